This is an optimization exercise on Yosys and OpenROAD, whose aim is small area, not a production implementation.
In this exercise RTL edits were held to simulation tests only and were not proved equivalent to the original.
Order is by start time. A run may have started before the one above it ended, and the first run may already hold edits.
The series may have gaps, and a smaller design here may also do less where the tests do not look.
Power figures rest on the tool's default switching activity, not on a simulated workload.

==> flow/design.v <==
module tick_clock(CLOCK_50,rst,move_en);
input wire CLOCK_50;
input wire rst;
output wire move_en;
reg move_clock;
reg [11:0]count;
assign move_en = (count == 2499) && ~move_clock;
always @( posedge CLOCK_50 )
	begin
		if (rst)
		begin
			count <= 0;
			move_clock <= 1'b0;
		end
		else
		begin
		count <= count + 1;
		if(count == 2499)
		begin
			move_clock <= ~move_clock;
			count <= 0;
		end
		end
	end
	endmodule
module vga_time_generator(
input       clk,
input       rst,
input       pix_en,
input [11:0]h_disp,
input [11:0]h_fporch,
input [11:0]h_sync,
input [11:0]h_bporch,
input [11:0]v_disp,
input [11:0]v_fporch,
input [11:0]v_sync,
input [11:0]v_bporch,
output     vga_hs,
output     vga_vs,
output     vga_blank,
output  reg[11:0]CounterY,
output  reg[11:0]CounterX
);
wire [11:0]h_total;
assign h_total = h_disp+h_fporch+h_sync+h_bporch;
reg [11:0]h_counter;
reg VGA_HS_o;
reg VGA_BLANK_HS_o;
always @(posedge clk)begin
if (rst) h_counter <= 0;
else if (pix_en) begin
if (h_counter  < (h_total-1) ) h_counter <= h_counter+1;
else h_counter <= 0;
end
end
reg [1:0] h_next;
always @(*)begin
h_next = {VGA_BLANK_HS_o,VGA_HS_o};
case(h_counter)
                        0:h_next=2'b01;
                 h_fporch:h_next=2'b00;
          h_fporch+h_sync:h_next=2'b01;
 h_fporch+h_sync+h_bporch:h_next=2'b11;
endcase
end
always @(posedge clk)begin
if (rst) {VGA_BLANK_HS_o,VGA_HS_o} <= 2'b00;
else if (pix_en) {VGA_BLANK_HS_o,VGA_HS_o} <= h_next;
end
wire hs_en;
assign hs_en = pix_en & ~VGA_HS_o & h_next[0];
wire [11:0]v_total;
assign v_total = v_disp+v_fporch+v_sync+v_bporch;
reg [11:0]v_counter;
reg VGA_VS_o;
reg VGA_BLANK_VS_o;
always @(posedge clk)begin
if (rst) v_counter <= 0;
else if (hs_en) begin
if (v_counter < (v_total-1)) v_counter <= v_counter+1; 
else v_counter <= 0;
end
end
always @(posedge clk)begin
if (rst) {VGA_BLANK_VS_o,VGA_VS_o} <= 2'b00;
else if (hs_en)
case(v_counter)
                        0:{VGA_BLANK_VS_o,VGA_VS_o}<=2'b01;
                 v_fporch:{VGA_BLANK_VS_o,VGA_VS_o}<=2'b00;
          v_fporch+v_sync:{VGA_BLANK_VS_o,VGA_VS_o}<=2'b01;
 v_fporch+v_sync+v_bporch:{VGA_BLANK_VS_o,VGA_VS_o}<=2'b11;
endcase
end
assign vga_hs=VGA_HS_o;
assign vga_vs=VGA_VS_o;
assign vga_blank=VGA_BLANK_VS_o & VGA_BLANK_HS_o;
always @(posedge clk)begin
if (rst) CounterX <= 0;
else if (pix_en) begin
if(!VGA_BLANK_HS_o)CounterX <= 0;
else CounterX <= CounterX+1;
end
end
always @(posedge clk)begin
if (rst) CounterY <= 0;
else if (hs_en) begin
if(!VGA_BLANK_VS_o)CounterY <= 0;
else CounterY <= CounterY+1;
end
end
endmodule
module direction(CLOCK_50,rst,sw0, sw1, sw2, sw3,direction,reset);
input wire sw0,sw1,sw2,sw3;
input wire reset;
input CLOCK_50;
input rst;
output reg [2:0] direction;
always@(posedge CLOCK_50)
begin
if (rst)
		direction<=3'd0;
else if (~reset)
	begin
		if (~sw0)
		direction<=3'd1;
		else if (~sw1)
		direction<=3'd2;
		else if (~sw2)
		direction<=(3'd3);
		else if (~sw3)
		direction<=3'd4;
		else direction<=direction;
	end
else
		direction<=3'd0;
end
endmodule
module snakebody(CLOCK_50,rst,move_en,CounterX,CounterY,start,reset,head,sw0, sw1, sw2, sw3);
input wire start,reset;
wire [2:0] direction;
input CLOCK_50,rst,move_en;
input wire [11:0]CounterX;
input wire [11:0]CounterY;
output reg head;
reg [11:0]headX; 
reg [11:0]headY; 
input wire sw0, sw1, sw2, sw3;
direction dir(.CLOCK_50(CLOCK_50),.rst(rst),.sw0(sw0), .sw1(sw1), .sw2(sw2), .sw3(sw3),
			 .direction(direction),.reset(reset));
always @(posedge CLOCK_50)
begin
	if (rst)
		begin
			headX<=320;
			headY<=240;
		end
	else if (move_en)
	begin
	if(start && (~reset))
		begin
	case(direction) 
		3'd1:headX<=headX+5; 
		3'd2:headX<=headX-5; 
		3'd3:headY<=headY+5; 
		3'd4:headY<=headY-5; 
		default:
		begin
		headX<=headX;
		headY<=headY;
		end
	endcase
	end
	else if(~start || reset)
		begin
			headX<=320;
			headY<=240;
		end
	end
end
always @(posedge CLOCK_50)
begin
	if (rst)
		head<=1'b0;
	else
		head<=(CounterX>headX && CounterX<(headX+5)) && (CounterY>headY && CounterY<headY+5);
end
endmodule
module ESLab_VGA(CLOCK_50,RESET,VGA_R,VGA_G,VGA_B,VGA_BLANK_N,VGA_CLK,VGA_HS,VGA_SYNC_N,VGA_VS,
					  KEY,
					  SW,LEDR,LEDG
					  );
wire start,reset;
input 						CLOCK_50;
input 						RESET;
output		  [7:0]		VGA_B;
output		        		VGA_BLANK_N;
output 	reg	        	VGA_CLK;
output		  [7:0]		VGA_G;
output	         		VGA_HS;
output  	  [7:0]		VGA_R;
output	         		VGA_SYNC_N;
output		        		VGA_VS;
input [3:0]KEY;
input [1:0] SW;
output [1:0] LEDR;
output [3:0] LEDG;
wire move_en;
wire pix_en;
always @( posedge CLOCK_50 )
	if (RESET)
		VGA_CLK <= 1'b0;
	else
		VGA_CLK <= VGA_CLK + 1'b1;
assign pix_en = ~VGA_CLK;
wire [11:0] CounterX;
wire [11:0] CounterY;
reg border;
wire head,body;
wire sw0, sw1, sw2, sw3;
assign reset=SW[0];
assign start=SW[1];
assign LEDR=SW;
assign LEDG=KEY;
tick_clock tick(.CLOCK_50(CLOCK_50),.rst(RESET),.move_en(move_en));
vga_time_generator vga0(
	.clk      (CLOCK_50),
	.rst      (RESET),
	.pix_en   (pix_en),
	.h_disp   (12'd640),
	.h_fporch (12'd16),
	.h_sync   (12'd96),
	.h_bporch (12'd48),
	.v_disp   (12'd480),
	.v_fporch (12'd10),
	.v_sync   (12'd2),
	.v_bporch (12'd33),
	.vga_hs   (VGA_HS),
	.vga_vs   (VGA_VS),
	.vga_blank(VGA_BLANK_N),
	.CounterY(CounterY),
	.CounterX(CounterX)
);
snakebody snake(.CLOCK_50(CLOCK_50),.rst(RESET),.move_en(move_en),.CounterX(CounterX),.CounterY(CounterY),
					 .start(start),.reset(reset),.head(head),.sw0(KEY[0]), .sw1(KEY[1]), .sw2(KEY[2]), .sw3(KEY[3])
					 );
assign VGA_SYNC_N = 1;
assign VGA_B = 8'h00;
always@(posedge CLOCK_50)
begin
	if (RESET)
		border <= 1'b0;
	else
		border<= (CounterX>=0) && (CounterX<=20)||(CounterX>=620) && (CounterX<=640) ||(CounterY>=0) && (CounterY<=20) ||(CounterY>=460) && (CounterY<=480);
end
assign VGA_R = VGA_BLANK_N && border? 10'h0FF : 10'h010;
assign VGA_G = VGA_BLANK_N && head? 10'h0FF : 10'h010;
endmodule
==> flow/run.sh <==
#!/bin/bash
# synth_recipe.tcl (not shown) runs the flow's synth.tcl, then flattens the netlist and writes it again
# the make line also repeats each setting of config.mk as NAME=value (left out here)
make -C /OpenROAD-flow-scripts/flow DESIGN_CONFIG=/design/flow/config.mk WORK_HOME=/design/flow/orfs CLKGATE_MAP_FILE= SYNTH_SCRIPT=/design/flow/synth_recipe.tcl finish
==> flow/config.mk <==
export PLATFORM = sky130hd
export DESIGN_NAME = ESLab_VGA
export DESIGN_NICKNAME = ESLab_VGA
export VERILOG_FILES = /design/flow/design.v
export SDC_FILE = /design/flow/constraint.sdc
export NUM_CORES = 4
export LEC_CHECK = 0
export CAP_MARGIN = 20
export CORE_MARGIN = 2
export CORE_UTILIZATION = 40
export SLEW_MARGIN = 20
==> flow/constraint.sdc <==
create_clock -name core_clock -period 20.0 [get_ports {CLOCK_50}]
set_input_delay 4.0000 -clock core_clock [delete_from_list [all_inputs] [get_ports {CLOCK_50}]]
set_output_delay 4.0000 -clock core_clock [all_outputs]
set_load 0.01 [all_outputs]
==> results of run 1 <==
[synthesized netlist by cell type (11+ instances only)]
library cell  count
nor3_1           18
dfxtp_1          95
a21oi_1          41
xor2_1           39
nor2b_1          11
nand2_1          49
nor2_1          107
nor4_1           15
buf_4            30
and3_1           18
ha_1             63
clkbuf_1         25
xnor2_1          35
inv_1            42
o21ai_0          32
nand4_1          24
nand3_1          29
[per-layer routing]
metal,GRT usage,up-vias
met1,0.2333,2527
li1,-,2850
met2,0.2561,116
met4,0.08303,0
met3,0.01961,21
met5,0,-
[kinds of logic (layout without fill, tap and decap cells)]
logic type / Yosys count / after routing
flops: 95 / 95
compound gates: 151 / 151
simple gates: 324 / 324
other cells: 2 / 11
mux: 8 / 8
xor+xnor: 74 / 74
fa+ha+maj: 63 / 63
buf+inv: 106 / 93
[state kept, by name, summed over array words and instances, names as in the netlist, 3 cells and up]
signal               cells
vga0.CounterY           12
vga0.v_counter          12
tick.count              12
vga0.h_counter          12
snake.headY             12
vga0.CounterX           12
snake.headX             12
snake.dir.direction      3
[per-stage QoR]
stage | utilization | hold WS (ns) | cell area (um^2) | instances
after floorplan | - | 0.4258 | 6615 | 832
after global placement | 0.4303 | 0.4405 | 6885 | 1020
after detailed placement | 0.4303 | 0.4460 | 6885 | 1020
after CTS | 0.4496 | 0.4615 | 7194 | 1035
after global routing | 0.4496 | 0.5167 | 7194 | 1035
final | 0.4496 | 0.4582 | 7194 | 1035
[layout by cell type, fill, tap and decap left out, types with 6 or more instances in the layout]
cell and count:
nor3_1 18, ha_1 63, a21oi_1 41, conb_1 11, nor2_1 107, or3_1 7
clkbuf_16 9, nand2b_1 8, mux2i_1 8, and2_1 7, xnor2_1 35, xor2_1 39
inv_1 42, nand2_1 49, o31ai_1 6, nand4_1 24, a21o_1 10, dfxtp_1 95
clkdlybuf4s50_1 31, and3_1 18, a211oi_1 8, nor2b_1 11, nand3_1 29, nor4_1 15
a31oi_1 10, o21ai_0 32
[path summary, 6_finish.rpt]
check / start / end / slack, ns / cells after the start
min: tick.count[0] / tick.count[0] / 0.46 / 1
max: SW[0] / LEDR[0] / 10.92 / 2
min reg2reg: tick.count[0] / tick.count[0] / 0.46 / 1
max reg2reg: snake.headY[0] / snake.head / 16.43 / 11
[layout make-up]
type,count,area share
clock buffer,13,0.03757
inverter,42,0.02191
tap,216,0.03757
sequential,95,0.2643
timing repair buffer,36,0.04835
clock inverter,2,0.005391
multi-input combinational,631,0.5849
[power by group through the flow]
stage | clock network (mW) | logic (mW) | registers (mW)
after floorplan | 0 | 0.0286 | 0.200
after global placement | 0 | 0.0369 | 0.202
after detailed placement | 0 | 0.0371 | 0.202
after CTS | 0.185 | 0.0373 | 0.197
after global routing | 0.192 | 0.0415 | 0.198
final | 0.179 | 0.0369 | 0.197
==> flow_summary.toml, run 1 <==
[cells_and_area]
drive_above_1_share = 0.03541
syn_to_final_growth_pct = 9.316
layout.nets = 886
register_area_um2 = 1902
n_fill_cell = 1642
multi_input_area_um2 = 4208
diodes = 0

[detailed_routing]
finalWirelength_um = 14530
routed.top_layer = "met4"
vias_per_cell = 5.328
drt_iter0_drc = 278
met3_length_um = 520
drcViolationCount = 0
dr.pass1.iters = 5
routedWlPerCell_um = 14.04
wl_met1_um = 7467
antenna_left = 0
vias = 5514
met2WireLength_um = 6142

[critical_path]
critical_path.cell_chain = "clkdlybuf4s50_1 -> clkdlybuf4s50_1"
critPathLaunchType = "primary input"
critPathSlowestCell = "clkdlybuf4s50_1"
cp_max_fo = 4
end_kind = "output port"
critical_path_buf_inv_count = 2
cp.required_ns = 16.00
worstPathArrival_ns = 5.08
max_stage_delay_ns = 0.56
crit_type = "in2out"
cp_common_cell = "clkdlybuf4s50_1"
path_delay_family = "buffers and inverters"

[status]
status = "timing/DRC/antenna clean"

[pwr]
p_leak_nw = 2.817
p_total_uw = 413.6
p_seq_frac = 0.477
pwr-share-clk = 0.434
power.density_nw_per_um2 = 57.49
p_int_uw = 314.7
netSwitchingFraction = 0.2391
switching_power_uw = 98.89
vdd_drop_max_uv = 32.18
pwr-share-comb = 0.089

[sta]
finalWorstSetupSlack_ns = 10.92
rsz0062_at_grt = "no"
setup_violations = 0
min_period_ns = 9.081
tns_ns = 0
worst_slew_pin_slew_ns = 0.9972
clock.fmax_ghz = 0.1101
clock_skew_ns = 0.008031
relSlewSlack = 0.3323
fin_crit_sh = 0.4541
hold_viol_final = 0
maxSlewViolCount = 0

[floorplan]
die_area_um2 = 17500
coreArea_um2 = 16000
rows = 46
die_y_um = 132.3
pin_count = 43
die_w_um = 132.3
start_util = 0.4113

[logic_synthesis]
synthTopCellsByArea = "dfxtp_1 29%, ha_1 12%, nor2_1 6.1%, xor2_1 5.2%, xnor2_1 4.7%"
ys_seq_area_frac = 0.2890
muxShareOfSynthArea = 0.01217
synth_top_area_share = 0.2890
synth_top_family_by_area = "simple AND/OR/NAND/NOR gates"
synthAdderAreaFrac = 0.1198
synthCells = 823
avgSynthCellArea_um2 = 7.997
synthFlopType = "dfxtp_1"
netlist-cell-type-count = 64
synthSimpleGateAreaFrac = 0.2519
synth-async-reset-ratio = 0
netlist_area_um2 = 6581
yosys_warnings = 5
synth_compound_area_frac = 0.1487
yosys_register_bits = 95
synth_edf_count = 0
synth_top_cell_by_area = "dfxtp_1"
synth_xor_area_frac = 0.09848

[cts]
path_clk_slew_ns = 0.06
ctsHoldBuffers = 0
worstSkewPairLatency_ns = 0.35
post-cts-setup-buffers = 0
clk_path_buf_depth = 2
cts.htree.levels = 3
numCtsBuffers = 9
cts_tree = "done"
cts_num_sinks = 95
clockRootBuffer = "clkbuf_16"
cts-resized-gates = 0

[grt]
grt-ovfl-total = 0
grt_use_total = 0.1674
grt_max_degree = 45
grt_pass1_wl_um = 24340
antenna_found_initial = 0
grt_pass1_vias = 4974

[hold_path]
hold_class = "reg2reg"

[job]
maxCapViolations = 0

[placed_design]
post-dp-hpwl_um = 10670
gp_congestion = 0.8445
preCtsSetupSlack_ns = 10.90
io_buffers = 31
==> run 2: changes to the inputs <==
==> flow/design.v (replaced) <==
module tick_clock(
  input  [10:0] p,
  input  [4:0]  r,
  output        move_en
);
wire [7:0] q = p[10:3];
assign move_en = (p[2:0] == 3'd2) & (
  (q == 8'd22  & r == 5'd1)  | (q == 8'd47  & r == 5'd4)  |
  (q == 8'd72  & r == 5'd7)  | (q == 8'd97  & r == 5'd10) |
  (q == 8'd122 & r == 5'd13) | (q == 8'd147 & r == 5'd16) |
  (q == 8'd172 & r == 5'd19) | (q == 8'd197 & r == 5'd23));
endmodule
module vga_time_generator(
  input             clk,
  input             rst,
  output reg [10:0] p,
  output reg [9:0]  y,
  output reg [4:0]  r,
  output            vga_clk,
  output            vga_hs,
  output            vga_vs,
  output            vga_blank,
  output            border
);
function ge11(input [10:0] v, input [10:0] c);
  integer i; reg t;
  begin t = 1'b1; for (i = 0; i < 11; i = i + 1) t = c[i] ? (v[i] & t) : (v[i] | t); ge11 = t; end
endfunction
function ge10(input [9:0] v, input [9:0] c);
  integer i; reg t;
  begin t = 1'b1; for (i = 0; i < 10; i = i + 1) t = c[i] ? (v[i] & t) : (v[i] | t); ge10 = t; end
endfunction
reg fresh;    
wire p_wrap = p[10] & p[9] & (&p[5:0]);           
wire line   = (p == 11'd1503);                     
wire y_wrap = y[9] & y[3] & y[2];                  
wire r_wrap = r[4] & r[3];                         
reg [10:0] p_inc; reg [9:0] y_inc; reg [4:0] r_inc;
integer i; reg c;
always @(*) begin
  c = 1'b1;
  for (i = 0; i < 11; i = i + 1) begin p_inc[i] = p[i] ^ c; c = c & p[i]; end
  c = 1'b1;
  for (i = 0; i < 10; i = i + 1) begin y_inc[i] = y[i] ^ c; c = c & y[i]; end
  c = 1'b1;
  for (i = 0; i < 5; i = i + 1) begin r_inc[i] = r[i] ^ c; c = c & r[i]; end
end
always @(posedge clk) begin
  fresh <= rst;
  if (rst) p <= 11'd1279;
  else p <= p_wrap ? 11'd0 : p_inc;
  if (rst) y <= 10'd480;
  else if (line) y <= y_wrap ? 10'd0 : y_inc;
  if (rst) r <= 5'd5;
  else if (line) r <= r_wrap ? 5'd0 : r_inc;
end
assign vga_clk   = ~p[0];
assign vga_hs    = ~fresh & (~ge11(p, 11'd1312) | ge11(p, 11'd1504));
assign vga_vs    = ~fresh & ~(y[9:1] == 9'd245);
assign vga_blank = ~ge11(p, 11'd1280) & ~ge10(y, 10'd480);
assign border    = ~ge11(p, 11'd43) | ge11(p, 11'd1241) | ~ge10(y, 10'd21) | ge10(y, 10'd460);
endmodule
module direction(
  input      CLOCK_50,
  input      rst,
  input      reset,
  input [3:0] KEY,
  output reg mv,
  output reg ax,
  output reg sg
);
wire any = ~&KEY;
always @(posedge CLOCK_50) begin
  if (rst | reset) mv <= 1'b0;
  else if (any) mv <= 1'b1;
  if (any) begin
    ax <= KEY[0] & KEY[1];
    sg <= KEY[0] & (~KEY[1] | KEY[2]);
  end
end
endmodule
module snakebody(
  input        CLOCK_50,
  input        rst,
  input        move_en,
  input [10:0] p,
  input [9:0]  y,
  input        start,
  input        reset,
  input [3:0]  KEY,
  output reg   head
);
wire mv, ax, sg;
reg [11:0] headX, headY;
direction dir(.CLOCK_50(CLOCK_50), .rst(rst), .reset(reset), .KEY(KEY), .mv(mv), .ax(ax), .sg(sg));
function [11:0] step5(input [11:0] v, input en, input sg);
  integer i; reg c;
  begin
    step5[0] = v[0] ^ en;
    c = en & (v[0] ^ sg);
    step5[1] = v[1] ^ c;
    c = c & (v[1] ^ sg);
    step5[2] = v[2] ^ en ^ c;
    c = en & ((v[2] ^ sg) | c);
    for (i = 3; i < 12; i = i + 1) begin step5[i] = v[i] ^ c; c = c & (v[i] ^ sg); end
  end
endfunction
function win(input [9:0] v, input [11:0] h);
  integer i; reg ok; reg c2;
  begin
    c2 = (v[1] & ~h[1]) | ((v[1] | ~h[1]) & v[0] & ~h[0]);
    ok = ~h[11] & ~h[10] & (v[9] | ~h[9]) & (c2 == ~(v[2] ^ h[2]));
    for (i = 2; i < 9; i = i + 1) ok = ok & (~(v[i+1] ^ h[i+1]) == (v[i] | ~h[i]));
    win = ok;
  end
endfunction
wire ld = rst | (move_en & ~(start & ~reset));
wire go = move_en & mv;
always @(posedge CLOCK_50) begin
  headX <= ld ? 12'd320 : step5(headX, go & ~ax, sg);
  headY <= ld ? 12'd240 : step5(headY, go & ax, sg);
end
always @(posedge CLOCK_50)
  head <= ~(p[10] & p[9]) & win(p[10:1], headX) & win(y, headY);
endmodule
module ESLab_VGA(CLOCK_50,RESET,VGA_R,VGA_G,VGA_B,VGA_BLANK_N,VGA_CLK,VGA_HS,VGA_SYNC_N,VGA_VS,
                 KEY,SW,LEDR,LEDG);
input         CLOCK_50;
input         RESET;
output [7:0]  VGA_B;
output        VGA_BLANK_N;
output        VGA_CLK;
output [7:0]  VGA_G;
output        VGA_HS;
output [7:0]  VGA_R;
output        VGA_SYNC_N;
output        VGA_VS;
input  [3:0]  KEY;
input  [1:0]  SW;
output [1:0]  LEDR;
output [3:0]  LEDG;
wire [10:0] p;
wire [9:0]  y;
wire [4:0]  r;
wire        move_en, border, head;
assign LEDR = SW;
assign LEDG = KEY;
assign VGA_SYNC_N = 1'b1;
assign VGA_B = 8'h00;
vga_time_generator vga0(.clk(CLOCK_50), .rst(RESET), .p(p), .y(y), .r(r), .vga_clk(VGA_CLK),
                        .vga_hs(VGA_HS), .vga_vs(VGA_VS), .vga_blank(VGA_BLANK_N), .border(border));
tick_clock tick(.p(p), .r(r), .move_en(move_en));
snakebody snake(.CLOCK_50(CLOCK_50), .rst(RESET), .move_en(move_en), .p(p), .y(y),
                .start(SW[1]), .reset(SW[0]), .KEY(KEY), .head(head));
assign VGA_R = (VGA_BLANK_N & border) ? 8'hFF : 8'h10;
assign VGA_G = (VGA_BLANK_N & head)   ? 8'hFF : 8'h10;
endmodule
==> flow_summary.toml, run 2 <==
[pwr]
p_leak_nw = 1.767
p_int_uw = 172.0
netSwitchingFraction = 0.3456
pwr-share-comb = 0.254
pwr-share-clk = 0.245
p_seq_frac = 0.501
vdd_drop_max_uv = 48.29
power.density_nw_per_um2 = 60.26
switching_power_uw = 90.81

[cells_and_area]
final_cell_mix = "53 x dfxtp_1, 48 x nand2_1, 43 x ha_1, 31 x a21oi_1, 31 x clkdlybuf4s50_1"
register_area_um2 = 1121
mostFrequentLayoutCell = "dfxtp_1"
top_regs = "snake.headX (12), snake.headY (12), vga0.p (11)"
n_fill_cell = 1012
diodes = 0
design_area_um2 = 4360
syn_to_final_growth_pct = 7.595
multi_input_area_um2 = 2527
layout.nets = 551
drive_above_1_share = 0.04591

[detailed_routing]
antenna_left = 0
finalWirelength_um = 9444
drt_iter0_drc = 131
vias_per_cell = 5.642
vias = 3577
drcViolationCount = 0
routedWlPerCell_um = 14.90
dr.pass1.iters = 5

[logic_synthesis]
synthFlopType = "dfxtp_1"
netlist-cell-type-count = 67
yosys_register_bits = 55
synth_edf_count = 2
ys_seq_area_frac = 0.2766
synth_top_area_share = 0.2618
netlist_area_um2 = 4053
synth.most_common_cell = "dfxtp_1"
netlist_top_cells_count = "53 x dfxtp_1, 48 x nand2_1, 43 x ha_1"
synth_top_cell_by_area = "dfxtp_1"
synth-async-reset-ratio = 0
synthCells = 503
avgSynthCellArea_um2 = 8.057
synthTopCellsByArea = "dfxtp_1 26%, ha_1 13%, buf_4 5.4%, nand2_1 4.4%, a21oi_1 3.8%"
yosys_warnings = 3

[floorplan]
rows = 36
start_util = 0.4127
die_y_um = 104.7
die_w_um = 104.7
die_area_um2 = 10950
pin_count = 43
coreArea_um2 = 9819

[sta]
setup_violations = 0
fin_crit_sh = 0.4523
rsz0062_at_grt = "no"
clock_skew_ns = 0.01052
tns_ns = 0
min_period_ns = 9.046
relSlewSlack = 0.4664
clock.fmax_ghz = 0.1105
hold_viol_final = 0
maxSlewViolCount = 0
worst_slew_pin_slew_ns = 0.8003

[job]
maxCapViolations = 0

[critical_path]
critPathSlowestCell = "clkdlybuf4s50_1"
end_kind = "output port"
cp_common_cell = "clkdlybuf4s50_1"
worstPathArrival_ns = 5.05
crit_type = "in2out"
max_stage_delay_ns = 0.55
critical_path.cell_chain = "clkdlybuf4s50_1 -> clkdlybuf4s50_1"
cp_max_fo = 3
cp.required_ns = 16.00
critPathLaunchType = "primary input"
path_delay_family = "buffers and inverters"
critical_path_buf_inv_count = 2

[cts]
cts.htree.levels = 2
clockRootBuffer = "clkbuf_8"
path_clk_slew_ns = 0.10
cts_num_sinks = 55
numCtsBuffers = 5
cts_tree = "done"
worstSkewPairLatency_ns = 0.32
ctsHoldBuffers = 0
clk_path_buf_depth = 2
cts-resized-gates = 0
post-cts-setup-buffers = 0

[hold_path]
hold_class = "reg2reg"

[placed_design]
placed_area_um2 = 4272
io_buffers = 31
gp_congestion = 0.8281
post-dp-hpwl_um = 6679

[grt]
grtUsageMet3 = 0.02121
grt_use_met1 = 0.2388
top_usage_layer = "met2"
grt_max_degree = 43
grt-ovfl-total = 0
grt_use_total = 0.1758
antenna_found_initial = 0
grt_pass1_vias = 3399
grt_pass1_wl_um = 15990
grt_use_met2 = 0.2862

[status]
status = "timing/DRC/antenna clean"
run 2: cell count changes in the layout (fill, tap and decap cells not counted), moves of 9 or more:
cell,change
nor2_1,-79
dfxtp_1,-42
xor2_1,-28
xnor2_1,-23
ha_1,-20
o21ai_0,-19
inv_1,-13
a21oi_1,-10
and3_1,-10
clkbuf_16,-9
nor3_1,-9
run 2: path summary, 6_finish.rpt:
path                                start        endpoint  slack [ns]  cells after the start
worst max-delay path                SW[0]         LEDR[0]       10.95                      2
worst min-delay path            vga0.y[1]       vga0.y[1]        0.51                      2
worst max register to register  vga0.r[1]  snake.headY[1]       17.34                      8
worst min register to register  vga0.y[1]       vga0.y[1]        0.51                      2
run 2: kinds of logic (layout without fill, tap and decap cells):
logic type / after synthesis / after routing / synth area share
compound gates: 101 / 101 / 0.1630
mux: 3 / 3 / 0.008952
other cells: 2 / 11 / 0.001853
fa+ha+maj: 44 / 44 / 0.1352
xor+xnor: 23 / 23 / 0.04971
buf+inv: 85 / 74 / 0.1081
simple gates: 190 / 190 / 0.2566
flops: 55 / 55 / 0.2766
run 2: power groups by stage:
stage	Combinational [mW]	Clock, mW	Sequential, mW
floorplan	0.0563	0	0.127
global placement	0.0654	0	0.134
detailed placement	0.0669	0	0.134
CTS	0.0673	0.0674	0.131
global route	0.0779	0.0707	0.134
finish	0.0668	0.0644	0.132
run 2: worst reg2reg max path, delay by kind of cell, from the launching register on:
family | cells | cell delay, ns
flops | 1 | 0.40
simple gates | 2 | 0.38
compound gates | 4 | 1.52
buf+inv | 1 | 0.09
fa+ha+maj | 1 | 0.18
run 2: area by class of cell:
class | count | share of cell area
flip-flops and latches | 55 | 0.2571
inverters | 31 | 0.02669
well taps | 133 | 0.03816
clock buffers | 5 | 0.01578
repair buffers | 35 | 0.07805
multi-input cells | 372 | 0.5796
clock inverters | 3 | 0.004591
run 2: layer usage:
layer	share of wire	routed length [um]
met1	0.48	4519
met2	0.45	4216
met3	0.049	464
met4	0.026	243
met5	0	0
run 2: metrics by stage:
step	std cells	power [mW]	hold slack, ns	util	setup slack [ns]
after CTS	634	0.2660	0.5077	0.4441	10.95
final	634	0.2628	0.5070	0.4441	10.95
after detailed placement	626	0.2009	0.4923	0.4350	10.96
after global placement	626	0.1990	0.4806	0.4350	10.96
after global routing	634	0.2821	0.5280	0.4441	10.92
after floorplan	512	0.1836	0.4615	-	11.88
==> run 3: changes to the inputs <==
--- a/flow/config.mk
+++ b/flow/config.mk
@@ -7,2 +7,3 @@
 export LEC_CHECK = 0
+export ABC_AREA = 1
 export CAP_MARGIN = 20
==> flow_summary.toml, run 3 <==
[logic_synthesis]
synth_top_area_share = 0.2744
avgSynthCellArea_um2 = 7.186
synthFlopType = "dfxtp_1"
ys_seq_area_frac = 0.2900
synthTopCellsByArea = "dfxtp_1 27%, ha_1 14%, inv_1 7.4%, nand2_1 7.3%, nor2_1 6.2%"
yosys_register_bits = 55
yosys_warnings = 3
synth_edf_count = 2
synth-async-reset-ratio = 0
synthCells = 538
synth_top_cell_by_area = "dfxtp_1"
netlist_area_um2 = 3866
netlist_top_cells_count = "76 x inv_1, 75 x nand2_1, 64 x nor2_1"
netlist-cell-type-count = 40
synth.most_common_cell = "inv_1"

[detailed_routing]
routed.top_layer = "met4"
vias_per_cell = 4.938
dr.pass1.iters = 5
wl_met1_um = 4174
routedWlPerCell_um = 12.54
drt_iter0_drc = 148
antenna_left = 0
vias = 3363
met3_length_um = 307
finalWirelength_um = 8540
drcViolationCount = 0
met2WireLength_um = 3956

[sta]
clock_skew_ns = 0.009350
clock.fmax_ghz = 0.1105
relSlewSlack = 0.6122
finalWorstSetupSlack_ns = 10.95
fin_crit_sh = 0.4525
setup_violations = 0
maxSlewViolCount = 0
hold_viol_final = 0
rsz0062_at_grt = "no"
worst_slew_pin_slew_ns = 0.5799
tns_ns = 0
min_period_ns = 9.050

[critical_path]
critical_path.cell_chain = "clkdlybuf4s50_1 -> clkdlybuf4s50_1"
r2r_start = "snake.dir.sg"
crit_path_start = "SW[0]"
max_stage_delay_ns = 0.55
critical_path_buf_inv_count = 2
crit_type = "in2out"
worstPathArrival_ns = 5.05
cp_common_cell = "clkdlybuf4s50_1"
end_kind = "output port"
cp_max_fo = 3
critPathLaunchType = "primary input"
cp.required_ns = 16.00
path_delay_family = "buffers and inverters"
critPathSlowestCell = "clkdlybuf4s50_1"

[grt]
grt_pass1_wl_um = 14400
grt_use_total = 0.1733
antenna_found_initial = 0
grt_max_degree = 18
grt-ovfl-total = 0
grt_pass1_vias = 3128

[floorplan]
die_area_um2 = 10470
start_util = 0.4145
die_y_um = 102.3
pin_count = 43
die_w_um = 102.3
rows = 35
coreArea_um2 = 9328

[job]
maxCapViolations = 0

[cts]
path_clk_slew_ns = 0.10
worstSkewPairLatency_ns = 0.32
ctsHoldBuffers = 0
clk_path_buf_depth = 2
cts_num_sinks = 55
cts-resized-gates = 0
cts_tree = "done"
cts.htree.levels = 2
post-cts-setup-buffers = 0
numCtsBuffers = 5
clockRootBuffer = "clkbuf_8"

[cells_and_area]
final_cell_mix = "76 x inv_1, 75 x nand2_1, 64 x nor2_1, 53 x dfxtp_1"
layout.nets = 602
mostFrequentLayoutCell = "inv_1"
diodes = 0
design_area_um2 = 4264
syn_to_final_growth_pct = 10.29
drive_above_1_share = 0.05978
n_fill_cell = 933
top_regs = "snake.headX (12), snake.headY (12), vga0.p (11)"

[pwr]
netSwitchingFraction = 0.3273
switching_power_uw = 90.72
pwr-share-clk = 0.305
p_seq_frac = 0.452
power.density_nw_per_um2 = 65.01
p_leak_nw = 1.959
vdd_drop_max_uv = 35.70
p_total_uw = 277.2
pwr-share-comb = 0.243
p_int_uw = 186.5

[hold_path]
hold_class = "reg2reg"
hp-start = "vga0.r[4]"

[placed_design]
placed_area_um2 = 4133
io_buffers = 31
gp_congestion = 0.9154
post-dp-hpwl_um = 6710
preCtsSetupSlack_ns = 10.96

[status]
status = "timing/DRC/antenna clean"
==> run 3: worst paths after layout <==
| kind | endpoint | slack, ns | depth (start not counted) |
|---|---|---|---|
| setup / recovery | LEDR[0] | 10.95 | 2 |
| hold / removal | vga0.r[4] | 0.50 | 1 |
| setup reg to reg | snake.headX[10] | 17.47 | 8 |
| hold reg to reg | vga0.r[4] | 0.50 | 1 |
==> run 3: metal layers <==
layer / track usage / up-vias
met2: 0.2991 / 64
met5: 0 / -
li1: - / 1756
met4: 0.04923 / 0
met3: 0.02326 / 8
met1: 0.2266 / 1535
==> run 3: final cells by class <==
cell class / instances / area (um^2) / share of cell area
multi-input cells: 371 / 2205 / 0.5170
inverters: 85 / 320.3 / 0.07512
flip-flops and latches: 55 / 1121 / 0.2629
well taps: 129 / 161.4 / 0.03785
clock inverters: 2 / 37.54 / 0.008803
repair buffers: 33 / 325.3 / 0.07629
clock buffers: 6 / 93.84 / 0.02201
==> run 3: cell families after synthesis <==
group | after synthesis | synth area share
flops | 55 | 0.2900
other cells | 2 | 0.001942
simple gates | 200 | 0.2424
fa+ha+maj | 43 | 0.1392
xor+xnor | 12 | 0.02718
buf+inv | 121 | 0.1485
compound gates | 105 | 0.1508
==> run 3: power groups by stage <==
stage                     sequential, mW  clock (mW)  combinational, mW
after floorplan                    0.125           0             0.0515
final                              0.125      0.0845             0.0674
after global placement             0.127           0             0.0661
after global routing               0.126      0.0911             0.0778
after detailed placement           0.128           0             0.0667
after CTS                          0.125      0.0870             0.0673
==> run 3: metrics by stage <==
step           hold slack, ns  instances  utilization
3_5_place_dp           0.4872        673       0.4431
5_1_grt                0.5340        681       0.4571
4_1_cts                0.5106        681       0.4571
3_3_place_gp           0.4783        673       0.4431
2_1_floorplan          0.4523        547            -
6_report               0.5033        681       0.4571
==> run 3: worst register-to-register path, cell delays in order (launching register included) <==
cell	delay, ns
edfxtp_1	0.65
inv_1	0.39
or2_2	0.39
o21ai_0	0.43
nand4_4	0.21
nor2_4	0.17
nand3_1	0.09
nand2_1	0.06
nor2_1	0.04
==> run 4: changes to the inputs <==
==> flow/flow/run.sh (new file) <==
#!/bin/bash
# Standard synthesis, then the combinational logic re-mapped by ABC for area (registers,
# their cell types and names untouched), checked equivalent by Yosys, then the standard
# layout steps on that netlist.
set -uo pipefail
W=$(pwd)
F=$W/flow
R=$W/orfs/results/$FLOW_PLATFORM/ESLab_VGA/base
YOSYS=$FLOW_HOME/../tools/install/yosys/bin/yosys
export LIB=$FLOW_HOME/platforms/sky130hd/lib/sky130_fd_sc_hd__tt_025C_1v80.lib
export TOP=$FLOW_TOP

bash standard.sh synth > std_synth.log 2>&1 || exit 1
cp $R/1_2_yosys.v std_1_2_yosys.v

ok=0
if $YOSYS -q -p "read_liberty -ignore_miss_func $LIB; write_verilog -noattr models_raw.v" > models.log 2>&1 &&
   python3 $F/models.py models_raw.v models.v >> models.log 2>&1; then
  export MODELS=$W/models.v IN_V=$W/std_1_2_yosys.v OUT_V=$W/reopt.v ABC_SCRIPT=$F/abc.script
  export DU="$(grep -oE 'cell \("sky130_fd_sc_hd__(lpflow|probe)[a-z0-9_]*' $LIB | sed 's/cell ("/-dont_use /' | tr '\n' ' ')"
  if $YOSYS -c $F/reopt.tcl > reopt.log 2>&1 && $YOSYS -c $F/equiv.tcl > equiv.log 2>&1; then
    ok=1
  fi
fi
if [[ $ok == 1 ]]; then
  echo "using the re-mapped netlist" > netlist_choice.txt
  cp reopt.v $R/1_2_yosys.v
else
  echo "using the standard netlist" > netlist_choice.txt
fi
touch $R/1_2_yosys.v
bash standard.sh finish > std_finish.log 2>&1 || exit 1
test -f out/final.def
==> flow/flow/abc.script (new file) <==
strash
dc2
dch -f
amap
topo
==> flow/flow/equiv.tcl (new file) <==
yosys read_liberty -ignore_miss_func $::env(LIB)
yosys read_verilog $::env(IN_V)
yosys rename $::env(TOP) gold
yosys read_verilog $::env(OUT_V)
yosys rename $::env(TOP) gate
yosys hierarchy -check
yosys flatten gold gate
yosys delete t:\$scopeinfo
yosys opt_clean
yosys equiv_make gold gate equiv
yosys hierarchy -top equiv
yosys equiv_simple
yosys equiv_status -assert
==> flow/flow/models.py (new file) <==
# Keep only the combinational cell models of a Yosys dump of the liberty file.
import re, sys
s = open(sys.argv[1]).read()
keep = []
for body, name in re.findall(r'(module (\S+)\(.*?endmodule)', s, re.S):
    kind = name.split('__')[1]
    if re.match(r'(df|edf|sdf|sedf|dl|sdl|conb|lpflow|probe|fill|tap|decap|diode|ebuf|einv|macro)', kind):
        continue
    if 'always' in body or 'reg ' in body:
        continue
    keep.append(body)
open(sys.argv[2], 'w').write("\n".join(keep) + "\n")
==> flow/flow/reopt.tcl (new file) <==
# re-map the combinational logic of the standard netlist; flip-flops and their names stay
yosys read_liberty -lib $::env(LIB)
yosys read_verilog $::env(IN_V)
yosys hierarchy -top $::env(TOP)
yosys techmap -map $::env(MODELS)
yosys techmap
yosys rename -hide w:_*_.*
yosys opt -fast
yosys opt_clean
yosys abc -liberty $::env(LIB) {*}$::env(DU) -script $::env(ABC_SCRIPT)
yosys opt_clean
yosys hilomap -singleton -hicell sky130_fd_sc_hd__conb_1 HI -locell sky130_fd_sc_hd__conb_1 LO
yosys splitnets
yosys insbuf -buf sky130_fd_sc_hd__buf_4 A X
yosys opt_clean
yosys write_verilog -noattr -noexpr -nohex -nodec $::env(OUT_V)
yosys tee -o $::env(OUT_V).stat stat -liberty $::env(LIB)
==> flow/standard.sh (new file) <==
#!/bin/bash
# synth_recipe.tcl (not shown) runs the flow's synth.tcl, then flattens the netlist and writes it again
# the make line also repeats each setting of config.mk as NAME=value (left out here)
make -C /OpenROAD-flow-scripts/flow DESIGN_CONFIG=/design/flow/config.mk WORK_HOME=/design/flow/orfs CLKGATE_MAP_FILE= SYNTH_SCRIPT=/design/flow/synth_recipe.tcl "${@:-finish}"
removed: flow/run.sh
==> flow_summary.toml, run 4 <==
[sta]
hold_viol_final = 0
clock.fmax_ghz = 0.1103
clock_skew_ns = 0.009479
tns_ns = 0
setup_violations = 0
relSlewSlack = 0.5115
min_period_ns = 9.066
maxSlewViolCount = 0
rsz0062_at_grt = "no"
worst_slew_pin_slew_ns = 0.7310
fin_crit_sh = 0.4533

[hold_path]
worstHoldPathCells = 1
hold_class = "reg2reg"
hp-start = "vga0.p[0]"

[detailed_routing]
antenna_left = 0
finalWirelength_um = 7969
drcViolationCount = 0
routedWlPerCell_um = 13.67
vias = 3214
dr.pass1.iters = 5
vias_per_cell = 5.513
drt_iter0_drc = 152

[placed_design]
io_buffers = 31
post-dp-hpwl_um = 6277
gp_congestion = 0.9464

[floorplan]
die_y_um = 93.89
start_util = 0.4161
die_area_um2 = 8814
rows = 32
die_w_um = 93.89
coreArea_um2 = 7767
pin_count = 43

[pwr]
switching_power_uw = 61.23
vdd_drop_max_uv = 27.70
p_int_uw = 157.3
p_leak_nw = 1.195
pwr-share-clk = 0.307
p_seq_frac = 0.547
power.density_nw_per_um2 = 60.81
pwr-share-comb = 0.146
netSwitchingFraction = 0.2802
p_total_uw = 218.5

[cells_and_area]
diodes = 0
drive_above_1_share = 0.01663
layout.nets = 488
final_cell_mix = "76 x nor2_1, 67 x clkinv_1, 53 x dfxtp_1, 45 x o21ai_0, 44 x nand2_1"
multi_input_area_um2 = 1675
mostFrequentLayoutCell = "nor2_1"
register_area_um2 = 1121
top_regs = "snake.headX (12), snake.headY (12), vga0.p (11)"
n_fill_cell = 811
syn_to_final_growth_pct = 11.19

[grt]
grt_use_total = 0.1909
antenna_found_initial = 0
grt_pass1_vias = 2857
grt_pass1_wl_um = 13510
grt_max_degree = 20
grt-ovfl-total = 0

[cts]
numCtsBuffers = 5
post-cts-setup-buffers = 0
cts_num_sinks = 55
cts_tree = "done"
ctsHoldBuffers = 0
cts-resized-gates = 0
clk_path_buf_depth = 2
cts.htree.levels = 2
path_clk_slew_ns = 0.09
worstSkewPairLatency_ns = 0.31
clockRootBuffer = "clkbuf_8"

[logic_synthesis]
synthCells = 461
netlist_area_um2 = 3232
avgSynthCellArea_um2 = 7.011
yosys_warnings = 3

[critical_path]
path_delay_family = "buffers and inverters"
end_kind = "output port"
critPathSlowestCell = "clkdlybuf4s50_1"
r2r_end = "snake.headX[11]"
cp_max_fo = 3
max_stage_delay_ns = 0.55
r2r_start = "vga0.p[8]"
cp_common_cell = "clkdlybuf4s50_1"
cp.required_ns = 16.00
crit_type = "in2out"
critical_path.cell_chain = "clkdlybuf4s50_1 -> clkdlybuf4s50_1"
cp-endpoint = "LEDG[2]"
worstPathArrival_ns = 5.07
critical_path_buf_inv_count = 2
critPathLaunchType = "primary input"
worst-path-stages = 2
reg2reg_depth = 17
reg2reg_slack_ns = 16.20
crit_path_start = "KEY[2]"

[job]
maxCapViolations = 0

[status]
status = "timing/DRC/antenna clean"
-- run 4: per-layer routing --
metal / global-route usage / share of wire
met1: 0.2620 / 0.47
met2: 0.3149 / 0.47
met3: 0.02889 / 0.046
met4: 0.04589 / 0.011
met5: 0 / 0
-- run 4: through the flow --
| step | hold WS, ns | cell area (um^2) | util | std cells | setup WS [ns] |
|---|---|---|---|---|---|
| 2_1_floorplan | 0.3972 | 3266 | - | 470 | 11.88 |
| 6_report | 0.4346 | 3593 | 0.4626 | 583 | 10.93 |
| 5_1_grt | 0.4484 | 3593 | 0.4626 | 583 | 10.88 |
| 3_3_place_gp | 0.4142 | 3493 | 0.4497 | 575 | 10.96 |
| 4_1_cts | 0.4415 | 3593 | 0.4626 | 583 | 10.93 |
| 3_5_place_dp | 0.4165 | 3493 | 0.4497 | 575 | 10.93 |
-- run 4: worst min path at each step --
stage,endpoint
3_3_place_gp,vga0.p[0]
4_1_cts,vga0.p[0]
3_5_place_dp,vga0.p[0]
5_1_grt,vga0.p[0]
6_report,vga0.p[0]
2_1_floorplan,vga0.p[0]
-- run 4: power groups by stage --
stage / logic (mW) / clock network [mW] / registers [mW]
global placement: 0.0318 / 0 / 0.122
floorplan: 0.0239 / 0 / 0.120
global route: 0.0364 / 0.0736 / 0.120
finish: 0.0319 / 0.0671 / 0.119
CTS: 0.0320 / 0.0696 / 0.119
detailed placement: 0.0317 / 0 / 0.122
-- run 4: layout make-up --
class                   count  area share
clock buffers               8     0.02786
inverters                  67     0.06999
multi-input cells         319      0.4662
flip-flops and latches     55      0.3120
well taps                 102     0.03552
repair buffers             32     0.08844
==> run 5: changes to the inputs <==
--- a/flow/flow/run.sh
+++ b/flow/flow/run.sh
@@ -31,2 +31,3 @@
 touch $R/1_2_yosys.v
+export BUFFER_PORTS_ARGS="-buffer_cell sky130_fd_sc_hd__buf_1"
 bash standard.sh finish > std_finish.log 2>&1 || exit 1
==> flow_summary.toml, run 5 <==
[cells_and_area]
diodes = 0
drive_above_1_share = 0.01663
design_area_um2 = 3391
layout.nets = 488
n_fill_cell = 831
final_cell_mix = "76 x nor2_1, 67 x clkinv_1, 53 x dfxtp_1, 45 x o21ai_0, 44 x nand2_1"
syn_to_final_growth_pct = 4.917
mostFrequentLayoutCell = "nor2_1"
top_regs = "snake.headX (12), snake.headY (12), vga0.p (11)"

[pwr]
p_int_uw = 150.4
pwr-share-clk = 0.302
switching_power_uw = 61.10
p_leak_nw = 1.115
pwr-share-comb = 0.134
p_seq_frac = 0.564
power.density_nw_per_um2 = 62.37
vdd_drop_max_uv = 40.62
p_total_uw = 211.5
netSwitchingFraction = 0.2889

[critical_path]
path_delay_family = "buffers and inverters"
worstPathArrival_ns = 4.28
max_stage_delay_ns = 0.16
cp_max_fo = 3
cp_common_cell = "buf_1"
critPathLaunchType = "primary input"
critical_path.cell_chain = "buf_1 -> buf_1"
crit_type = "in2out"
critical_path_buf_inv_count = 2
critPathSlowestCell = "buf_1"
cp.required_ns = 16.00
end_kind = "output port"

[cts]
post-cts-setup-buffers = 0
clk_path_buf_depth = 2
clockRootBuffer = "clkbuf_8"
numCtsBuffers = 5
cts.htree.levels = 2
path_clk_slew_ns = 0.09
cts-resized-gates = 0
ctsHoldBuffers = 0
cts_num_sinks = 55
worstSkewPairLatency_ns = 0.31
cts_tree = "done"

[logic_synthesis]
synthCells = 461
avgSynthCellArea_um2 = 7.011
netlist_area_um2 = 3232
yosys_warnings = 3

[detailed_routing]
vias_per_cell = 5.504
antenna_left = 0
vias = 3209
drcViolationCount = 0
routedWlPerCell_um = 13.36
dr.pass1.iters = 6
finalWirelength_um = 7788
drt_iter0_drc = 193

[grt]
grt-ovfl-total = 0
grt_pass1_wl_um = 12920
grt_pass1_vias = 2848
antenna_found_initial = 0
grt_max_degree = 20
grt_use_total = 0.1822

[sta]
tns_ns = 0
worst_slew_pin_slew_ns = 0.6822
relSlewSlack = 0.5441
clock.fmax_ghz = 0.1208
fin_crit_sh = 0.4141
hold_viol_final = 0
clock_skew_ns = 0.007176
setup_violations = 0
maxSlewViolCount = 0
rsz0062_at_grt = "no"
min_period_ns = 8.281

[status]
status = "timing/DRC/antenna clean"

[placed_design]
placed_area_um2 = 3299
gp_congestion = 0.9630
post-dp-hpwl_um = 6047
io_buffers = 31

[floorplan]
die_area_um2 = 8814
start_util = 0.4161
pin_count = 43
rows = 32
die_w_um = 93.89
coreArea_um2 = 7767
die_y_um = 93.89

[hold_path]
hold_class = "reg2reg"

[job]
maxCapViolations = 0
[run 5: cell types whose count changed in the layout (fill, tap and decap cells not counted), sizes merged]
cell / before / now
buf: 1 / 32
clkinv: 67 / 68
clkdlybuf4s50: 31 / 0
clkbuf: 8 / 7
[run 5: worst paths after layout]
check	start	endpoint	slack [ns]	cells after the start
setup / recovery	KEY[2]	LEDG[2]	11.72	2
hold / removal	vga0.p[0]	vga0.p[0]	0.43	1
setup reg to reg	vga0.r[0]	snake.headX[11]	16.34	19
hold reg to reg	vga0.p[0]	vga0.p[0]	0.43	1
[run 5: layer usage]
metal	vias up	GRT usage	share of wire
li1	1664	-	-
met1	1429	0.2418	0.47
met2	106	0.3024	0.46
met3	10	0.02889	0.052
met4	0	0.05797	0.015
met5	-	0	0
[run 5: power by group through the flow]
stage / combinational (mW) / clock [mW] / sequential (mW)
after detailed placement: 0.0281 / 0 / 0.122
after floorplan: 0.0239 / 0 / 0.120
after global routing: 0.0325 / 0.0712 / 0.120
after CTS: 0.0283 / 0.0666 / 0.119
final: 0.0284 / 0.0639 / 0.119
after global placement: 0.0279 / 0 / 0.122
[run 5: stage by stage]
| stage | worst slack, ns | hold WS, ns | std cells | util |
|---|---|---|---|---|
| 6_report | 11.72 | 0.4317 | 583 | 0.4365 |
| 5_1_grt | 11.69 | 0.4674 | 583 | 0.4365 |
| 4_1_cts | 11.71 | 0.4380 | 583 | 0.4365 |
| 3_5_place_dp | 11.72 | 0.4146 | 575 | 0.4248 |
| 3_3_place_gp | 11.73 | 0.4120 | 575 | 0.4248 |
| 2_1_floorplan | 11.88 | 0.3972 | 470 | - |
[run 5: cell type report]
class	instances	area, um^2	area share
timing repair buffer	32	123.9	0.03653
tap	102	127.6	0.03764
clock buffer	7	86.33	0.02546
sequential	55	1121	0.3306
inverter	67	251.5	0.07417
clock inverter	1	5.005	0.001476
multi-input combinational	319	1675	0.4941
==> run 6: changes to the inputs <==
--- a/flow/design.v
+++ b/flow/design.v
@@ -1,3 +1,3 @@
 module tick_clock(
-  input  [10:0] p,
+  input  [10:0] q,
   input  [4:0]  r,
@@ -5,8 +5,7 @@
 );
-wire [7:0] q = p[10:3];
-assign move_en = (p[2:0] == 3'd2) & (
-  (q == 8'd22  & r == 5'd1)  | (q == 8'd47  & r == 5'd4)  |
-  (q == 8'd72  & r == 5'd7)  | (q == 8'd97  & r == 5'd10) |
-  (q == 8'd122 & r == 5'd13) | (q == 8'd147 & r == 5'd16) |
-  (q == 8'd172 & r == 5'd19) | (q == 8'd197 & r == 5'd23));
+assign move_en =
+  (q == 11'd178  & r == 5'd28) | (q == 11'd378  & r == 5'd31) |
+  (q == 11'd578  & r == 5'd9)  | (q == 11'd778  & r == 5'd12) |
+  (q == 11'd978  & r == 5'd15) | (q == 11'd1178 & r == 5'd18) |
+  (q == 11'd1826 & r == 5'd21) | (q == 11'd2026 & r == 5'd25);
 endmodule
@@ -15,3 +14,3 @@
   input             rst,
-  output reg [10:0] p,
+  output reg [10:0] q,
   output reg [9:0]  y,
@@ -33,7 +32,6 @@
 reg fresh;    
-wire p_wrap = p[10] & p[9] & (&p[5:0]);           
-wire line   = (p == 11'd1503);                     
-wire y_wrap = y[9] & y[3] & y[2];                  
-wire r_wrap = r[4] & r[3];                         
-reg [10:0] p_inc; reg [9:0] y_inc; reg [4:0] r_inc;
+wire q_jump = q[10] & ~q[9] & (&q[7:1]) & ~q[0];    
+wire line   = (q == 11'd1951);                        
+wire y_jump = ~y[9] & y[8] & y[7] & y[6] & (&y[4:0]);  
+reg [10:0] q_inc; reg [9:0] y_inc; reg [4:0] r_inc; reg r_cy;
 integer i; reg c;
@@ -41,7 +39,8 @@
   c = 1'b1;
-  for (i = 0; i < 11; i = i + 1) begin p_inc[i] = p[i] ^ c; c = c & p[i]; end
-  c = 1'b1;
+  for (i = 0; i < 11; i = i + 1) begin q_inc[i] = q[i] ^ c; c = c & q[i]; end
+  c = line;
   for (i = 0; i < 10; i = i + 1) begin y_inc[i] = y[i] ^ c; c = c & y[i]; end
-  c = 1'b1;
+  c = line;
   for (i = 0; i < 5; i = i + 1) begin r_inc[i] = r[i] ^ c; c = c & r[i]; end
+  r_cy = c;
 end
@@ -49,14 +48,11 @@
   fresh <= rst;
-  if (rst) p <= 11'd1279;
-  else p <= p_wrap ? 11'd0 : p_inc;
-  if (rst) y <= 10'd480;
-  else if (line) y <= y_wrap ? 10'd0 : y_inc;
-  if (rst) r <= 5'd5;
-  else if (line) r <= r_wrap ? 5'd0 : r_inc;
+  q <= (rst | q_jump) ? 11'd1727 : q_inc;
+  y <= (rst | (line & y_jump)) ? 10'd979 : y_inc;
+  r <= (rst | r_cy) ? 5'd7 : r_inc;
 end
-assign vga_clk   = ~p[0];
-assign vga_hs    = ~fresh & (~ge11(p, 11'd1312) | ge11(p, 11'd1504));
-assign vga_vs    = ~fresh & ~(y[9:1] == 9'd245);
-assign vga_blank = ~ge11(p, 11'd1280) & ~ge10(y, 10'd480);
-assign border    = ~ge11(p, 11'd43) | ge11(p, 11'd1241) | ~ge10(y, 10'd21) | ge10(y, 10'd460);
+assign vga_clk   = ~q[0];
+assign vga_hs    = ~fresh & (~ge11(q, 11'd1760) | ge11(q, 11'd1952));
+assign vga_vs    = ~fresh & ~(y == 10'd989 || y == 10'd990);
+assign vga_blank = ~(q[10] & q[9] & (q[8] | q[6])) & ~y[9];
+assign border    = ~ge11(q, 11'd43) | ge11(q, 11'd1241) | ~ge10(y, 10'd21) | ge10(y, 10'd460);
 endmodule
@@ -85,3 +81,3 @@
   input        move_en,
-  input [10:0] p,
+  input [10:0] q,
   input [9:0]  y,
@@ -96,11 +92,14 @@
 function [11:0] step5(input [11:0] v, input en, input sg);
-  integer i; reg c;
+  integer i; reg cu, cd;
   begin
     step5[0] = v[0] ^ en;
-    c = en & (v[0] ^ sg);
-    step5[1] = v[1] ^ c;
-    c = c & (v[1] ^ sg);
-    step5[2] = v[2] ^ en ^ c;
-    c = en & ((v[2] ^ sg) | c);
-    for (i = 3; i < 12; i = i + 1) begin step5[i] = v[i] ^ c; c = c & (v[i] ^ sg); end
+    cu = en & ~sg & v[0];  cd = en & sg & ~v[0];
+    step5[1] = v[1] ^ (cu | cd);
+    cu = cu & v[1];        cd = cd & ~v[1];
+    step5[2] = v[2] ^ en ^ (cu | cd);
+    cu = en & ~sg & (v[2] | cu); cd = en & sg & (~v[2] | cd);
+    for (i = 3; i < 12; i = i + 1) begin
+      step5[i] = v[i] ^ (cu | cd);
+      cu = cu & v[i]; cd = cd & ~v[i];
+    end
   end
@@ -123,3 +122,3 @@
 always @(posedge CLOCK_50)
-  head <= ~(p[10] & p[9]) & win(p[10:1], headX) & win(y, headY);
+  head <= ~(q[10] & q[9]) & win(q[10:1], headX) & win(y, headY);
 endmodule
@@ -141,3 +140,3 @@
 output [3:0]  LEDG;
-wire [10:0] p;
+wire [10:0] q;
 wire [9:0]  y;
@@ -149,6 +148,6 @@
 assign VGA_B = 8'h00;
-vga_time_generator vga0(.clk(CLOCK_50), .rst(RESET), .p(p), .y(y), .r(r), .vga_clk(VGA_CLK),
+vga_time_generator vga0(.clk(CLOCK_50), .rst(RESET), .q(q), .y(y), .r(r), .vga_clk(VGA_CLK),
                         .vga_hs(VGA_HS), .vga_vs(VGA_VS), .vga_blank(VGA_BLANK_N), .border(border));
-tick_clock tick(.p(p), .r(r), .move_en(move_en));
-snakebody snake(.CLOCK_50(CLOCK_50), .rst(RESET), .move_en(move_en), .p(p), .y(y),
+tick_clock tick(.q(q), .r(r), .move_en(move_en));
+snakebody snake(.CLOCK_50(CLOCK_50), .rst(RESET), .move_en(move_en), .q(q), .y(y),
                 .start(SW[1]), .reset(SW[0]), .KEY(KEY), .head(head));
==> flow/flow/run.sh (replaced) <==
#!/bin/bash
set -uo pipefail
W=$(pwd)
F=$W/flow
R=$W/orfs/results/$FLOW_PLATFORM/ESLab_VGA/base
YOSYS=$FLOW_HOME/../tools/install/yosys/bin/yosys
export LIB=$FLOW_HOME/platforms/sky130hd/lib/sky130_fd_sc_hd__tt_025C_1v80.lib
export TOP=$FLOW_TOP

bash standard.sh synth > std_synth.log 2>&1 || exit 1
cp $R/1_2_yosys.v std.v

export DU="$(grep -oE 'cell \("sky130_fd_sc_hd__(lpflow|probe)[a-z0-9_]*' $LIB | sed 's/cell ("/-dont_use /' | tr '\n' ' ')"
$YOSYS -q -p "read_liberty -ignore_miss_func $LIB; write_verilog -noattr models_raw.v" > models.log 2>&1
python3 $F/models.py models_raw.v models.v >> models.log 2>&1
export MODELS=$W/models.v

# candidate NAME: make cand_NAME.v, then check it
reopt() {  # name script
  MODELS=$W/models.v IN_V=$W/std.v OUT_V=$W/cand_$1.v ABC_SCRIPT=$F/$2 $YOSYS -c $F/reopt.tcl > cand_$1.log 2>&1
}
own() {    # name script
  DESIGN_V=$W/design.v OUT_V=$W/own_$1.v ABC_SCRIPT=$F/$2 $YOSYS -c $F/own.tcl > cand_$1.log 2>&1 &&
  python3 $F/rename.py std.v own_$1.v cand_$1.v >> cand_$1.log 2>&1
}
reopt A abc.script &
own B abc.script &
reopt C abc_deep.script &
own D abc_deep.script &
wait

best=std; best_area=1e12
for c in A B C D; do
  [[ -f cand_$c.v ]] || continue
  if IN_V=$W/std.v OUT_V=$W/cand_$c.v $YOSYS -c $F/equiv.tcl > equiv_$c.log 2>&1; then
    a=$($YOSYS -q -p "read_liberty -lib $LIB; read_verilog cand_$c.v; hierarchy -top $TOP; tee -o /dev/stdout stat -liberty $LIB" 2>/dev/null | grep "Chip area" | awk '{print $NF}')
    echo "candidate $c: proven equivalent, area $a" >> choice.txt
    if [[ -n "$a" ]] && python3 -c "import sys; sys.exit(0 if float('$a') < float('$best_area') else 1)"; then
      best=$c; best_area=$a
    fi
  else
    echo "candidate $c: not proven equivalent" >> choice.txt
  fi
done
echo "chosen: $best" >> choice.txt
if [[ $best != std ]]; then cp cand_$best.v $R/1_2_yosys.v; fi
touch $R/1_2_yosys.v

export BUFFER_PORTS_ARGS="-buffer_cell sky130_fd_sc_hd__buf_1"
bash standard.sh finish > std_finish.log 2>&1 || exit 1
test -f out/final.def
==> flow/flow/abc_deep.script (new file) <==
strash
&get -n
&deepsyn -T 120
&put
dch -f
amap
topo
--- a/flow/flow/equiv.tcl
+++ b/flow/flow/equiv.tcl
@@ -1 +1,2 @@
+# combinational equivalence of two netlists whose flip-flops have the same instance names
 yosys read_liberty -ignore_miss_func $::env(LIB)
@@ -6,2 +7,3 @@
 yosys hierarchy -check
+yosys rename -hide gold/w:_* gold/c:_* gate/w:_* gate/c:_*
 yosys flatten gold gate
==> flow/flow/own.tcl (new file) <==
# own synthesis of the design from RTL (no fsm/share passes, flattened), mapped for area
yosys read_verilog -sv $::env(DESIGN_V)
yosys hierarchy -check -top $::env(TOP)
yosys synth -nofsm -noshare -flatten -top $::env(TOP)
yosys opt -purge
yosys dfflibmap -liberty $::env(LIB) {*}$::env(DU)
yosys opt_clean
yosys abc -liberty $::env(LIB) {*}$::env(DU) -script $::env(ABC_SCRIPT)
yosys opt_clean
yosys hilomap -singleton -hicell sky130_fd_sc_hd__conb_1 HI -locell sky130_fd_sc_hd__conb_1 LO
yosys splitnets
yosys insbuf -buf sky130_fd_sc_hd__buf_4 A X
yosys opt_clean
yosys write_verilog -noattr -noexpr -nohex -nodec $::env(OUT_V)
yosys tee -o $::env(OUT_V).stat stat -liberty $::env(LIB)
==> flow/flow/rename.py (new file) <==
# Give the own netlist's flip-flops the standard netlist's instance names, pairing them by the
# net on Q; fail unless every flip-flop pairs, one to one, with the same cell type.
import re, sys
FF = r'sky130_fd_sc_hd__(?:dfxtp|edfxtp|dfxbp|edfxbp|sdfxtp|dfrtp|dfstp|dfbbp|dfrbp|dfsbp|sdfrtp|sedfxtp|dlxtp)_\d+'
def ffs(text):
    out = {}
    for m in re.finditer(r'^\s*(' + FF + r')\s+(\S+)\s*\((.*?)\);', text, re.S | re.M):
        typ, name, body = m.group(1), m.group(2), m.group(3)
        q = re.search(r'\.Q\(\s*(.*?)\s*\)\s*(,|$)', body, re.S)
        if not q: sys.exit("no Q on " + name)
        out[q.group(1).strip()] = (typ, name, m.start(2), m.end(2))
    return out
std = ffs(open(sys.argv[1]).read())
own_text = open(sys.argv[2]).read()
own = ffs(own_text)
if set(std) != set(own) or len(std) != len(own):
    sys.exit("flip-flop Q nets differ: %s" % sorted(set(std) ^ set(own))[:10])
edits = []
for qn, (typ, name, s, e) in own.items():
    styp, sname = std[qn][0], std[qn][1]
    if re.sub(r'_\d+$', '', typ) != re.sub(r'_\d+$', '', styp):
        sys.exit("cell type differs for %s: %s vs %s" % (qn, typ, styp))
    edits.append((s, e, sname, styp, typ))
for s, e, sname, styp, typ in sorted(edits, reverse=True):
    own_text = own_text[:s] + sname + own_text[e:]
open(sys.argv[3], 'w').write(own_text)
print("renamed %d flip-flops" % len(edits))
==> flow_summary.toml, run 6 <==
[critical_path]
max_stage_delay_ns = 0.17
path_delay_family = "buffers and inverters"
cp_common_cell = "buf_1"
worst-path-stages = 2
cp-endpoint = "LEDG[0]"
critical_path.cell_chain = "buf_1 -> buf_1"
worstPathArrival_ns = 4.28
critPathLaunchType = "primary input"
reg2reg_depth = 18
critical_path_buf_inv_count = 2
r2r_start = "vga0.q[7]"
reg2reg_slack_ns = 15.74
end_kind = "output port"
critPathSlowestCell = "buf_1"
crit_type = "in2out"
cp_max_fo = 3
r2r_end = "snake.headX[11]"
crit_path_start = "KEY[0]"
cp.required_ns = 16.00

[sta]
rsz0062_at_grt = "no"
min_period_ns = 8.278
relSlewSlack = 0.6221
worst_slew_pin_slew_ns = 0.5609
tns_ns = 0
clock.fmax_ghz = 0.1208
maxSlewViolCount = 0
clock_skew_ns = 0.01034
fin_crit_sh = 0.4139
hold_viol_final = 0
setup_violations = 0

[floorplan]
coreArea_um2 = 7727
die_w_um = 93.31
pin_count = 43
start_util = 0.4129
die_y_um = 93.31
die_area_um2 = 8707
rows = 32

[cts]
ctsHoldBuffers = 0
numCtsBuffers = 5
clockRootBuffer = "clkbuf_8"
path_clk_slew_ns = 0.10
cts.htree.levels = 2
cts_num_sinks = 55
worstSkewPairLatency_ns = 0.31
clk_path_buf_depth = 2
post-cts-setup-buffers = 0
cts_tree = "done"
cts-resized-gates = 0

[detailed_routing]
vias_per_cell = 5.478
finalWirelength_um = 7727
vias = 3150
dr.pass1.iters = 5
drcViolationCount = 0
drt_iter0_drc = 148
antenna_left = 0
routedWlPerCell_um = 13.44

[logic_synthesis]
yosys_warnings = 3
avgSynthCellArea_um2 = 7.028
netlist_area_um2 = 3191
synthCells = 454

[cells_and_area]
drive_above_1_share = 0.01691
diodes = 0
top_regs = "snake.headX (12), snake.headY (12), vga0.q (11)"
syn_to_final_growth_pct = 5.137
final_cell_mix = "101 x nor2_1, 69 x clkinv_1, 53 x dfxtp_1, 33 x o21ai_0, 31 x buf_1"
layout.nets = 480
mostFrequentLayoutCell = "nor2_1"

[pwr]
power.density_nw_per_um2 = 61.83
p_total_uw = 207.4
vdd_drop_max_uv = 41.10
p_leak_nw = 1.141

[grt]
grt_pass1_vias = 2827
grt_use_total = 0.1843
grt_max_degree = 20
antenna_found_initial = 0
grt-ovfl-total = 0
grt_pass1_wl_um = 13080

[placed_design]
post-dp-hpwl_um = 6145
io_buffers = 31
gp_congestion = 0.9433

[job]
maxCapViolations = 0

[status]
status = "timing/DRC/antenna clean"

[hold_path]
hold_class = "reg2reg"
-- run 6: layout make-up --
class	instances	area, um^2
tap	102	127.6
multi-input combinational	309	1623
fill	831	4373
inverter	69	259.0
timing repair buffer	32	123.9
clock buffer	8	100.1
sequential	55	1121
-- run 6: worst min-delay path by stage --
stage                    from   endpoint  slack, ns  depth (start not counted)
finish              vga0.q[0]  vga0.q[0]       0.43                          1
global route        vga0.q[0]  vga0.q[0]       0.48                          1
CTS                 vga0.q[0]  vga0.q[0]       0.43                          1
detailed placement  vga0.q[0]  vga0.q[0]       0.41                          1
global placement    vga0.q[0]  vga0.q[0]       0.41                          1
floorplan           vga0.q[0]  vga0.q[0]       0.38                          1
-- run 6: power breakdown --
part           switching, mW  internal, mW
clock                 0.0360        0.0317
sequential           0.00451         0.113
combinational         0.0157       0.00667
total                 0.0562         0.151
-- run 6: through the flow --
stage / cells / utilization / setup slack, ns / cell area (um^2) / hold WS (ns)
after floorplan: 463 / - / 11.88 / 3224 / 0.3830
after global placement: 567 / 0.4211 / 11.73 / 3254 / 0.4086
after detailed placement: 567 / 0.4211 / 11.72 / 3254 / 0.4067
after CTS: 575 / 0.4341 / 11.72 / 3354 / 0.4315
after global routing: 575 / 0.4341 / 11.69 / 3354 / 0.4768
final: 575 / 0.4341 / 11.72 / 3354 / 0.4287
-- run 6: layer usage --
layer	track usage	vias to the layer above	wire, um
li1	-	1597	-
met5	0	-	0
met3	0.02901	12	468
met1	0.2487	1428	3478
met4	0.04412	0	116
met2	0.3088	113	3663
==> run 7: changes to the inputs <==
--- a/flow/config.mk
+++ b/flow/config.mk
@@ -11,2 +11,4 @@
 export CORE_UTILIZATION = 40
+export CTS_BUF_LIST = sky130_fd_sc_hd__clkbuf_4 sky130_fd_sc_hd__clkbuf_8
+export CTS_CLUSTER_SIZE = 10
 export SLEW_MARGIN = 20
==> flow_summary.toml, run 7 <==
[status]
status = "timing/DRC/antenna clean"

[grt]
grt-ovfl-total = 0
grt_max_degree = 20
antenna_found_initial = 0
grt_pass1_wl_um = 13080
grt_pass1_vias = 2827
grt_use_total = 0.1843

[cts]
cts_tree = "done"
clk_path_buf_depth = 2
cts.htree.levels = 2
clockRootBuffer = "clkbuf_8"
worstSkewPairLatency_ns = 0.31
post-cts-setup-buffers = 0
cts_num_sinks = 55
numCtsBuffers = 5
ctsHoldBuffers = 0
path_clk_slew_ns = 0.10
cts-resized-gates = 0

[detailed_routing]
finalWirelength_um = 7730
routedWlPerCell_um = 13.44
drcViolationCount = 0
antenna_left = 0
dr.pass1.iters = 5
vias = 3162
drt_iter0_drc = 148
vias_per_cell = 5.499

[sta]
relSlewSlack = 0.6221
min_period_ns = 8.278
fin_hold_ws_ns = 0.4287
hold_viol_final = 0
clock.fmax_ghz = 0.1208
tns_ns = 0
worst_slew_pin_slew_ns = 0.5609
clock_skew_ns = 0.008750
maxSlewViolCount = 0
finalWorstSetupSlack_ns = 11.72
setup_violations = 0
fin_crit_sh = 0.4139
rsz0062_at_grt = "no"

[critical_path]
max_stage_delay_ns = 0.17
crit_type = "in2out"
cp_common_cell = "buf_1"
cp.required_ns = 16.00
cp_max_fo = 3
reg2reg_slack_ns = 15.74
critPathSlowestCell = "buf_1"
r2r_start = "vga0.q[7]"
r2r_end = "snake.headX[11]"
worstPathArrival_ns = 4.28
critPathLaunchType = "primary input"
reg2reg_depth = 18
worst-path-stages = 2
end_kind = "output port"
path_delay_family = "buffers and inverters"
critical_path_buf_inv_count = 2
critical_path.cell_chain = "buf_1 -> buf_1"

[placed_design]
io_buffers = 31
placed_area_um2 = 3254
gp_congestion = 0.9433
preCtsSetupSlack_ns = 11.72
post-dp-hpwl_um = 6145

[logic_synthesis]
yosys_warnings = 3
avgSynthCellArea_um2 = 7.028
netlist_area_um2 = 3191
synthCells = 454

[floorplan]
die_w_um = 93.31
die_y_um = 93.31
coreArea_um2 = 7727
start_util = 0.4129
pin_count = 43
die_area_um2 = 8707
rows = 32

[hold_path]
worstHoldPathCells = 1
whs_endpoint = "vga0.q[0]"
hp-start = "vga0.q[0]"
hold_class = "reg2reg"

[cells_and_area]
n_fill_cell = 830
syn_to_final_growth_pct = 5.255
diodes = 0
mostFrequentLayoutCell = "nor2_1"
final_cell_mix = "101 x nor2_1, 69 x clkinv_1, 53 x dfxtp_1, 33 x o21ai_0, 31 x buf_1"
design_area_um2 = 3358
drive_above_1_share = 0.01903
layout.nets = 480
top_regs = "snake.headX (12), snake.headY (12), vga0.q (11)"

[pwr]
p_leak_nw = 1.144
p_total_uw = 208.9
vdd_drop_max_uv = 41.29
power.density_nw_per_um2 = 62.21

[job]
maxCapViolations = 0
[run 7: cell type report]
cell class / instances / area, um^2 / area share
Multi-Input combinational cell: 309 / 1623 / 0.4832
Sequential cell: 55 / 1121 / 0.3338
Inverter: 69 / 259.0 / 0.07712
Tap cell: 102 / 127.6 / 0.03800
Timing Repair Buffer: 32 / 123.9 / 0.03689
Clock buffer: 8 / 103.9 / 0.03092
[run 7: power breakdown]
| group | total [mW] | internal, mW | switching [mW] |
|---|---|---|---|
| clock | 0.0692 | 0.0331 | 0.0361 |
| sequential | 0.117 | 0.113 | 0.00452 |
| combinational | 0.0224 | 0.00667 | 0.0157 |
[run 7: per-stage QoR]
stage / cells / utilization
2_1_floorplan: 463 / -
3_3_place_gp: 567 / 0.4211
3_5_place_dp: 567 / 0.4211
4_1_cts: 575 / 0.4346
5_1_grt: 575 / 0.4346
6_report: 575 / 0.4346
[run 7: metal layers]
layer  part of all wire  routed length [um]  track usage  vias up
li1                   -                   -            -     1596
met1               0.45                3494       0.2487     1440
met2               0.47                3653       0.3088      112
met3              0.060                 461      0.02901       14
met4              0.016                 121      0.04412        0
met5                  0                   0            0        -
[run 7: how the worst max path moves through the flow]
stage	startpoint	to	slack, ns
after global placement	KEY[2]	LEDG[2]	11.73
final	KEY[0]	LEDG[0]	11.72
after floorplan	KEY[0]	LEDG[0]	11.88
after detailed placement	KEY[0]	LEDG[0]	11.72
after global routing	KEY[0]	LEDG[0]	11.69
after CTS	KEY[0]	LEDG[0]	11.72
==> run 8: changes to the inputs <==
--- a/flow/config.mk
+++ b/flow/config.mk
@@ -11,4 +11,5 @@
 export CORE_UTILIZATION = 40
-export CTS_BUF_LIST = sky130_fd_sc_hd__clkbuf_4 sky130_fd_sc_hd__clkbuf_8
-export CTS_CLUSTER_SIZE = 10
+export CTS_BUF_LIST = sky130_fd_sc_hd__clkbuf_16
+export CTS_CLUSTER_DIAMETER = 500
+export CTS_CLUSTER_SIZE = 60
 export SLEW_MARGIN = 20
==> flow_summary.toml, run 8 <==
[sta]
hold_viol_final = 0
setup_violations = 0
clock_skew_ns = 0.005817
clock.fmax_ghz = 0.1208
relSlewSlack = 0.6031
rsz0062_at_grt = "no"
fin_crit_sh = 0.4139
tns_ns = 0
min_period_ns = 8.278
maxSlewViolCount = 0
worst_slew_pin_slew_ns = 0.5891

[critical_path]
cp.required_ns = 16.00
critPathSlowestCell = "buf_1"
r2r_start = "vga0.q[7]"
critical_path.cell_chain = "buf_1 -> buf_1"
cp_max_fo = 3
reg2reg_depth = 18
max_stage_delay_ns = 0.17
critPathLaunchType = "primary input"
worstPathArrival_ns = 4.28
end_kind = "output port"
path_delay_family = "buffers and inverters"
crit_path_start = "KEY[0]"
worst-path-stages = 2
critical_path_buf_inv_count = 2
cp_common_cell = "buf_1"
crit_type = "in2out"

[cells_and_area]
top_regs = "snake.headX (12), snake.headY (12), vga0.q (11)"
n_fill_cell = 825
register_area_um2 = 1121
layout.nets = 480
syn_to_final_growth_pct = 6.274
mostFrequentLayoutCell = "nor2_1"
diodes = 0
drive_above_1_share = 0.01268
final_cell_mix = "101 x nor2_1, 71 x clkinv_1, 53 x dfxtp_1, 33 x o21ai_0, 31 x buf_1"
multi_input_area_um2 = 1623

[floorplan]
coreArea_um2 = 7727
die_area_um2 = 8707
die_w_um = 93.31
rows = 32
pin_count = 43
start_util = 0.4129
die_y_um = 93.31

[job]
maxCapViolations = 0

[detailed_routing]
drt_iter0_drc = 156
antenna_left = 0
drcViolationCount = 0
vias_per_cell = 5.430
finalWirelength_um = 7705
vias = 3122
dr.pass1.iters = 5
routedWlPerCell_um = 13.40

[logic_synthesis]
synthCells = 454
yosys_warnings = 3
avgSynthCellArea_um2 = 7.028
netlist_area_um2 = 3191

[cts]
cts_num_sinks = 55
path_clk_slew_ns = 0.07
ctsHoldBuffers = 0
cts_tree = "done"
numCtsBuffers = 5
cts-resized-gates = 0
cts.htree.levels = 2
post-cts-setup-buffers = 0
worstSkewPairLatency_ns = 0.29
clockRootBuffer = "clkbuf_16"
clk_path_buf_depth = 2

[pwr]
vdd_drop_max_uv = 40.89
power.density_nw_per_um2 = 65.55
p_total_uw = 222.2
p_leak_nw = 1.159

[grt]
grt_use_total = 0.1843
antenna_found_initial = 0
grt_pass1_wl_um = 13070
grt_pass1_vias = 2817
grt-ovfl-total = 0
grt_max_degree = 20

[placed_design]
io_buffers = 31
gp_congestion = 0.9433
post-dp-hpwl_um = 6145

[hold_path]
hp-start = "vga0.q[0]"
hold_class = "reg2reg"
worstHoldPathCells = 1

[status]
status = "timing/DRC/antenna clean"
run 8: final timing paths:
kind                endpoint  slack [ns]
min                vga0.q[0]        0.42
max reg2reg  snake.headX[11]       15.70
max                  LEDG[0]       11.72
min reg2reg        vga0.q[0]        0.42
run 8: per-stage QoR:
step | instances | area [um^2] | hold WS [ns] | setup WS (ns) | util
after floorplan | 463 | 3224 | 0.3830 | 11.88 | -
after global placement | 567 | 3254 | 0.4086 | 11.73 | 0.4211
after detailed placement | 567 | 3254 | 0.4067 | 11.72 | 0.4211
after CTS | 575 | 3391 | 0.4240 | 11.72 | 0.4388
after global routing | 575 | 3391 | 0.4681 | 11.69 | 0.4388
final | 575 | 3391 | 0.4219 | 11.72 | 0.4388
run 8: layer usage:
metal	up-vias	GRT usage	routed length, um
met1	1419	0.2508	3531
met3	6	0.02901	407
met2	97	0.3064	3691
met4	0	0.04412	74
met5	-	0	0
li1	1600	-	-
run 8: power by group:
part	switching, mW	total (mW)	internal (mW)	leakage (nW)
clock network	0.0372	0.0824	0.0452	0.0701
registers	0.00456	0.117	0.113	0.452
logic	0.0158	0.0225	0.00667	0.637
run 8: area by class of cell:
type	instances	area share
Multi-Input combinational cell	309	0.4786
Sequential cell	55	0.3306
Inverter	69	0.07638
Tap cell	102	0.03764
Timing Repair Buffer	32	0.03653
Clock buffer	5	0.03690
Clock inverter	3	0.003321
==> run 9: changes to the inputs <==
--- a/flow/flow/run.sh
+++ b/flow/flow/run.sh
@@ -49,2 +49,3 @@
 export BUFFER_PORTS_ARGS="-buffer_cell sky130_fd_sc_hd__buf_1"
+export CTS_ARGS="-sink_clustering_enable -repair_clock_nets -dont_use_dummy_load -buf_list sky130_fd_sc_hd__clkbuf_8"
 bash standard.sh finish > std_finish.log 2>&1 || exit 1
--- a/flow/config.mk
+++ b/flow/config.mk
@@ -11,5 +11,2 @@
 export CORE_UTILIZATION = 40
-export CTS_BUF_LIST = sky130_fd_sc_hd__clkbuf_16
-export CTS_CLUSTER_DIAMETER = 500
-export CTS_CLUSTER_SIZE = 60
 export SLEW_MARGIN = 20
==> flow_summary.toml, run 9 <==
[floorplan]
coreArea_um2 = 7687
die_w_um = 93.01
pin_count = 43
die_area_um2 = 8651
die_y_um = 93.01
start_util = 0.4123
rows = 32

[critical_path]
cp_common_cell = "buf_1"
cp_max_fo = 3
critical_path_buf_inv_count = 2
cp.required_ns = 16.00
worstPathArrival_ns = 4.28
critical_path.cell_chain = "buf_1 -> buf_1"
critPathSlowestCell = "buf_1"
max_stage_delay_ns = 0.17
crit_type = "in2out"
path_delay_family = "buffers and inverters"
critPathLaunchType = "primary input"
end_kind = "output port"

[placed_design]
numPlacedInstances = 559
placed_area_um2 = 3226
gp_congestion = 0.8821
preCtsSetupSlack_ns = 11.72
post-dp-hpwl_um = 5911
io_buffers = 31

[grt]
grt_pass1_vias = 2668
antenna_found_initial = 0
grt_use_met2 = 0.2874
grt_use_met1 = 0.2633
grt_max_degree = 22
grt_pass1_wl_um = 12830
grt-ovfl-total = 0
grtUsageMet3 = 0.02901
top_usage_layer = "met2"
grt_use_total = 0.1836

[cells_and_area]
syn_to_final_growth_pct = 3.948
fin_cells = 564
drive_above_1_share = 0.01082
final_core_util = 0.4285
layout.nets = 472
n_fill_cell = 836
diodes = 0
design_area_um2 = 3294
final_cell_mix = "89 x nor2_1, 77 x clkinv_1, 53 x dfxtp_1, 35 x o21ai_0, 31 x buf_1"
mostFrequentLayoutCell = "nor2_1"
top_regs = "snake.headX (12), snake.headY (12), vga0.q (11)"
register_area_um2 = 1121
multi_input_area_um2 = 1572

[sta]
clock.fmax_ghz = 0.1207
hold_viol_final = 0
clock_skew_ns = 0.01893
fin_crit_sh = 0.4142
min_period_ns = 8.283
tns_ns = 0
setup_violations = 0
fin_hold_ws_ns = 0.4069
finalWorstSetupSlack_ns = 11.72
maxSlewViolCount = 0
rsz0062_at_grt = "no"
worst_slew_pin_slew_ns = 0.7960
relSlewSlack = 0.4681

[detailed_routing]
antenna_left = 0
finalWirelength_um = 7489
vias_per_cell = 5.411
drt_iter0_drc = 193
routedWlPerCell_um = 13.28
dr.pass1.iters = 4
drcViolationCount = 0
vias = 3052

[status]
status = "timing/DRC/antenna clean"

[cts]
post-cts-setup-buffers = 0
clockRootBuffer = "clkbuf_8"
cts-resized-gates = 0
cts.htree.levels = 2
numCtsBuffers = 5
worstSkewPairLatency_ns = 0.31
ctsHoldBuffers = 0
clk_path_buf_depth = 2
path_clk_slew_ns = 0.09
cts_tree = "done"
cts_num_sinks = 55

[pwr]
p_total_uw = 193.5
pwr-share-clk = 0.290
vdd_drop_max_uv = 35.58
switching_power_uw = 52.42
p_int_uw = 141.1
p_seq_frac = 0.608
pwr-share-comb = 0.102
power.density_nw_per_um2 = 58.75
p_leak_nw = 1.088
netSwitchingFraction = 0.2708

[hold_path]
hold_class = "reg2reg"

[logic_synthesis]
synthCells = 447
yosys_warnings = 3
avgSynthCellArea_um2 = 7.090
netlist_area_um2 = 3169

[job]
maxCapViolations = 0
-- run 9: power groups by stage --
stage	sequential, mW	combinational (mW)	clock [mW]
after floorplan	0.119	0.0165	0
after global placement	0.120	0.0194	0
after detailed placement	0.120	0.0195	0
after CTS	0.118	0.0197	0.0587
after global routing	0.118	0.0228	0.0625
final	0.118	0.0198	0.0561
-- run 9: cell type report --
cell class,count,area share
Tap cell,102,0.03874
Inverter,77,0.08773
Clock buffer,5,0.02089
Multi-Input combinational cell,294,0.4770
Timing Repair Buffer,31,0.03532
Sequential cell,55,0.3403
-- run 9: worst paths after layout --
path	from	to	slack (ns)	depth (start not counted)
max	KEY[2]	LEDG[2]	11.72	2
min reg2reg	vga0.q[0]	vga0.q[0]	0.41	1
min	vga0.q[0]	vga0.q[0]	0.41	1
max reg2reg	vga0.q[3]	snake.headX[10]	16.05	15
-- run 9: routing by layer --
layer / vias up / routed length, um
met5: - / 0
met4: 0 / 93
met3: 8 / 412
met2: 87 / 3507
met1: 1371 / 3476
li1: 1586 / -
==> run 10: changes to the inputs <==
--- a/flow/design.v
+++ b/flow/design.v
@@ -1,11 +1,7 @@
 module tick_clock(
-  input  [10:0] q,
-  input  [4:0]  r,
-  output        move_en
+  input        step200,
+  input  [4:0] w,
+  output       move_en
 );
-assign move_en =
-  (q == 11'd178  & r == 5'd28) | (q == 11'd378  & r == 5'd31) |
-  (q == 11'd578  & r == 5'd9)  | (q == 11'd778  & r == 5'd12) |
-  (q == 11'd978  & r == 5'd15) | (q == 11'd1178 & r == 5'd18) |
-  (q == 11'd1826 & r == 5'd21) | (q == 11'd2026 & r == 5'd25);
+assign move_en = step200 & (w == 5'd19);
 endmodule
@@ -16,3 +12,4 @@
   output reg [9:0]  y,
-  output reg [4:0]  r,
+  output reg [4:0]  w,
+  output            step200,
   output            vga_clk,
@@ -34,4 +31,7 @@
 wire line   = (q == 11'd1951);                        
+wire [7:0] qh = q[10:3];
+assign step200 = (q[2:0] == 3'd2) &
+  (qh == 8'd22 | qh == 8'd47 | qh == 8'd72 | qh == 8'd97 | qh == 8'd122 | qh == 8'd147 | qh == 8'd228 | qh == 8'd253);
 wire y_jump = ~y[9] & y[8] & y[7] & y[6] & (&y[4:0]);  
-reg [10:0] q_inc; reg [9:0] y_inc; reg [4:0] r_inc; reg r_cy;
+reg [10:0] q_inc; reg [9:0] y_inc; reg [4:0] w_inc; reg w_cy;
 integer i; reg c;
@@ -42,5 +42,5 @@
   for (i = 0; i < 10; i = i + 1) begin y_inc[i] = y[i] ^ c; c = c & y[i]; end
-  c = line;
-  for (i = 0; i < 5; i = i + 1) begin r_inc[i] = r[i] ^ c; c = c & r[i]; end
-  r_cy = c;
+  c = step200;
+  for (i = 0; i < 5; i = i + 1) begin w_inc[i] = w[i] ^ c; c = c & w[i]; end
+  w_cy = c;
 end
@@ -50,3 +50,3 @@
   y <= (rst | (line & y_jump)) ? 10'd979 : y_inc;
-  r <= (rst | r_cy) ? 5'd7 : r_inc;
+  w <= (rst | w_cy) ? 5'd7 : w_inc;
 end
@@ -142,3 +142,4 @@
 wire [9:0]  y;
-wire [4:0]  r;
+wire [4:0]  w;
+wire        step200;
 wire        move_en, border, head;
@@ -148,5 +149,5 @@
 assign VGA_B = 8'h00;
-vga_time_generator vga0(.clk(CLOCK_50), .rst(RESET), .q(q), .y(y), .r(r), .vga_clk(VGA_CLK),
+vga_time_generator vga0(.clk(CLOCK_50), .rst(RESET), .q(q), .y(y), .w(w), .step200(step200), .vga_clk(VGA_CLK),
                         .vga_hs(VGA_HS), .vga_vs(VGA_VS), .vga_blank(VGA_BLANK_N), .border(border));
-tick_clock tick(.q(q), .r(r), .move_en(move_en));
+tick_clock tick(.step200(step200), .w(w), .move_en(move_en));
 snakebody snake(.CLOCK_50(CLOCK_50), .rst(RESET), .move_en(move_en), .q(q), .y(y),
==> flow_summary.toml, run 10 <==
[floorplan]
coreArea_um2 = 7647
rows = 32
start_util = 0.4080
die_area_um2 = 8524
die_y_um = 92.33
pin_count = 43
die_w_um = 92.33

[detailed_routing]
drcViolationCount = 0
drt_iter0_drc = 210
vias_per_cell = 5.126
dr.pass1.iters = 5
vias = 2896
antenna_left = 0
routedWlPerCell_um = 11.88
finalWirelength_um = 6711

[critical_path]
cp_common_cell = "buf_1"
cp_max_fo = 3
max_stage_delay_ns = 0.16
critical_path_buf_inv_count = 2
end_kind = "output port"
critPathSlowestCell = "buf_1"
critPathLaunchType = "primary input"
worstPathArrival_ns = 4.28
r2r_start = "vga0.q[9]"
cp.required_ns = 16.00
reg2reg_slack_ns = 14.96
critical_path.cell_chain = "buf_1 -> buf_1"
r2r_end = "snake.headY[11]"
reg2reg_depth = 20
path_delay_family = "buffers and inverters"
crit_type = "in2out"

[grt]
grt_pass1_vias = 2585
grt_use_total = 0.1671
grt_pass1_wl_um = 11650
antenna_found_initial = 0
grt_max_degree = 19
grt-ovfl-total = 0

[cells_and_area]
mostFrequentLayoutCell = "nor2_1"
fin_cells = 565
top_regs = "snake.headX (12), snake.headY (12), vga0.q (11)"
layout.nets = 473
syn_to_final_growth_pct = 4.370
design_area_um2 = 3257
diodes = 0
final_cell_mix = "89 x nor2_1, 62 x clkinv_1, 53 x dfxtp_1, 39 x nand2_1, 38 x o21ai_0"
drive_above_1_share = 0.01296

[logic_synthesis]
synthCells = 446
yosys_warnings = 3
avgSynthCellArea_um2 = 6.997
netlist_area_um2 = 3120

[cts]
path_clk_slew_ns = 0.09
clk_path_buf_depth = 2
ctsHoldBuffers = 0
cts_tree = "done"
post-cts-setup-buffers = 0
clockRootBuffer = "clkbuf_8"
numCtsBuffers = 5
worstSkewPairLatency_ns = 0.30
cts.htree.levels = 2
cts_num_sinks = 55
cts-resized-gates = 0

[hold_path]
whs_endpoint = "vga0.q[0]"
worstHoldPathCells = 1
hold_class = "reg2reg"
hp-start = "vga0.q[0]"

[pwr]
p_total_uw = 193.5
power.density_nw_per_um2 = 59.40
p_leak_nw = 1.156
vdd_drop_max_uv = 25.94

[sta]
maxSlewViolCount = 0
clock_skew_ns = 0.01875
hold_viol_final = 0
clock.fmax_ghz = 0.1207
worst_slew_pin_slew_ns = 0.6738
fin_hold_ws_ns = 0.4144
min_period_ns = 8.282
setup_violations = 0
relSlewSlack = 0.5487
rsz0062_at_grt = "no"
tns_ns = 0
fin_crit_sh = 0.4141

[placed_design]
numPlacedInstances = 560
post-dp-hpwl_um = 5321
gp_congestion = 0.8842
placed_area_um2 = 3188
io_buffers = 31

[job]
maxCapViolations = 0

[status]
status = "timing/DRC/antenna clean"
run 10: worst max-delay path by stage:
stage                     endpoint  depth (start not counted)    from
after detailed placement   LEDG[2]                          2  KEY[2]
after global routing       LEDG[2]                          2  KEY[2]
after floorplan            LEDG[0]                          1  KEY[0]
after global placement     LEDG[2]                          2  KEY[2]
final                      LEDG[2]                          2  KEY[2]
after CTS                  LEDG[2]                          2  KEY[2]
run 10: area by class of cell:
| class | instances | area, um^2 |
|---|---|---|
| clock buffer | 5 | 68.82 |
| fill | 794 | 4390 |
| inverter | 62 | 232.7 |
| multi-input combinational | 309 | 1583 |
| sequential | 55 | 1121 |
| tap | 102 | 127.6 |
| timing repair buffer | 32 | 123.9 |
run 10: report_power, final:
group / internal (mW) / total (mW) / switching [mW]
logic: 0.00641 / 0.0210 / 0.0146
registers: 0.113 / 0.117 / 0.00403
clock network: 0.0227 / 0.0557 / 0.0330
total: 0.142 / 0.193 / 0.0516
run 10: stage by stage:
stage	worst slack [ns]	utilization
after floorplan	11.88	-
after global placement	11.73	0.4169
after detailed placement	11.72	0.4169
after CTS	11.72	0.4259
after global routing	11.69	0.4259
final	11.72	0.4259
run 10: metal layers:
metal,up-vias,wire [um],GRT usage
li1,1561,-,-
met1,1252,3253,0.2208
met2,79,3097,0.2798
met3,4,310,0.03499
met4,0,48,0.03980
met5,-,0,0
==> run 11: changes to the inputs <==
--- a/flow/flow/run.sh
+++ b/flow/flow/run.sh
@@ -29,2 +29,3 @@
 own D abc_deep.script &
+own E abc_deepmfs.script &
 wait
@@ -32,3 +33,3 @@
 best=std; best_area=1e12
-for c in A B C D; do
+for c in A B C D E; do
   [[ -f cand_$c.v ]] || continue
@@ -49,3 +50,3 @@
 export BUFFER_PORTS_ARGS="-buffer_cell sky130_fd_sc_hd__buf_1"
-export CTS_ARGS="-sink_clustering_enable -repair_clock_nets -dont_use_dummy_load -buf_list sky130_fd_sc_hd__clkbuf_8"
+export CTS_ARGS="-sink_clustering_enable -repair_clock_nets -dont_use_dummy_load -buf_list sky130_fd_sc_hd__clkbuf_8 -sink_clustering_size 30 -sink_clustering_max_diameter 200"
 bash standard.sh finish > std_finish.log 2>&1 || exit 1
==> flow/flow/abc_deepmfs.script (new file) <==
strash
&get -n
&deepsyn -T 120
&put
dc2
dch -f
amap
mfs3 -a
topo
==> flow_summary.toml, run 11 <==
[cts]
cts.htree.levels = 2
worstSkewPairLatency_ns = 0.30
cts_tree = "done"
path_clk_slew_ns = 0.09
cts-resized-gates = 0
post-cts-setup-buffers = 0
numCtsBuffers = 5
ctsHoldBuffers = 0
cts_num_sinks = 55
clockRootBuffer = "clkbuf_8"
clk_path_buf_depth = 2

[grt]
antenna_found_initial = 0
grt_pass1_wl_um = 11650
grt_use_total = 0.1671
grt_pass1_vias = 2585
grt_max_degree = 19
grt-ovfl-total = 0

[pwr]
p_leak_nw = 1.156
vdd_drop_max_uv = 25.94
power.density_nw_per_um2 = 59.40

[sta]
maxSlewViolCount = 0
fin_crit_sh = 0.4141
clock_skew_ns = 0.01875
tns_ns = 0
relSlewSlack = 0.5487
hold_viol_final = 0
setup_violations = 0
clock.fmax_ghz = 0.1207
worst_slew_pin_slew_ns = 0.6738
rsz0062_at_grt = "no"
min_period_ns = 8.282

[critical_path]
crit_type = "in2out"
r2r_end = "snake.headY[11]"
r2r_start = "vga0.q[9]"
worst-path-stages = 2
cp.required_ns = 16.00
cp-endpoint = "LEDG[2]"
cp_max_fo = 3
cp_common_cell = "buf_1"
reg2reg_slack_ns = 14.96
crit_path_start = "KEY[2]"
max_stage_delay_ns = 0.16
critPathLaunchType = "primary input"
critPathSlowestCell = "buf_1"
end_kind = "output port"
worstPathArrival_ns = 4.28
critical_path_buf_inv_count = 2
critical_path.cell_chain = "buf_1 -> buf_1"
path_delay_family = "buffers and inverters"
reg2reg_depth = 20

[cells_and_area]
layout.nets = 473
diodes = 0
top_regs = "snake.headX (12), snake.headY (12), vga0.q (11)"
multi_input_area_um2 = 1583
final_cell_mix = "89 x nor2_1, 62 x clkinv_1, 53 x dfxtp_1, 39 x nand2_1, 38 x o21ai_0"
syn_to_final_growth_pct = 4.370
mostFrequentLayoutCell = "nor2_1"
drive_above_1_share = 0.01296
final_core_util = 0.4259
register_area_um2 = 1121
n_fill_cell = 794

[floorplan]
pin_count = 43
die_area_um2 = 8524
coreArea_um2 = 7647
die_y_um = 92.33
start_util = 0.4080
rows = 32
die_w_um = 92.33

[detailed_routing]
drcViolationCount = 0
antenna_left = 0
routedWlPerCell_um = 11.88
drt_iter0_drc = 210
dr.pass1.iters = 5
vias_per_cell = 5.126
finalWirelength_um = 6711
vias = 2896

[placed_design]
io_buffers = 31
gp_congestion = 0.8842
post-dp-hpwl_um = 5321

[status]
status = "timing/DRC/antenna clean"

[logic_synthesis]
avgSynthCellArea_um2 = 6.997
netlist_area_um2 = 3120
synthCells = 446
yosys_warnings = 3

[job]
maxCapViolations = 0

[hold_path]
hold_class = "reg2reg"
## run 11: metrics by stage
step | total power [mW] | hold WS, ns | instances | setup WS, ns | instance area, um^2
finish | 0.1935 | 0.4144 | 565 | 11.72 | 3257
global route | 0.2046 | 0.4308 | 565 | 11.69 | 3257
CTS | 0.1964 | 0.4154 | 565 | 11.72 | 3257
detailed placement | 0.1402 | 0.3940 | 560 | 11.72 | 3188
global placement | 0.1402 | 0.3863 | 560 | 11.73 | 3188
floorplan | 0.1356 | 0.3755 | 455 | 11.88 | 3154
## run 11: report_power, final
part | switching, mW | internal [mW]
registers | 0.00403 | 0.113
logic | 0.0146 | 0.00641
clock network | 0.0330 | 0.0227
## run 11: worst register-to-register path, delay by kind of cell, from the launching register on
family / cells / cell delay [ns]
buf+inv: 2 / 0.36
simple gates: 13 / 3.19
compound gates: 5 / 0.89
flops: 1 / 0.50
## run 11: routing by layer
metal,up-vias,global-route usage,part of all wire
met3,4,0.03499,0.046
met2,79,0.2798,0.46
met1,1252,0.2208,0.48
li1,1561,-,-
met4,0,0.03980,0.0072
met5,-,0,0
## run 11: worst min path at each step
stage	from	to	slack [ns]	depth (start not counted)
floorplan	vga0.q[0]	vga0.q[0]	0.38	1
global placement	vga0.q[0]	vga0.q[0]	0.39	1
detailed placement	vga0.q[0]	vga0.q[0]	0.39	1
CTS	vga0.q[0]	vga0.q[0]	0.42	1
global route	vga0.q[0]	vga0.q[0]	0.43	1
finish	vga0.q[0]	vga0.q[0]	0.41	1
## run 11: cell type report
class | count | area share
Clock buffer | 5 | 0.02113
Inverter | 62 | 0.07146
Multi-Input combinational cell | 309 | 0.4860
Sequential cell | 55 | 0.3442
Tap cell | 102 | 0.03919
Timing Repair Buffer | 32 | 0.03803
==> run 12: changes to the inputs <==
--- a/flow/flow/run.sh
+++ b/flow/flow/run.sh
@@ -26,3 +26,2 @@
 reopt A abc.script &
-own B abc.script &
 reopt C abc_deep.script &
@@ -30,2 +29,4 @@
 own E abc_deepmfs.script &
+own F abc_deepmfs_s1.script &
+reopt G abc_deepmfs_s1.script &
 wait
@@ -33,3 +34,3 @@
 best=std; best_area=1e12
-for c in A B C D E; do
+for c in A C D E F G; do
   [[ -f cand_$c.v ]] || continue
@@ -50,3 +51,3 @@
 export BUFFER_PORTS_ARGS="-buffer_cell sky130_fd_sc_hd__buf_1"
-export CTS_ARGS="-sink_clustering_enable -repair_clock_nets -dont_use_dummy_load -buf_list sky130_fd_sc_hd__clkbuf_8 -sink_clustering_size 30 -sink_clustering_max_diameter 200"
+export CTS_ARGS="-sink_clustering_enable -repair_clock_nets -dont_use_dummy_load -buf_list sky130_fd_sc_hd__clkbuf_8"
 bash standard.sh finish > std_finish.log 2>&1 || exit 1
==> flow/flow/abc_deepmfs_s1.script (new file) <==
strash
&get -n
&deepsyn -S 1 -T 120
&put
dc2
dch -f
amap
mfs3 -a
topo
==> flow_summary.toml, run 12 <==
[detailed_routing]
finalWirelength_um = 6711
vias_per_cell = 5.126
drt_iter0_drc = 210
drcViolationCount = 0
vias = 2896
antenna_left = 0
dr.pass1.iters = 5
routedWlPerCell_um = 11.88

[cts]
path_clk_slew_ns = 0.09
post-cts-setup-buffers = 0
worstSkewPairLatency_ns = 0.30
numCtsBuffers = 5
clockRootBuffer = "clkbuf_8"
cts_tree = "done"
cts.htree.levels = 2
cts-resized-gates = 0
ctsHoldBuffers = 0
clk_path_buf_depth = 2
cts_num_sinks = 55

[job]
maxCapViolations = 0

[pwr]
vdd_drop_max_uv = 25.94
p_leak_nw = 1.156
power.density_nw_per_um2 = 59.40

[grt]
grt-ovfl-total = 0
grt_max_degree = 19
grt_use_total = 0.1671
grt_pass1_wl_um = 11650
antenna_found_initial = 0
grt_pass1_vias = 2585

[critical_path]
cp.required_ns = 16.00
reg2reg_slack_ns = 14.96
crit_type = "in2out"
worstPathArrival_ns = 4.28
end_kind = "output port"
path_delay_family = "buffers and inverters"
cp_common_cell = "buf_1"
r2r_start = "vga0.q[9]"
critical_path_buf_inv_count = 2
critPathLaunchType = "primary input"
critical_path.cell_chain = "buf_1 -> buf_1"
max_stage_delay_ns = 0.16
crit_path_start = "KEY[2]"
cp_max_fo = 3
critPathSlowestCell = "buf_1"

[sta]
hold_viol_final = 0
finalWorstSetupSlack_ns = 11.72
worst_slew_pin_slew_ns = 0.6738
clock_skew_ns = 0.01875
min_period_ns = 8.282
setup_violations = 0
tns_ns = 0
relSlewSlack = 0.5487
maxSlewViolCount = 0
rsz0062_at_grt = "no"
fin_crit_sh = 0.4141
fin_hold_ws_ns = 0.4144
clock.fmax_ghz = 0.1207

[floorplan]
die_y_um = 92.33
pin_count = 43
start_util = 0.4080
rows = 32
die_w_um = 92.33
die_area_um2 = 8524
coreArea_um2 = 7647

[placed_design]
placed_area_um2 = 3188
gp_congestion = 0.8842
preCtsSetupSlack_ns = 11.72
io_buffers = 31
post-dp-hpwl_um = 5321

[cells_and_area]
final_cell_mix = "89 x nor2_1, 62 x clkinv_1, 53 x dfxtp_1, 39 x nand2_1, 38 x o21ai_0"
layout.nets = 473
syn_to_final_growth_pct = 4.370
mostFrequentLayoutCell = "nor2_1"
diodes = 0
top_regs = "snake.headX (12), snake.headY (12), vga0.q (11)"
final_core_util = 0.4259
design_area_um2 = 3257
drive_above_1_share = 0.01296

[status]
status = "timing/DRC/antenna clean"

[logic_synthesis]
synthCells = 446
yosys_warnings = 3
netlist_area_um2 = 3120
avgSynthCellArea_um2 = 6.997

[hold_path]
hp-start = "vga0.q[0]"
hold_class = "reg2reg"
[run 12: per-stage QoR]
stage / total power [mW] / std cells
after global routing: 0.2046 / 565
after global placement: 0.1402 / 560
after CTS: 0.1964 / 565
after floorplan: 0.1356 / 455
after detailed placement: 0.1402 / 560
final: 0.1935 / 565
[run 12: cell type report]
class | count | area (um^2)
clock buffer | 5 | 68.82
fill | 794 | 4390
inverter | 62 | 232.7
multi-input combinational | 309 | 1583
sequential | 55 | 1121
tap | 102 | 127.6
timing repair buffer | 32 | 123.9
[run 12: path summary, 6_finish.rpt]
| check | end | cells past startpoint |
|---|---|---|
| setup / recovery | LEDG[2] | 2 |
| hold / removal | vga0.q[0] | 1 |
| setup reg to reg | snake.headY[11] | 20 |
| hold reg to reg | vga0.q[0] | 1 |
[run 12: report_power, final]
part           leakage (nW)  switching [mW]  total [mW]  internal, mW
sequential            0.452         0.00403       0.117         0.113
clock                0.0359          0.0330      0.0557        0.0227
combinational         0.668          0.0146      0.0210       0.00641
total                  1.16          0.0516       0.193         0.142
[run 12: layer usage]
metal / wire, um / up-vias / part of all wire / track usage
li1: - / 1561 / - / -
met1: 3253 / 1252 / 0.48 / 0.2208
met2: 3097 / 79 / 0.46 / 0.2798
met3: 310 / 4 / 0.046 / 0.03499
met4: 48 / 0 / 0.0072 / 0.03980
met5: 0 / - / 0 / 0
==> run 13: changes to the inputs <==
--- a/flow/design.v
+++ b/flow/design.v
@@ -29,4 +29,4 @@
 reg fresh;    
+reg line;
 wire q_jump = q[10] & ~q[9] & (&q[7:1]) & ~q[0];    
-wire line   = (q == 11'd1951);                        
 wire [7:0] qh = q[10:3];
@@ -40,3 +40,3 @@
   for (i = 0; i < 11; i = i + 1) begin q_inc[i] = q[i] ^ c; c = c & q[i]; end
-  c = line;
+  line = c;    
   for (i = 0; i < 10; i = i + 1) begin y_inc[i] = y[i] ^ c; c = c & y[i]; end
@@ -54,3 +54,3 @@
 assign vga_hs    = ~fresh & (~ge11(q, 11'd1760) | ge11(q, 11'd1952));
-assign vga_vs    = ~fresh & ~(y == 10'd989 || y == 10'd990);
+assign vga_vs    = ~fresh & ~(ge11(q, 11'd1952) ? (y == 10'd988 || y == 10'd989) : (y == 10'd989 || y == 10'd990));
 assign vga_blank = ~(q[10] & q[9] & (q[8] | q[6])) & ~y[9];
==> flow_summary.toml, run 13 <==
[cells_and_area]
mostFrequentLayoutCell = "nor2_1"
final_cell_mix = "78 x nor2_1, 61 x clkinv_1, 53 x dfxtp_1, 52 x o21ai_0, 48 x nand2_1"
syn_to_final_growth_pct = 4.420
top_regs = "snake.headX (12), snake.headY (12), vga0.q (11)"
diodes = 0
drive_above_1_share = 0.01313
n_fill_cell = 848
layout.nets = 467

[sta]
clock_skew_ns = 0.02138
rsz0062_at_grt = "no"
min_period_ns = 8.270
clock.fmax_ghz = 0.1209
maxSlewViolCount = 0
hold_viol_final = 0
worst_slew_pin_slew_ns = 0.6965
relSlewSlack = 0.5335
fin_hold_ws_ns = 0.4276
fin_crit_sh = 0.4135
tns_ns = 0
setup_violations = 0

[critical_path]
critPathLaunchType = "primary input"
cp.required_ns = 16.00
crit_path_start = "KEY[2]"
max_stage_delay_ns = 0.16
r2r_end = "snake.headX[10]"
worst-path-stages = 2
end_kind = "output port"
critPathSlowestCell = "buf_1"
path_delay_family = "buffers and inverters"
r2r_start = "vga0.q[8]"
cp_max_fo = 3
reg2reg_depth = 28
critical_path.cell_chain = "buf_1 -> buf_1"
reg2reg_slack_ns = 14.86
cp-endpoint = "LEDG[2]"
worstPathArrival_ns = 4.27
crit_type = "in2out"
critical_path_buf_inv_count = 2
cp_common_cell = "buf_1"

[cts]
ctsHoldBuffers = 0
cts.htree.levels = 2
path_clk_slew_ns = 0.11
worstSkewPairLatency_ns = 0.32
clk_path_buf_depth = 2
cts_num_sinks = 55
numCtsBuffers = 5
post-cts-setup-buffers = 0
clockRootBuffer = "clkbuf_8"
cts-resized-gates = 0
cts_tree = "done"

[floorplan]
die_w_um = 91.83
die_y_um = 91.83
start_util = 0.4056
rows = 32
pin_count = 43
coreArea_um2 = 7607
die_area_um2 = 8432

[placed_design]
post-dp-hpwl_um = 5300
gp_congestion = 0.8853
io_buffers = 31

[detailed_routing]
drcViolationCount = 0
antenna_left = 0
finalWirelength_um = 6821
drt_iter0_drc = 202
routedWlPerCell_um = 12.20
vias_per_cell = 5.250
dr.pass1.iters = 5
vias = 2935

[logic_synthesis]
avgSynthCellArea_um2 = 7.012
yosys_warnings = 3
synthCells = 440
netlist_area_um2 = 3085

[pwr]
switching_power_uw = 53.05
p_leak_nw = 1.154
pwr-share-comb = 0.108
p_int_uw = 141.6
p_seq_frac = 0.598
pwr-share-clk = 0.295
netSwitchingFraction = 0.2725
power.density_nw_per_um2 = 60.41
vdd_drop_max_uv = 36.10

[job]
maxCapViolations = 0

[grt]
grt_pass1_wl_um = 11410
grt-ovfl-total = 0
grt_pass1_vias = 2473
grt_max_degree = 20
antenna_found_initial = 0
grt_use_total = 0.1658

[status]
status = "timing/DRC/antenna clean"

[hold_path]
worstHoldPathCells = 1
hold_class = "reg2reg"
run 13: stage by stage:
stage                     cells  power (mW)    util  cell area (um^2)  worst slack [ns]
after floorplan             449      0.1350       -              3119             11.88
after global placement      554      0.1396  0.4145              3153             11.73
after detailed placement    554      0.1395  0.4145              3153             11.73
after CTS                   559      0.1967  0.4235              3222             11.72
after global routing        559      0.2046  0.4235              3222             11.70
final                       559      0.1946  0.4235              3222             11.73
run 13: how the worst min path moves through the flow:
stage              start        end  slack [ns]
6_report       vga0.q[0]  vga0.q[0]        0.43
5_1_grt        vga0.q[0]  vga0.q[0]        0.45
4_1_cts        vga0.q[0]  vga0.q[0]        0.43
3_5_place_dp   vga0.q[0]  vga0.q[0]        0.41
3_3_place_gp   vga0.q[0]  vga0.q[0]        0.40
2_1_floorplan  vga0.q[0]  vga0.q[0]        0.39
run 13: layout make-up:
cell class | instances | area, um^2 | area share
clock buffers | 5 | 68.82 | 0.02136
inverters | 61 | 229.0 | 0.07107
multi-input cells | 304 | 1551 | 0.4816
flip-flops and latches | 55 | 1121 | 0.3480
well taps | 102 | 127.6 | 0.03961
repair buffers | 32 | 123.9 | 0.03845
run 13: metal layers:
metal,up-vias,share of wire,GRT usage
li1,1551,-,-
met1,1290,0.49,0.2202
met2,87,0.46,0.2800
met3,7,0.043,0.02547
met4,0,0.012,0.04602
met5,-,0,0
run 13: power by group through the flow:
stage	Sequential, mW	Combinational [mW]	Clock, mW
2_1_floorplan	0.118	0.0172	0
3_3_place_gp	0.119	0.0206	0
3_5_place_dp	0.119	0.0206	0
4_1_cts	0.116	0.0209	0.0596
5_1_grt	0.117	0.0237	0.0640
6_report	0.116	0.0209	0.0573

port drivers added, routing unchanged:
No port has a modelled driver above. Below, the same layouts with a new extraction and two added sets of constraints. Step 1 assumes that a clkbuf_16 drives the clock port and a buf_2 every other input. Step 2 moves the port delays by t, midway between the first and last clock arrival at a register: inputs arrive t later, outputs are due t later. That takes back most of the time a late clock gives input paths. Slacks: no drivers / after step 1 / after step 2; pairs: no drivers / after step 1.
run	t, ns	setup slack, ns	cell pins on the clock port's net
run 1	0.390	10.919 / 10.886 / 10.886	1
run 2	0.343	10.954 / 10.931 / 10.931	1
run 3	0.343	10.950 / 10.925 / 10.925	1
run 4	0.335	10.934 / 10.905 / 10.905	1
run 5	0.331	11.719 / 11.690 / 11.690	1
run 6	0.335	11.722 / 11.700 / 11.700	1
run 7	0.336	11.722 / 11.700 / 11.700	1
run 8	0.319	11.722 / 11.700 / 11.700	1
run 9	0.332	11.717 / 11.694 / 11.694	1
run 10	0.324	11.718 / 11.696 / 11.696	1
run 11	0.324	11.718 / 11.696 / 11.696	1
run 12	0.324	11.718 / 11.696 / 11.696	1
run 13	0.335	11.730 / 11.709 / 11.709	1
After both steps setup and hold are still met in every run listed. The setup slack of run 1, which loses most, moves by -0.033 ns with the drivers and by -0.033 ns with both steps.
